Context: an optimization exercise on an open-source flow, tuned for a short achievable clock period and few clock cycles. The choices shown serve that exercise and are no tape-out recipe.
Only simulation tests tie the RTL to the original design; equivalence was not proved.
Order is by start time. A run may have started before the one above it ended, and the first run may already hold edits.
The series may have gaps, and a smaller design here may also do less where the tests do not look.

`flow/design.v`:
```
module cpu(
    input  logic        clk, reset,
    output logic [31:0] pcF,
    input  logic [31:0] instrF,
    output logic        memwriteM,
    output logic [31:0] aluoutM, writedataM,
    input  logic [31:0] readdataM
);
    localparam int DSTEP = 8;             
    localparam int DCYC  = 32 / DSTEP;    
    logic rst_q;
    always_ff @(posedge clk or posedge reset) begin
        if (reset) rst_q <= 1'b1;
        else       rst_q <= 1'b0;
    end
    logic [7:0]   pc;                     
    assign pcF = {22'b0, pc, 2'b00};
    logic [7:0]   bt_tgt [0:255];
    logic [511:0] bt_ctr;
    logic [1:0]   ctr_f;
    logic [7:0]   pred_f;
    assign ctr_f  = bt_ctr[{pc, 1'b0} +: 2];
    assign pred_f = ctr_f[1] ? bt_tgt[pc] : pc + 8'd1;
    logic [31:0] ir;
    logic [7:0]  ir_pc, ir_pred;
    logic        ir_v;
    logic [31:0] h_i;
    logic [7:0]  h_pc, h_pred;
    logic        sel;
    logic [31:0] xi;
    logic [7:0]  xpc, xpred;
    logic        xv;
    assign xi    = sel ? h_i    : ir;
    assign xpc   = sel ? h_pc   : ir_pc;
    assign xpred = sel ? h_pred : ir_pred;
    assign xv    = sel | ir_v;
    logic [5:0] op, fn;
    logic [4:0] rs, rt, rd, dest;
    assign op = xi[31:26];
    assign fn = xi[5:0];
    assign rs = xi[25:21];
    assign rt = xi[20:16];
    assign rd = xi[15:11];
    logic is_r, is_addi, is_lw, is_sw, is_beq, is_j;
    logic f_sub, f_and, f_or, f_slt, f_mult, f_div, f_mflo, f_mfhi;
    assign is_r    = op == 6'h00;
    assign is_addi = op == 6'h08;
    assign is_lw   = op == 6'h23;
    assign is_sw   = op == 6'h2b;
    assign is_beq  = op == 6'h04;
    assign is_j    = op == 6'h02;
    assign f_sub   = fn == 6'h22;
    assign f_and   = fn == 6'h24;
    assign f_or    = fn == 6'h25;
    assign f_slt   = fn == 6'h2a;
    assign f_mult  = fn == 6'h18;
    assign f_div   = fn == 6'h1a;
    assign f_mflo  = fn == 6'h12;
    assign f_mfhi  = fn == 6'h10;
    logic uses_rs, uses_rt, regwrite, is_mdu;
    assign uses_rs  = is_r | is_addi | is_lw | is_sw | is_beq;
    assign uses_rt  = is_r | is_sw | is_beq;
    assign dest     = is_r ? rd : rt;
    assign regwrite = (is_r | is_addi | is_lw) & (dest != 5'd0);
    assign is_mdu   = is_r & (f_mult | f_div | f_mflo | f_mfhi);
    logic [31:0] rf [1:31];
    logic        m_rw, m_ld, w_rw, w_ld;
    logic [4:0]  m_dest, w_dest;
    logic [31:0] w_alu, w_rd, w_res;
    assign w_res = w_ld ? w_rd : w_alu;
    logic [31:0] A, B;
    always_comb begin
        if (rs == 5'd0)                 A = 32'd0;
        else if (m_rw && m_dest == rs)  A = aluoutM;
        else if (w_rw && w_dest == rs)  A = w_res;
        else                            A = rf[rs];
    end
    always_comb begin
        if (rt == 5'd0)                 B = 32'd0;
        else if (m_rw && m_dest == rt)  B = aluoutM;
        else if (w_rw && w_dest == rt)  B = w_res;
        else                            B = rf[rt];
    end
    logic [31:0] hi, lo;
    logic [63:0] prod;
    logic        busy, mul_p;
    logic stall;
    assign stall = xv & ((m_rw & m_ld & ((uses_rs & m_dest == rs) |
                                         (uses_rt & m_dest == rt))) |
                         (is_mdu & busy));
    logic go;
    assign go = xv & ~stall;
    logic [31:0] simm, res;
    assign simm = {{16{xi[15]}}, xi[15:0]};
    always_comb begin
        if (!is_r)       res = A + simm;
        else if (f_sub)  res = A - B;
        else if (f_and)  res = A & B;
        else if (f_or)   res = A | B;
        else if (f_slt)  res = {31'd0, (A[31] != B[31]) ? A[31] : (A < B)};
        else if (f_mflo) res = mul_p ? prod[31:0]  : lo;
        else if (f_mfhi) res = mul_p ? prod[63:32] : hi;
        else if (f_mult | f_div) res = 32'd0;
        else             res = A + B;
    end
    logic [7:0] seq, ttgt, actual;
    logic       taken, mispredict;
    assign seq    = xpc + 8'd1;
    assign ttgt   = is_j ? xi[7:0] : seq + xi[7:0];
    assign taken  = is_j | (is_beq & (A == B));
    assign actual = taken ? ttgt : seq;
    assign mispredict = go & (actual != xpred);
    always_ff @(posedge clk) begin
        if (rst_q) begin
            pc   <= 8'd0;
            ir_v <= 1'b0;
            sel  <= 1'b0;
        end else begin
            pc   <= mispredict ? actual : (stall ? pc : pred_f);
            ir_v <= ~mispredict;
            sel  <= stall;
        end
    end
    always_ff @(posedge clk) begin
        ir      <= instrF;
        ir_pc   <= pc;
        ir_pred <= pred_f;
        if (stall) begin
            h_i    <= xi;
            h_pc   <= xpc;
            h_pred <= xpred;
        end
    end
    logic bt_upd;
    logic [1:0] ctr_x, ctr_n;
    assign bt_upd = go & (is_beq | is_j);
    assign ctr_x  = bt_ctr[{xpc, 1'b0} +: 2];
    always_comb begin
        if (is_j)              ctr_n = 2'b11;
        else if (taken)        ctr_n = (ctr_x == 2'b11) ? 2'b11 : ctr_x + 2'b01;
        else                   ctr_n = (ctr_x == 2'b00) ? 2'b00 : ctr_x - 2'b01;
    end
    always_ff @(posedge clk) begin
        if (rst_q) bt_ctr <= '0;
        else if (bt_upd) bt_ctr[{xpc, 1'b0} +: 2] <= ctr_n;
    end
    always_ff @(posedge clk) begin
        if (bt_upd) bt_tgt[xpc] <= ttgt;
    end
    always_ff @(posedge clk or posedge reset) begin
        if (reset) memwriteM <= 1'b0;
        else       memwriteM <= go & is_sw & ~rst_q;
    end
    always_ff @(posedge clk) begin
        m_rw <= go & regwrite & ~rst_q;
        m_ld <= is_lw;
    end
    always_ff @(posedge clk) begin
        m_dest     <= dest;
        aluoutM    <= res;
        writedataM <= B;
    end
    always_ff @(posedge clk) begin
        w_rw <= m_rw & ~rst_q;
    end
    always_ff @(posedge clk) begin
        w_ld   <= m_ld;
        w_dest <= m_dest;
        w_alu  <= aluoutM;
        w_rd   <= readdataM;
        if (w_rw) rf[w_dest] <= w_res;
    end
    function automatic logic [63:0] dstep(input logic [63:0] rq, input logic [31:0] d,
                                          input logic [33:0] d3);
        logic [34:0] r4, s1, s2, s3;
        r4 = {1'b0, rq[63:30]};
        s1 = r4 - {3'b0, d};
        s2 = r4 - {2'b0, d, 1'b0};
        s3 = r4 - {1'b0, d3};
        if (!s3[34])      dstep = {s3[31:0], rq[29:0], 2'b11};
        else if (!s2[34]) dstep = {s2[31:0], rq[29:0], 2'b10};
        else if (!s1[34]) dstep = {s1[31:0], rq[29:0], 2'b01};
        else              dstep = {r4[31:0], rq[29:0], 2'b00};
    endfunction
    logic [31:0] ma, mb;
    logic [33:0] mb3;
    logic [3:0]  dcnt;
    assign busy = dcnt != 0;
    assign prod = {32'd0, ma} * {32'd0, mb};
    logic [63:0] dnext;
    always_comb begin
        dnext = {hi, lo};
        for (int k = 0; k < DSTEP / 2; k++) dnext = dstep(dnext, mb, mb3);
    end
    always_ff @(posedge clk) begin
        if (rst_q) begin
            mul_p <= 1'b0;
            dcnt  <= '0;
        end else begin
            mul_p <= go & is_r & f_mult;
            if (go & is_r & f_div) dcnt <= DCYC;
            else if (dcnt != 0)    dcnt <= dcnt - 1'b1;
        end
    end
    always_ff @(posedge clk) begin
        if (go & is_r & (f_mult | f_div)) begin
            ma  <= A;
            mb  <= B;
            mb3 <= {2'b0, B} + {1'b0, B, 1'b0};
        end
        if (go & is_r & f_div) begin
            hi <= 32'd0;
            lo <= A;
        end else if (mul_p) begin
            {hi, lo} <= prod;
        end else if (dcnt != 0) begin
            {hi, lo} <= dnext;
        end
    end
endmodule
```
`flow/run.sh`:
```
#!/bin/bash
# synth_recipe.tcl (not shown) runs the flow's synth.tcl, then flattens the netlist and writes it again
# the make line also repeats each setting of config.mk as NAME=value (left out here)
make -C /OpenROAD-flow-scripts/flow DESIGN_CONFIG=/design/flow/config.mk WORK_HOME=/design/flow/orfs CLKGATE_MAP_FILE= SYNTH_SCRIPT=/design/flow/synth_recipe.tcl finish
```
`flow/config.mk`:
```
export PLATFORM = sky130hd
export DESIGN_NAME = cpu
export DESIGN_NICKNAME = cpu
export VERILOG_FILES = /design/flow/design.v
export SDC_FILE = /design/flow/constraint.sdc
export NUM_CORES = 4
export LEC_CHECK = 0
export CAP_MARGIN = 20
export CORE_MARGIN = 2
export CORE_UTILIZATION = 40
export SLEW_MARGIN = 20
```
`flow/constraint.sdc`:
```
create_clock -name core_clock -period 150.0 [get_ports {clk}]
set_input_delay 30.0000 -clock core_clock [delete_from_list [all_inputs] [get_ports {clk}]]
set_output_delay 30.0000 -clock core_clock [all_outputs]
set_load 0.01 [all_outputs]
```
==> impl_metrics.ini, run 1 <==
[yosys]
synth-edff-count = 3217
seq_area_frac_synth_pct = 48.4
synthArstFlopShare_pct = 0.0503
synth-main-ff-cell = edfxtp_1
avgSynthCellArea_sq_um = 10.9
synth_cell_types = 93
synth_seq_cells = 3976
synth_warnings = 1
synth_area_sq_mm = 0.231
synthCells = 21288

[timing]
period_needed_ns = 32.46
rsz0062_at_grt = false
setup_violations = 0
slew_headroom_pct = 13.2
fin_ws_ns = 117.54
hold_violations = 0
drv_slew = 0
worst_pin_slew_ns = 1.29
fin_skew_ns = 0.125
fmax_ghz = 0.0308
fin_crit_sh_pct = 21.6
setup-tns-final_ns = 0

[floorplan]
die_w_um = 764
io_pins = 163
die_y_um = 764
rows = 279
start_util_pct = 40.1
die_area_sq_mm = 0.584
core_area_sq_mm = 0.576

[global_routing]
grtUsageMet2_pct = 40.4
grt_pass1_wl_um = 1160000
gr-max-usage-layer = met2
grt_max_degree = 213
grt_util_all_layers_pct = 26.7
use_met3_pct = 5.92
grt_pass1_vias = 166722
grt_use_met1_pct = 36.5
grt-ovfl-total = 0
antenna_found_initial = 76

[placed_design]
io_buffers = 138
dpl_worst_slack_ns = 118.56
gp_congestion = 0.974
hpwlAfterDp_um = 522000

[route]
postRouteWirelength_um = 800000
drt.antenna.violating_nets = 0
vias = 173708
via_per_inst = 5.99
drt_iter0_drc = 21676
wl_per_cell_um = 27.6
drc = 0
drtPass1Iterations = 9

[layout]
nNetsFinal = 22676
drive_gt1_share_pct = 9.68
syn_to_final_growth_pct = 10.5
num-fill-cells = 52849

[setup_path]
arrival_ns = 2.46
critical_path_required_ns = 120.00
crit_fanout = 31
worstPathCellList = clkdlybuf4s50_1
worstSetupStartpointType = flip-flop
critPathKind = reg -> out
cp_top_family = flip-flops
path_buf_inv = 1
slowest_stage = dfxtp_4
end_kind = output port
worst_path_largest_cell_delay_ns = 0.79

[cts]
clk_pin_slew_ns = 0.07
cts_setup_buffers = 0
clockRootBuffer = clkbuf_16
cts_resized = 0
cts_made_buffers = 419
clock_latency_ns = 1.06
cts_sinks = 3976
cts_hold_buf = 0
cts_tree = yes
cts-htree-levels = 5
cts.path.max_buffers = 4

[worst_hold_path]
hold_path.class = reg -> reg

[flow_run]
max_cap_viol_count = 0

[run_status]
status = finished clean
## cell usage in the layout (no fill, tap or decap), types with 65 or more instances in the layout
master / netlist / final
nor2b_1: 85 / 85
nand2b_1: 90 / 90
and2_1: 277 / 276
o211ai_1: 151 / 151
fa_1: 913 / 913
nor3_1: 496 / 491
xor2_1: 175 / 174
a21oi_1: 1094 / 1091
or3_1: 65 / 65
nand3_1: 1136 / 1129
a211oi_1: 115 / 114
inv_1: 1296 / 1287
ha_1: 825 / 825
mux4_2: 764 / 764
and3_1: 299 / 296
o21bai_1: 72 / 72
o21ai_0: 562 / 551
clkbuf_16: 0 / 430
clkinv_2: 0 / 73
nor2_1: 1165 / 1119
buf_4: 26 / 380
edfxtp_1: 3217 / 3217
clkbuf_1: 1165 / 89
mux2i_1: 153 / 133
a31oi_1: 167 / 166
a21o_1: 204 / 204
o21a_1: 84 / 84
clkdlybuf4s50_1: 0 / 138
dfxtp_1: 757 / 745
xnor2_1: 335 / 335
a311oi_1: 391 / 390
clkinv_1: 7 / 68
nand2_1: 4250 / 4243
## per-stage QoR
| step | area, sq um | utilization, % | hold slack, ns | cells |
|---|---|---|---|---|
| after floorplan | 231000 | - | 0.331 | 21312 |
| after global placement | 241000 | 41.8 | 0.338 | 28173 |
| after detailed placement | 241000 | 41.8 | 0.346 | 28175 |
| after CTS | 255000 | 44.3 | 0.366 | 28946 |
| after global routing | 255000 | 44.3 | 0.378 | 28954 |
| final | 255000 | 44.3 | 0.350 | 28979 |
## kinds of logic (layout without fill, tap and decap cells)
logic type	Yosys count	count (layout)	share of synthesized area, %
mux	970	970	8.37
buf+inv	2712	2622	4.45
other cells	1	55	0.00162
simple gates	8024	8024	15.0
fa+ha+maj	1738	1738	12.4
xor+xnor	510	510	1.93
compound gates	3357	3357	9.47
flops	3976	3976	48.4
## cell type report
cell class	instances	area (sq um)	area share [%]
Inverter	1307	4960	1.94
Clock buffer	549	11500	4.50
Antenna cell	30	75.1	0.0294
Sequential cell	3976	112000	43.8
Timing Repair Buffer	544	4760	1.86
Clock inverter	222	2620	1.03
Tap cell	7727	9670	3.79
Multi-Input combinational cell	14624	110000	43.1
## sequential cells by signal, summed over array words and instances (netlist names), 33 cells and up, named ones only
signal	flops
bt_ctr	512
bt_tgt	2048
mb3	33
rf	992
## metal layers
metal / vias to the layer above / wire, um
met2: 9479 / 351000
met3: 1888 / 85900
met5: - / 349
met1: 86974 / 318000
li1: 75311 / -
met4: 56 / 43800
## synth_stat cells (65+ instances only)
master | number | area share, %
xor2_1 | 175 | 0.66
o21ai_0 | 562 | 1.2
xnor2_1 | 335 | 1.3
inv_1 | 1296 | 2.1
buf_1 | 208 | 0.34
a311oi_1 | 391 | 1.5
a21oi_1 | 1094 | 2.4
mux4_2 | 764 | 7.4
a21o_1 | 204 | 0.66
o21a_1 | 84 | 0.27
nor2_1 | 1165 | 1.9
and2_1 | 277 | 0.75
nand2_1 | 4250 | 6.9
nor3_1 | 496 | 1.1
nor2b_1 | 85 | 0.23
o21bai_1 | 72 | 0.23
a31oi_1 | 167 | 0.45
nand2b_1 | 90 | 0.24
mux2i_1 | 153 | 0.66
dfxtp_1 | 757 | 6.6
fa_1 | 913 | 7.9
ha_1 | 825 | 4.5
or3_1 | 65 | 0.18
nand3_1 | 1136 | 2.5
clkbuf_1 | 1165 | 1.9
o211ai_1 | 151 | 0.49
edfxtp_1 | 3217 | 42
and3_1 | 299 | 0.81
a211oi_1 | 115 | 0.37
## worst paths after layout
| check | from | to | slack (ns) | cells past startpoint |
|---|---|---|---|---|
| hold / removal | m_ld$_DFF_P_ | w_ld$_DFF_P_ | 0.35 | 0 |
| min in group asynchronous | reset | memwriteM$_DFF_PP0_ | 29.21 | 2 |
| hold reg to reg | m_ld$_DFF_P_ | w_ld$_DFF_P_ | 0.35 | 0 |
| setup reg to reg | mb[1]$_DFFE_PP_ | hi[13]$_SDFFE_PP0P_ | 129.16 | 65 |
| max in group asynchronous | reset | rst_q$_DFF_PP1_ | 120.59 | 2 |
| setup / recovery | pc[1]$_SDFFE_PP0N_ | pcF[3] | 117.54 | 1 |
Testbench counts, summed over its fixed seeds: cycles 51,101.
Power of run 1 is left out: the tool's default activity adds up to more than one toggle a clock period on the data nets, which glitch-free logic cannot reach.
==> run 2, diff against run 1 <==
--- a/flow/design.v
+++ b/flow/design.v
@@ -13,14 +13,25 @@
         if (reset) rst_q <= 1'b1;
         else       rst_q <= 1'b0;
     end
-    logic [7:0]   pc;                     
-    assign pcF = {22'b0, pc, 2'b00};
-    logic [7:0]   bt_tgt [0:255];
-    logic [511:0] bt_ctr;
-    logic [1:0]   ctr_f;
-    logic [7:0]   pred_f;
-    assign ctr_f  = bt_ctr[{pc, 1'b0} +: 2];
-    assign pred_f = ctr_f[1] ? bt_tgt[pc] : pc + 8'd1;
+    logic [7:0]   pc, pc_o;
+    logic [7:0]   npc;
+    assign pcF = {22'b0, pc_o, 2'b00};
+    localparam int NB = 32;
+    logic [NB-1:0] b_v;
+    logic [7:0]    b_tag [0:NB-1];
+    logic [7:0]    b_tgt [0:NB-1];
+    logic [1:0]    b_ctr [0:NB-1];
+    logic [4:0]    b_ptr;
+    logic [NB-1:0] hf;
+    logic [7:0]    tgt_f, pred_f;
+    always_comb begin
+        tgt_f = 8'd0;
+        for (int i = 0; i < NB; i++) begin
+            hf[i] = b_v[i] & (b_tag[i] == pc) & b_ctr[i][1];
+            tgt_f = tgt_f | ({8{hf[i]}} & b_tgt[i]);
+        end
+    end
+    assign pred_f = (|hf) ? tgt_f : pc + 8'd1;
     logic [31:0] ir;
     logic [7:0]  ir_pc, ir_pred;
     logic        ir_v;
@@ -66,18 +77,18 @@
     logic [31:0] rf [1:31];
     logic        m_rw, m_ld, w_rw, w_ld;
     logic [4:0]  m_dest, w_dest;
-    logic [31:0] w_alu, w_rd, w_res;
+    logic [31:0] w_alu, w_rd, w_res, m_res;
     assign w_res = w_ld ? w_rd : w_alu;
     logic [31:0] A, B;
     always_comb begin
         if (rs == 5'd0)                 A = 32'd0;
-        else if (m_rw && m_dest == rs)  A = aluoutM;
+        else if (m_rw && m_dest == rs)  A = m_res;
         else if (w_rw && w_dest == rs)  A = w_res;
         else                            A = rf[rs];
     end
     always_comb begin
         if (rt == 5'd0)                 B = 32'd0;
-        else if (m_rw && m_dest == rt)  B = aluoutM;
+        else if (m_rw && m_dest == rt)  B = m_res;
         else if (w_rw && w_dest == rt)  B = w_res;
         else                            B = rf[rt];
     end
@@ -116,10 +127,16 @@
             ir_v <= 1'b0;
             sel  <= 1'b0;
         end else begin
-            pc   <= mispredict ? actual : (stall ? pc : pred_f);
+            pc   <= npc;
             ir_v <= ~mispredict;
             sel  <= stall;
         end
+    end
+    assign npc = mispredict ? actual : (stall ? pc : pred_f);
+    always_ff @(posedge clk or posedge reset) begin
+        if (reset)      pc_o <= 8'd0;
+        else if (rst_q) pc_o <= 8'd0;
+        else            pc_o <= npc;
     end
     always_ff @(posedge clk) begin
         ir      <= instrF;
@@ -132,20 +149,33 @@
         end
     end
     logic bt_upd;
-    logic [1:0] ctr_x, ctr_n;
+    logic [NB-1:0] hx;
+    always_comb
+        for (int i = 0; i < NB; i++) hx[i] = b_v[i] & (b_tag[i] == xpc);
     assign bt_upd = go & (is_beq | is_j);
-    assign ctr_x  = bt_ctr[{xpc, 1'b0} +: 2];
-    always_comb begin
-        if (is_j)              ctr_n = 2'b11;
-        else if (taken)        ctr_n = (ctr_x == 2'b11) ? 2'b11 : ctr_x + 2'b01;
-        else                   ctr_n = (ctr_x == 2'b00) ? 2'b00 : ctr_x - 2'b01;
-    end
-    always_ff @(posedge clk) begin
-        if (rst_q) bt_ctr <= '0;
-        else if (bt_upd) bt_ctr[{xpc, 1'b0} +: 2] <= ctr_n;
-    end
-    always_ff @(posedge clk) begin
-        if (bt_upd) bt_tgt[xpc] <= ttgt;
+    always_ff @(posedge clk) begin
+        if (rst_q) begin
+            b_v   <= '0;
+            b_ptr <= '0;
+        end else if (bt_upd) begin
+            if (|hx) begin
+                for (int i = 0; i < NB; i++) if (hx[i]) begin
+                    b_tgt[i] <= ttgt;
+                    if (is_j | taken) b_ctr[i] <= (b_ctr[i] == 2'b11) ? 2'b11 : b_ctr[i] + 2'b01;
+                    else              b_ctr[i] <= (b_ctr[i] == 2'b00) ? 2'b00 : b_ctr[i] - 2'b01;
+                end
+            end else if (taken) begin
+                b_v[b_ptr % NB]   <= 1'b1;
+                b_tag[b_ptr % NB] <= xpc;
+                b_tgt[b_ptr % NB] <= ttgt;
+                b_ctr[b_ptr % NB] <= is_j ? 2'b11 : 2'b10;
+                b_ptr <= (b_ptr + 5'd1) % NB;
+            end
+        end
+    end
+    always_ff @(posedge clk or posedge reset) begin
+        if (reset) aluoutM <= 32'd0;
+        else       aluoutM <= res;
     end
     always_ff @(posedge clk or posedge reset) begin
         if (reset) memwriteM <= 1'b0;
@@ -157,7 +187,7 @@
     end
     always_ff @(posedge clk) begin
         m_dest     <= dest;
-        aluoutM    <= res;
+        m_res      <= res;
         writedataM <= B;
     end
     always_ff @(posedge clk) begin
@@ -166,7 +196,7 @@
     always_ff @(posedge clk) begin
         w_ld   <= m_ld;
         w_dest <= m_dest;
-        w_alu  <= aluoutM;
+        w_alu  <= m_res;
         w_rd   <= readdataM;
         if (w_rw) rf[w_dest] <= w_res;
     end
==> impl_metrics.ini, run 2 <==
[timing]
fin_crit_sh_pct = 21.2
drv_slew = 0
setup_violations = 0
setup-tns-final_ns = 0
fin_ws_ns = 118.14
hold_violations = 0
fin_skew_ns = 0.144
fmax_ghz = 0.0314
rsz0062_at_grt = false
slew_headroom_pct = 7.92
period_needed_ns = 31.86
worst_pin_slew_ns = 1.35

[global_routing]
grt_util_all_layers_pct = 28.2
use_met3_pct = 4.91
grt-ovfl-total = 0
grt_pass1_vias = 124166
gr-max-usage-layer = met2
grt_pass1_wl_um = 826000
grtUsageMet2_pct = 44.1
grt_max_degree = 162
grt_use_met1_pct = 37.3
antenna_found_initial = 31

[cts]
cts-htree-levels = 4
cts_made_buffers = 232
clock_latency_ns = 1.02
clk_pin_slew_ns = 0.09
cts.path.max_buffers = 4
cts_tree = yes
cts_hold_buf = 0
cts_resized = 0
clockRootBuffer = clkbuf_16
cts_sinks = 2061
cts_setup_buffers = 0

[yosys]
avgSynthCellArea_sq_um = 9.42
synth_seq_cells = 2061
yosysTopAreaCell = edfxtp_1
seq_area_frac_synth_pct = 37.9
synthArstFlopShare_pct = 2.04
synth-edff-count = 1713
synth_top_area_share_pct = 33.2
synthCells = 16421
synth_cell_types = 97
netlist_top_cells_count = nand2_1 (3342), edfxtp_1 (1713), inv_1 (1342)
synth_area_sq_mm = 0.155
synth_warnings = 1
yosysMostFrequentCell = nand2_1
synth-main-ff-cell = edfxtp_1
synth.area.top_cells = edfxtp_1 (33%), fa_1 (12%), nand2_1 (8.1%), ha_1 (6.7%), xnor2_1 (4.2%)

[floorplan]
die_area_sq_mm = 0.392
die_w_um = 626
io_pins = 163
rows = 228
die_y_um = 626
core_area_sq_mm = 0.385
start_util_pct = 40.1

[setup_path]
r2r_start = mb[1]$_DFFE_PP_
cp-startpoint = writedataM[17]$_DFF_P_
worstPathCellList = clkdlybuf4s50_1
worstSetupStartpointType = flip-flop
cp_top_family = buffers and inverters
crit_fanout = 1
critPathKind = reg -> out
arrival_ns = 1.86
worst_path_largest_cell_delay_ns = 0.52
path_buf_inv = 1
rrSetupSlack_ns = 129.26
critical_path_required_ns = 120.00
slowest_stage = clkdlybuf4s50_1
end_kind = output port

[route]
postRouteWirelength_um = 569000
drc = 0
wl_per_cell_um = 26.3
drt_iter0_drc = 15280
drt.antenna.violating_nets = 0
vias = 128526
drtPass1Iterations = 6
via_per_inst = 5.95

[placed_design]
gp_congestion = 0.974
io_buffers = 138
hpwlAfterDp_um = 387000
dpl_worst_slack_ns = 118.63

[layout]
layout_commonest_cell = nand2_1
top_register = rf
syn_to_final_growth_pct = 9.98
drive_gt1_share_pct = 6.19
nNetsFinal = 18021
largest_reg_flops = 992
final_cell_mix = nand2_1 (3340), edfxtp_1 (1713), inv_1 (1336), fa_1 (913), a21oi_1 (848)
fin_util_pct = 44.2
num-fill-cells = 36582

[worst_hold_path]
hold_path.class = reg -> reg
hp-start = m_res[1]$_DFF_P_

[run_status]
status = finished clean

[flow_run]
max_cap_viol_count = 0
-- run 2: cell families after synthesis --
logic type,after synthesis,share of synthesized area (%)
simple gates,5981,17.1
compound gates,3078,13.3
buf+inv,2286,5.63
flops,2061,37.9
fa+ha+maj,1740,18.5
xor+xnor,1001,5.67
mux,273,1.87
other cells,1,0.00242
-- run 2: path summary, 6_finish.rpt --
check                      cells after the start               endpoint
max                                            1         writedataM[17]
min                                            0       w_alu[1]$_DFF_P_
max reg2reg                                   64    hi[16]$_SDFFE_PP0P_
min reg2reg                                    0       w_alu[1]$_DFF_P_
max in group asynchronous                      3  aluoutM[22]$_DFF_PP0_
min in group asynchronous                      3      pc_o[0]$_DFF_PP0_
-- run 2: per-layer routing --
metal	wire length [um]	up-vias
met5	77	-
met4	35900	12
met3	56500	1281
met2	252000	6862
met1	224000	63611
li1	-	56760
-- run 2: stage by stage --
stage	instance area [sq um]	instances	hold slack, ns
after floorplan	155000	16445	0.329
after global placement	162000	21157	0.337
after detailed placement	162000	21157	0.342
after CTS	170000	21587	0.315
after global routing	170000	21589	0.329
final	170000	21610	0.301
-- run 2: layout make-up --
type,instances,area [sq um],share of cell area (%)
Multi-Input combinational cell,12098,88300,51.9
Sequential cell,2061,58600,34.5
Clock buffer,325,6600,3.88
Tap cell,5175,6470,3.81
Inverter,1350,5100,3.00
Timing Repair Buffer,473,4010,2.36
Clock inverter,105,1030,0.607
Antenna cell,23,57.6,0.0338
Testbench counts for the RTL of run 2, summed over its fixed seeds: cycles 50,859.
Power of run 2 is left out for the same reason.
==> run 3, diff against run 2 <==
==> flow/flow/run.sh (new file) <==
#!/bin/bash
# Layout flow: the standard ORFS flow (standard.sh, unchanged synthesis)
# with two changes to how the layout is optimised:
#  - the port buffers are buf_4 cells instead of the default pick;
#  - the timing repair steps aim for SETUP_SLACK_MARGIN ns of setup slack, so
#    the resizer works on the I/O paths, which are met with a large slack at
#    the design's period and otherwise left unoptimised.
# The clock period, SDC and every other setting are the standard flow's.
set -uo pipefail
export BUFFER_PORTS_ARGS="-buffer_cell sky130_fd_sc_hd__buf_4"
export SETUP_SLACK_MARGIN=119.0
bash standard.sh > standard_flow.log 2>&1
status=$?
mkdir -p logs_orfs
cp -r orfs/logs/* logs_orfs/ 2>/dev/null || true
exit $status
==> flow/standard.sh (new file) <==
#!/bin/bash
# synth_recipe.tcl (not shown) runs the flow's synth.tcl, then flattens the netlist and writes it again
# the make line also repeats each setting of config.mk as NAME=value (left out here)
make -C /OpenROAD-flow-scripts/flow DESIGN_CONFIG=/design/flow/config.mk WORK_HOME=/design/flow/orfs CLKGATE_MAP_FILE= SYNTH_SCRIPT=/design/flow/synth_recipe.tcl "${@:-finish}"
removed: flow/run.sh
==> impl_metrics.ini, run 3 <==
[setup_path]
crit_fanout = 1
r2r-end = hi[16]$_SDFFE_PP0P_
worstPathCellList = buf_6
worstSetupStartpointType = flip-flop
r2r_start = mb[6]$_DFFE_PP_
rrSetupSlack_ns = 129.12
slowest_stage = dfrtp_1
cp_top_family = flip-flops
end_kind = output port
arrival_ns = 1.52
rr_worst_depth = 63
worst_path_largest_cell_delay_ns = 0.38
path_buf_inv = 1
critPathKind = reg -> out
critical_path_required_ns = 120.00

[global_routing]
grt-ovfl-total = 0
grt_max_degree = 133
grt_pass1_vias = 122999
grt_util_all_layers_pct = 28.2
antenna_found_initial = 31
grt_pass1_wl_um = 825000

[yosys]
synth.area.top_cells = edfxtp_1 (33%), fa_1 (12%), nand2_1 (8.1%), ha_1 (6.7%), xnor2_1 (4.2%)
synth_top_area_share_pct = 33.2
synth_warnings = 1
synth_seq_cells = 2061
synth_cell_types = 97
yosysMostFrequentCell = nand2_1
synthCells = 16421
yosysTopAreaCell = edfxtp_1
synth-edff-count = 1713
synthArstFlopShare_pct = 2.04
synth_area_sq_mm = 0.155
netlist_top_cells_count = nand2_1 (3342), edfxtp_1 (1713), inv_1 (1342)
avgSynthCellArea_sq_um = 9.42
seq_area_frac_synth_pct = 37.9
synth-main-ff-cell = edfxtp_1

[cts]
clk_pin_slew_ns = 0.06
cts_sinks = 2061
cts_setup_buffers = 0
cts.path.max_buffers = 4
clock_latency_ns = 1.03
cts-htree-levels = 4
cts_tree = yes
cts_made_buffers = 230
clockRootBuffer = clkbuf_16

[timing]
hold_violations = 0
period_needed_ns = 31.52
setup_violations = 0
fin_crit_sh_pct = 21.0
slew_headroom_pct = 19.7
rsz0062_at_grt = true
fmax_ghz = 0.0317
setup-tns-final_ns = 0
worst_pin_slew_ns = 1.20
drv_slew = 0
fin_skew_ns = 0.143

[route]
vias = 127987
drt.antenna.violating_nets = 0
wl_per_cell_um = 26.3
drc = 0
via_per_inst = 5.93
postRouteWirelength_um = 567000
drt_iter0_drc = 15248
drtPass1Iterations = 9

[placed_design]
io_buffers = 138
dp_cells = 21142
gp_congestion = 0.969
hpwlAfterDp_um = 385000

[layout]
fin_cells = 21586
layout_commonest_cell = nand2_1
top_register = rf
largest_reg_flops = 992
final_cell_mix = nand2_1 (3339), edfxtp_1 (1713), inv_1 (1336), fa_1 (913), a21oi_1 (848)
nNetsFinal = 18006
drive_gt1_share_pct = 7.17
syn_to_final_growth_pct = 9.89

[floorplan]
start_util_pct = 40.1
rows = 228
io_pins = 163
die_w_um = 626
core_area_sq_mm = 0.385
die_area_sq_mm = 0.392
die_y_um = 626

[worst_hold_path]
hold_path.class = reg -> reg
hold_end = w_alu[3]$_DFF_P_
min_path_cells = 0
hp-start = m_res[3]$_DFF_P_

[flow_run]
max_cap_viol_count = 0

[run_status]
status = finished clean
-- run 3: cell counts after synthesis --
Identical to the previous run, type by type.
-- run 3: how the worst max path moves through the flow --
stage	from	end	slack [ns]	depth (start not counted)
after floorplan	reset	aluoutM[0]$_DFF_PP0_	119.03	1
after global placement	reset	aluoutM[24]$_DFF_PP0_	118.98	3
after detailed placement	reset	aluoutM[24]$_DFF_PP0_	118.97	3
after CTS	aluoutM[14]$_DFF_PP0_	aluoutM[14]	118.44	1
after global routing	aluoutM[14]$_DFF_PP0_	aluoutM[14]	118.46	1
final	aluoutM[14]$_DFF_PP0_	aluoutM[14]	118.48	1
-- run 3: final cells by class --
class,instances,area (sq um)
inverter,1350,5100
tap,5175,6470
multi-input combinational,12098,88300
clock inverter,121,1130
clock buffer,309,6480
antenna,12,30.0
timing repair buffer,460,3870
fill,36933,215000
sequential,2061,58700
-- run 3: cells by family after synthesis --
| kind of cell | Yosys count | synth area share, % |
|---|---|---|
| and+or+nand+nor | 5981 | 17.1 |
| adders and majority gates | 1740 | 18.5 |
| buffers and inverters | 2286 | 5.63 |
| xor gates and xnor gates | 1001 | 5.67 |
| muxes | 273 | 1.87 |
| DFF | 2061 | 37.9 |
| AOI/OAI and AO/OA | 3078 | 13.3 |
| other | 1 | 0.00242 |
-- run 3: routing by layer --
metal / global-route usage, % / wire length, um
met2: 43.9 / 250000
met1: 37.7 / 225000
met3: 4.95 / 57900
met5: 0 / 101
met4: 14.7 / 34600
-- run 3: stage by stage --
| step | util, % | worst slack, ns | hold slack [ns] | cell area, sq um |
|---|---|---|---|---|
| after floorplan | - | 119.03 | 0.329 | 155000 |
| after global placement | 42.0 | 118.98 | 0.337 | 162000 |
| after detailed placement | 42.0 | 118.97 | 0.337 | 162000 |
| after CTS | 44.1 | 118.44 | 0.346 | 170000 |
| after global routing | 44.1 | 118.46 | 0.356 | 170000 |
| final | 44.1 | 118.48 | 0.338 | 170000 |
-- run 3: repair_timing --
item,CTS,global route
gates resized for setup,88,17
endpoints found under the hold margin,0,0
hold buffers,0,0
endpoints found under the setup margin,73,73
Power of run 3 is left out for the same reason.
==> run 4, diff against run 3 <==
--- a/flow/design.v
+++ b/flow/design.v
@@ -94,7 +94,8 @@
     end
     logic [31:0] hi, lo;
     logic [63:0] prod;
-    logic        busy, mul_p;
+    logic        busy, dlast, mul_p;
+    logic [63:0] dnext;
     logic stall;
     assign stall = xv & ((m_rw & m_ld & ((uses_rs & m_dest == rs) |
                                          (uses_rt & m_dest == rt))) |
@@ -109,8 +110,8 @@
         else if (f_and)  res = A & B;
         else if (f_or)   res = A | B;
         else if (f_slt)  res = {31'd0, (A[31] != B[31]) ? A[31] : (A < B)};
-        else if (f_mflo) res = mul_p ? prod[31:0]  : lo;
-        else if (f_mfhi) res = mul_p ? prod[63:32] : hi;
+        else if (f_mflo) res = mul_p ? prod[31:0]  : dlast ? dnext[31:0]  : lo;
+        else if (f_mfhi) res = mul_p ? prod[63:32] : dlast ? dnext[63:32] : hi;
         else if (f_mult | f_div) res = 32'd0;
         else             res = A + B;
     end
@@ -132,7 +133,10 @@
             sel  <= stall;
         end
     end
-    assign npc = mispredict ? actual : (stall ? pc : pred_f);
+    logic jF, take_jF;
+    assign jF      = instrF[31:26] == 6'h02;
+    assign take_jF = jF & ~mispredict & ~stall;
+    assign npc = take_jF ? instrF[7:0] : (mispredict ? actual : (stall ? pc : pred_f));
     always_ff @(posedge clk or posedge reset) begin
         if (reset)      pc_o <= 8'd0;
         else if (rst_q) pc_o <= 8'd0;
@@ -141,7 +145,7 @@
     always_ff @(posedge clk) begin
         ir      <= instrF;
         ir_pc   <= pc;
-        ir_pred <= pred_f;
+        ir_pred <= jF ? instrF[7:0] : pred_f;
         if (stall) begin
             h_i    <= xi;
             h_pc   <= xpc;
@@ -164,7 +168,7 @@
                     if (is_j | taken) b_ctr[i] <= (b_ctr[i] == 2'b11) ? 2'b11 : b_ctr[i] + 2'b01;
                     else              b_ctr[i] <= (b_ctr[i] == 2'b00) ? 2'b00 : b_ctr[i] - 2'b01;
                 end
-            end else if (taken) begin
+            end else if (taken & ~is_j) begin
                 b_v[b_ptr % NB]   <= 1'b1;
                 b_tag[b_ptr % NB] <= xpc;
                 b_tgt[b_ptr % NB] <= ttgt;
@@ -215,12 +219,25 @@
     logic [31:0] ma, mb;
     logic [33:0] mb3;
     logic [3:0]  dcnt;
-    assign busy = dcnt != 0;
+    assign busy  = dcnt[3:1] != 3'd0;
+    assign dlast = dcnt == 4'd1;
     assign prod = {32'd0, ma} * {32'd0, mb};
-    logic [63:0] dnext;
     always_comb begin
         dnext = {hi, lo};
         for (int k = 0; k < DSTEP / 2; k++) dnext = dstep(dnext, mb, mb3);
+    end
+    logic [5:0] dskip;
+    logic [3:0] dcyc0;
+    always_comb begin
+        if (B[31:24] != 8'd0 || A[31:8] < B[23:0]) begin
+            dskip = 6'd24; dcyc0 = 4'd1;
+        end else if (B[31:16] != 16'd0 || A[31:16] < B[15:0]) begin
+            dskip = 6'd16; dcyc0 = 4'd2;
+        end else if (B[31:8] != 24'd0 || A[31:24] < B[7:0]) begin
+            dskip = 6'd8;  dcyc0 = 4'd3;
+        end else begin
+            dskip = 6'd0;  dcyc0 = 4'd4;
+        end
     end
     always_ff @(posedge clk) begin
         if (rst_q) begin
@@ -228,7 +245,7 @@
             dcnt  <= '0;
         end else begin
             mul_p <= go & is_r & f_mult;
-            if (go & is_r & f_div) dcnt <= DCYC;
+            if (go & is_r & f_div) dcnt <= dcyc0;
             else if (dcnt != 0)    dcnt <= dcnt - 1'b1;
         end
     end
@@ -239,8 +256,7 @@
             mb3 <= {2'b0, B} + {1'b0, B, 1'b0};
         end
         if (go & is_r & f_div) begin
-            hi <= 32'd0;
-            lo <= A;
+            {hi, lo} <= {32'd0, A} << dskip;
         end else if (mul_p) begin
             {hi, lo} <= prod;
         end else if (dcnt != 0) begin
--- a/flow/config.mk
+++ b/flow/config.mk
@@ -7,5 +7,5 @@
 export LEC_CHECK = 0
 export CAP_MARGIN = 20
 export CORE_MARGIN = 2
-export CORE_UTILIZATION = 40
+export CORE_UTILIZATION = 65
 export SLEW_MARGIN = 20
==> impl_metrics.ini, run 4 <==
[timing]
period_needed_ns = 31.47
setup-tns-final_ns = 0
drv_slew = 0
setup_violations = 0
fmax_ghz = 0.0318
worst_pin_slew_ns = 1.41
fin_crit_sh_pct = 21.0
hold_violations = 0
rsz0062_at_grt = true
fin_skew_ns = 0.112
slew_headroom_pct = 5.82

[global_routing]
grt_pass1_vias = 130765
grt_pass1_wl_um = 859000
grt-ovfl-total = 0
antenna_found_initial = 40
grt_max_degree = 140
grt_util_all_layers_pct = 47.5

[cts]
cts_tree = yes
cts.path.max_buffers = 3
clock_latency_ns = 0.96
cts_made_buffers = 210
clockRootBuffer = clkbuf_16
cts_setup_buffers = 0
clk_pin_slew_ns = 0.07
cts_sinks = 2061
cts_hold_buf = 0
cts-htree-levels = 4

[yosys]
seq_area_frac_synth_pct = 37.4
avgSynthCellArea_sq_um = 9.35
synth_warnings = 1
synthCells = 16876
synth_area_sq_mm = 0.158
synthArstFlopShare_pct = 2.04
synth_seq_cells = 2061
yosysTopAreaCell = edfxtp_1
synth-edff-count = 1745
synth-main-ff-cell = edfxtp_1
synth_top_area_share_pct = 33.2
synth.area.top_cells = edfxtp_1 (33%), fa_1 (12%), nand2_1 (7.9%), ha_1 (7.0%), xnor2_1 (4.1%)
synth_cell_types = 117
yosysMostFrequentCell = nand2_1
netlist_top_cells_count = nand2_1 (3320), edfxtp_1 (1745), inv_1 (1357)

[worst_hold_path]
hold_path.class = reg -> reg
hp-start = m_res[27]$_DFF_P_

[run_status]
status = finished with violations
failed_checks = antenna violations

[route]
vias = 136964
wl_per_cell_um = 29.5
drtPass1Iterations = 9
postRouteWirelength_um = 594000
drc = 0
via_per_inst = 6.81
drt.antenna.violating_nets = 1
drt_iter0_drc = 21105

[layout]
layout_commonest_cell = nand2_1
nNetsFinal = 18561
largest_reg_flops = 992
multi_input_area_sq_mm = 0.0909
seq_area_sq_mm = 0.0590
drive_gt1_share_pct = 7.39
num-fill-cells = 18054
top_register = rf
syn_to_final_growth_pct = 8.28
final_cell_mix = nand2_1 (3318), edfxtp_1 (1745), inv_1 (1351), nand3_1 (954), fa_1 (913)

[floorplan]
die_y_um = 497
io_pins = 163
die_w_um = 497
rows = 180
start_util_pct = 65.5
die_area_sq_mm = 0.247
core_area_sq_mm = 0.241

[flow_run]
max_cap_viol_count = 0

[setup_path]
cp_top_family = flip-flops
worstSetupStartpointType = flip-flop
path_buf_inv = 1
critPathKind = reg -> out
crit_fanout = 1
worstPathCellList = buf_6
end_kind = output port
r2r_start = mb[2]$_DFFE_PP_
worst_path_largest_cell_delay_ns = 0.39
critical_path_required_ns = 120.00
arrival_ns = 1.47
cp-startpoint = pc_o[6]$_DFF_PP0_
slowest_stage = dfrtp_1

[placed_design]
io_buffers = 138
gp_congestion = 1.11
hpwlAfterDp_um = 401000
## run 4: changes by cell type after synthesis, sizes merged, moves of 62 or more
cell and delta:
nand4 +62, and3 -91, nor2 +103, o21ai +111, nand3 +219, a311oi -153, a21oi -129
## run 4: kinds of logic (layout without fill, tap and decap cells)
group	count (synthesis)	in the layout	share of synthesized area, %
multiplexers	247	247	1.66
flip-flops	2061	2061	37.4
XOR/XNOR	1013	1013	5.62
AO/OA/AOI/OAI	3132	3132	13.3
buffers and inverters	2312	2290	5.60
adder cells (fa/ha/maj)	1799	1799	18.6
AND/OR/NAND/NOR	6311	6311	17.8
other	1	65	0.00238
## run 4: path summary, 6_finish.rpt
kind	cells past startpoint	endpoint	slack, ns
hold / removal	0	w_alu[27]$_DFF_P_	0.33
max in group asynchronous	3	pc_o[2]$_DFF_PP0_	119.98
hold reg to reg	0	w_alu[27]$_DFF_P_	0.33
setup / recovery	1	pcF[8]	118.53
min in group asynchronous	2	aluoutM[31]$_DFF_PP0_	29.12
setup reg to reg	63	aluoutM[8]$_DFF_PP0_	127.42
## run 4: per-stage QoR
stage / setup WS, ns / instances / area (sq um) / util, % / hold slack, ns
final: 118.53 / 20103 / 171000 / 70.9 / 0.331
after global routing: 118.52 / 20079 / 171000 / 70.9 / 0.348
after CTS: 118.49 / 20062 / 171000 / 70.8 / 0.333
after detailed placement: 118.36 / 19669 / 163000 / 67.7 / 0.349
after global placement: 118.37 / 19668 / 163000 / 67.7 / 0.352
after floorplan: 118.70 / 16900 / 158000 / - / 0.329
## run 4: cell type report
type	instances	area share (%)
antenna	40	0.0586
clock buffer	292	3.52
clock inverter	101	0.780
inverter	1367	3.03
multi-input combinational	12527	53.2
sequential	2061	34.5
tap	3185	2.33
timing repair buffer	530	2.56
## run 4: timing repair
item,in CTS,in global routing
gates resized for setup,89,14
cloned,0,0
endpoints found under the setup margin,73,73
## run 4: routing by layer
metal / part of all wire (%) / global-route usage [%] / vias up
met5: 0.025 / 0.463 / -
met2: 42 / 70.1 / 10687
met4: 9.1 / 35.0 / 24
met3: 14 / 14.4 / 2626
li1: - / - / 58495
met1: 34 / 59.1 / 65132
Testbench counts for the RTL of run 4, summed over its fixed seeds: cycles 49,718.
Power of run 4 is left out for the same reason.
==> run 5, diff against run 4 <==
--- a/flow/design.v
+++ b/flow/design.v
@@ -77,18 +77,18 @@
     logic [31:0] rf [1:31];
     logic        m_rw, m_ld, w_rw, w_ld;
     logic [4:0]  m_dest, w_dest;
-    logic [31:0] w_alu, w_rd, w_res, m_res;
+    logic [31:0] w_alu, w_rd, w_res, m_res, m_fwd;
     assign w_res = w_ld ? w_rd : w_alu;
     logic [31:0] A, B;
     always_comb begin
         if (rs == 5'd0)                 A = 32'd0;
-        else if (m_rw && m_dest == rs)  A = m_res;
+        else if (m_rw && m_dest == rs)  A = m_fwd;
         else if (w_rw && w_dest == rs)  A = w_res;
         else                            A = rf[rs];
     end
     always_comb begin
         if (rt == 5'd0)                 B = 32'd0;
-        else if (m_rw && m_dest == rt)  B = m_res;
+        else if (m_rw && m_dest == rt)  B = m_fwd;
         else if (w_rw && w_dest == rt)  B = w_res;
         else                            B = rf[rt];
     end
@@ -96,10 +96,14 @@
     logic [63:0] prod;
     logic        busy, dlast, mul_p;
     logic [63:0] dnext;
+    logic dep_a, dep_b, alu_op, defer, sw_ld;
+    assign dep_a  = m_rw & m_ld & uses_rs & (m_dest == rs);
+    assign dep_b  = m_rw & m_ld & uses_rt & (m_dest == rt);
+    assign alu_op = is_addi | (is_r & ~is_mdu);
+    assign defer  = alu_op & (dep_a | dep_b);
+    assign sw_ld  = is_sw & dep_b & ~dep_a;
     logic stall;
-    assign stall = xv & ((m_rw & m_ld & ((uses_rs & m_dest == rs) |
-                                         (uses_rt & m_dest == rt))) |
-                         (is_mdu & busy));
+    assign stall = xv & (((dep_a | dep_b) & ~alu_op & ~sw_ld) | (is_mdu & busy));
     logic go;
     assign go = xv & ~stall;
     logic [31:0] simm, res;
@@ -192,15 +196,43 @@
     always_ff @(posedge clk) begin
         m_dest     <= dest;
         m_res      <= res;
-        writedataM <= B;
-    end
+        writedataM <= sw_ld ? readdataM : B;
+    end
+    logic        m_def, m_sela, m_selb;
+    logic [2:0]  m_ctl;
+    logic [31:0] m_opa, m_opb, la, lb, late;
+    always_ff @(posedge clk) begin
+        m_def  <= go & defer;
+        m_sela <= dep_a;
+        m_selb <= dep_b & is_r;
+        m_opa  <= A;
+        m_opb  <= is_r ? B : simm;
+        if (!is_r)      m_ctl <= 3'd0;
+        else if (f_sub) m_ctl <= 3'd1;
+        else if (f_and) m_ctl <= 3'd2;
+        else if (f_or)  m_ctl <= 3'd3;
+        else if (f_slt) m_ctl <= 3'd4;
+        else            m_ctl <= 3'd0;
+    end
+    assign la = m_sela ? w_rd : m_opa;
+    assign lb = m_selb ? w_rd : m_opb;
+    always_comb begin
+        case (m_ctl)
+            3'd1:    late = la - lb;
+            3'd2:    late = la & lb;
+            3'd3:    late = la | lb;
+            3'd4:    late = {31'd0, (la[31] != lb[31]) ? la[31] : (la < lb)};
+            default: late = la + lb;
+        endcase
+    end
+    assign m_fwd = m_def ? late : m_res;
     always_ff @(posedge clk) begin
         w_rw <= m_rw & ~rst_q;
     end
     always_ff @(posedge clk) begin
         w_ld   <= m_ld;
         w_dest <= m_dest;
-        w_alu  <= m_res;
+        w_alu  <= m_fwd;
         w_rd   <= readdataM;
         if (w_rw) rf[w_dest] <= w_res;
     end
--- a/flow/config.mk
+++ b/flow/config.mk
@@ -7,5 +7,5 @@
 export LEC_CHECK = 0
 export CAP_MARGIN = 20
 export CORE_MARGIN = 2
-export CORE_UTILIZATION = 65
+export CORE_UTILIZATION = 40
 export SLEW_MARGIN = 20
==> impl_metrics.ini, run 5 <==
[route]
wl_per_cell_um = 27.4
drtPass1Iterations = 7
postRouteWirelength_um = 642000
drc = 0
drt_iter0_drc = 17596
drt.antenna.violating_nets = 0
vias = 140738
via_per_inst = 6.00

[timing]
worst_pin_slew_ns = 1.37
setup_violations = 0
slew_headroom_pct = 7.52
hold_violations = 0
setup-tns-final_ns = 0
fmax_ghz = 0.0319
drv_slew = 0
period_needed_ns = 31.40
fin_crit_sh_pct = 20.9
rsz0062_at_grt = true
fin_skew_ns = 0.140

[yosys]
synth.area.top_cells = edfxtp_1 (32%), fa_1 (11%), nand2_1 (7.9%), ha_1 (7.4%), xnor2_1 (4.2%)
synth_xor_area_share_pct = 5.52
synth_mux_area_share_pct = 1.56
synth_area_sq_mm = 0.165
netlist_top_cells_count = nand2_1 (3480), edfxtp_1 (1745), inv_1 (1449)
yosysMostFrequentCell = nand2_1
seq_area_frac_synth_pct = 36.6
synth_warnings = 1
synthCells = 18010
synth_top_family_by_area = adder cells
synthSimpleGateAreaFrac_pct = 18.4
synthArstFlopShare_pct = 1.97
synth-compound-area-share_pct = 13.7
synthAdderAreaFrac_pct = 18.5
synth-main-ff-cell = edfxtp_1
synth_seq_cells = 2131
avgSynthCellArea_sq_um = 9.16
synth-edff-count = 1745
synth_cell_types = 114
yosysTopAreaCell = edfxtp_1
synth_top_area_share_pct = 31.7

[cts]
cts_hold_buf = 0
cts.path.max_buffers = 4
cts_sinks = 2131
clk_pin_slew_ns = 0.06
clock_latency_ns = 0.97
cts-htree-levels = 4
cts_tree = yes
clockRootBuffer = clkbuf_16
cts_made_buffers = 223

[placed_design]
hpwlAfterDp_um = 442000
gp_congestion = 1.03
io_buffers = 138

[setup_path]
path_buf_inv = 1
worstSetupStartpointType = flip-flop
worstPathCellList = buf_6
crit_fanout = 1
cp_top_family = flip-flops
critical_path_required_ns = 120.00
critPathKind = reg -> out
end_kind = output port
worst_path_largest_cell_delay_ns = 0.42
arrival_ns = 1.40
slowest_stage = dfrtp_1

[flow_run]
max_cap_viol_count = 0

[floorplan]
die_w_um = 646
rows = 235
die_area_sq_mm = 0.418
die_y_um = 646
io_pins = 163
start_util_pct = 40.2
core_area_sq_mm = 0.410

[layout]
final_cell_mix = nand2_1 (3478), edfxtp_1 (1745), inv_1 (1442), nand3_1 (1144), ha_1 (981)
top_register = rf
largest_reg_flops = 992
nNetsFinal = 19761
layout_commonest_cell = nand2_1
syn_to_final_growth_pct = 9.79
drive_gt1_share_pct = 7.23

[global_routing]
grt_pass1_wl_um = 926000
grt_max_degree = 161
antenna_found_initial = 23
grt_util_all_layers_pct = 29.9
grt_pass1_vias = 134226
grt-ovfl-total = 0

[worst_hold_path]
hold_path.class = reg -> reg

[run_status]
status = finished clean
[run 5: cell type report]
class                   instances  area (sq um)
diodes                         34          85.1
clock buffers                 290          6160
clock inverters               119          1390
fillers                     39508        229000
inverters                    1455          5510
multi-input cells           13420         96200
flip-flops and latches       2131         60400
well taps                    5451          6820
repair buffers                568          4640
[run 5: worst reg2reg max path: cells and delay by family (launching register included)]
family                     cells  cell delay, ns
adders and majority gates      4            1.60
DFF                            1            0.79
muxes                          1            0.53
and+or+nand+nor               12            2.29
AOI/OAI and AO/OA             41           14.56
buffers and inverters          9            2.73
[run 5: cells by family after synthesis]
group / after synthesis
AOI/OAI and AO/OA: 3373
xor gates and xnor gates: 1041
adders and majority gates: 1898
buffers and inverters: 2483
DFF: 2131
muxes: 243
other: 1
and+or+nand+nor: 6840
[run 5: per-layer routing]
metal,part of all wire [%],GRT usage (%)
met5,0.012,0
met4,7.0,18.1
met3,9.7,4.90
met2,44,46.4
met1,39,39.3
[run 5: worst paths after layout]
check,startpoint,slack (ns),to,cells past startpoint
setup / recovery,pc_o[4]$_DFF_PP0_,118.60,pcF[6],1
hold / removal,m_dest[0]$_DFF_P_,0.40,w_dest[0]$_DFF_P_,0
setup reg to reg,mb[14]$_DFFE_PP_,127.18,aluoutM[8]$_DFF_PP0_,67
hold reg to reg,m_dest[0]$_DFF_P_,0.40,w_dest[0]$_DFF_P_,0
max in group asynchronous,reset,120.04,aluoutM[2]$_DFF_PP0_,2
min in group asynchronous,reset,29.36,memwriteM$_DFF_PP0_,2
[run 5: metrics by stage]
stage	area, sq um	utilization (%)	hold WS [ns]	std cells	setup slack (ns)
detailed placement	173000	42.2	0.391	23019	118.11
CTS	181000	44.1	0.402	23428	118.56
floorplan	165000	-	0.329	18034	118.63
finish	181000	44.2	0.401	23468	118.60
global placement	173000	42.2	0.387	23019	118.12
global route	181000	44.2	0.415	23449	118.58
[run 5: repair_timing]
item	4_1_cts	5_1_grt
gates resized for setup	90	10
gates cloned	0	0
setup buffers	0	1
pin swaps	0	1
endpoints found under the setup margin	73	87
Testbench counts for the RTL of run 5, summed over its fixed seeds: cycles 49,398.
Power of run 5 is left out for the same reason.
==> run 6, diff against run 5 <==
==> flow/design.v (replaced) <==
module idec(
    input  logic [31:0] i,
    output logic [4:0]  rs, rt, dest,
    output logic        rw,              
    output logic        urs, urt,        
    output logic        lw, sw, mem, beq, j,
    output logic        mult, div, mflo, mfhi, mdu,
    output logic        imm,             
    output logic [2:0]  ctl              
);
    logic r, addi;
    logic [5:0] fn;
    assign fn   = i[5:0];
    assign r    = i[31:26] == 6'h00;
    assign addi = i[31:26] == 6'h08;
    assign lw   = i[31:26] == 6'h23;
    assign sw   = i[31:26] == 6'h2b;
    assign beq  = i[31:26] == 6'h04;
    assign j    = i[31:26] == 6'h02;
    assign mem  = lw | sw;
    assign mult = r & (fn == 6'h18);
    assign div  = r & (fn == 6'h1a);
    assign mflo = r & (fn == 6'h12);
    assign mfhi = r & (fn == 6'h10);
    assign mdu  = mult | div | mflo | mfhi;
    assign rs   = i[25:21];
    assign rt   = i[20:16];
    assign dest = r ? i[15:11] : i[20:16];
    assign rw   = (r | addi | lw) & (dest != 5'd0);
    assign urs  = r | addi | lw | sw | beq;
    assign urt  = r | sw | beq;
    assign imm  = ~r;
    always_comb begin
        if (!r)                ctl = 3'd0;
        else if (fn == 6'h22)  ctl = 3'd1;
        else if (fn == 6'h24)  ctl = 3'd2;
        else if (fn == 6'h25)  ctl = 3'd3;
        else if (fn == 6'h2a)  ctl = 3'd4;
        else if (mult | div)   ctl = 3'd5;
        else                   ctl = 3'd0;
    end
endmodule
module cpu(
    input  logic        clk, reset,
    output logic [31:0] pcF,
    input  logic [31:0] instrF,
    output logic        memwriteM,
    output logic [31:0] aluoutM, writedataM,
    input  logic [31:0] readdataM
);
    localparam int DSTEP = 8;             
    logic rst_q;
    always_ff @(posedge clk or posedge reset) begin
        if (reset) rst_q <= 1'b1;
        else       rst_q <= 1'b0;
    end
    logic [7:0]   pc_o;                   
    assign pcF = {22'b0, pc_o, 2'b00};
    logic [31:0]  fq;                     
    logic [7:0]   fq_pc;
    logic         fq_v;
    logic [31:0]  ice [0:127];            
    logic [31:0]  ico [0:127];            
    logic [255:0] icv;
    always_ff @(posedge clk) begin
        fq    <= instrF;
        fq_pc <= pc_o;
        if (fq_v) begin
            if (fq_pc[0]) ico[fq_pc[7:1]] <= fq;
            else          ice[fq_pc[7:1]] <= fq;
        end
    end
    always_ff @(posedge clk) begin
        if (rst_q) begin
            fq_v <= 1'b0;
            icv  <= '0;
        end else begin
            fq_v <= 1'b1;
            if (fq_v) icv[fq_pc] <= 1'b1;
        end
    end
    logic [7:0]  dpc, dpc1, dpc2;
    assign dpc1 = dpc + 8'd1;
    assign dpc2 = dpc + 8'd2;
    logic [6:0]  eidx, oidx;
    logic [31:0] ew, ow, i0, i1;
    logic        fe, fo, eav, oav, a0, a1;
    assign eidx = dpc[7:1] + {6'd0, dpc[0]};
    assign oidx = dpc[7:1];
    assign fe   = fq_v & ~fq_pc[0] & (fq_pc[7:1] == eidx);
    assign fo   = fq_v &  fq_pc[0] & (fq_pc[7:1] == oidx);
    assign ew   = fe ? fq : ice[eidx];
    assign ow   = fo ? fq : ico[oidx];
    assign eav  = fe | icv[{eidx, 1'b0}];
    assign oav  = fo | icv[{oidx, 1'b1}];
    assign i0   = dpc[0] ? ow : ew;
    assign i1   = dpc[0] ? ew : ow;
    assign a0   = dpc[0] ? oav : eav;
    assign a1   = dpc[0] ? eav : oav;
    logic [4:0] d0_rs, d0_rt, d0_dest, d1_rs, d1_rt, d1_dest;
    logic d0_rw, d0_urs, d0_urt, d0_lw, d0_sw, d0_mem, d0_beq, d0_j;
    logic d0_mult, d0_div, d0_mflo, d0_mfhi, d0_mdu, d0_imm;
    logic d1_rw, d1_urs, d1_urt, d1_lw, d1_sw, d1_mem, d1_beq, d1_j;
    logic d1_mult, d1_div, d1_mflo, d1_mfhi, d1_mdu, d1_imm;
    logic [2:0] d0_ctl, d1_ctl;
    idec dec_d0(.i(i0), .rs(d0_rs), .rt(d0_rt), .dest(d0_dest), .rw(d0_rw),
                .urs(d0_urs), .urt(d0_urt), .lw(d0_lw), .sw(d0_sw), .mem(d0_mem),
                .beq(d0_beq), .j(d0_j), .mult(d0_mult), .div(d0_div),
                .mflo(d0_mflo), .mfhi(d0_mfhi), .mdu(d0_mdu), .imm(d0_imm),
                .ctl(d0_ctl));
    idec dec_d1(.i(i1), .rs(d1_rs), .rt(d1_rt), .dest(d1_dest), .rw(d1_rw),
                .urs(d1_urs), .urt(d1_urt), .lw(d1_lw), .sw(d1_sw), .mem(d1_mem),
                .beq(d1_beq), .j(d1_j), .mult(d1_mult), .div(d1_div),
                .mflo(d1_mflo), .mfhi(d1_mfhi), .mdu(d1_mdu), .imm(d1_imm),
                .ctl(d1_ctl));
    logic [511:0] bctr;
    logic         p0, p1, tk0d, tk1d, pair;
    logic [7:0]   t0d, t1d, dnext;
    assign p0   = bctr[{dpc, 1'b1}];
    assign p1   = bctr[{dpc1, 1'b1}];
    assign t0d  = d0_j ? i0[7:0] : dpc1 + i0[7:0];
    assign t1d  = d1_j ? i1[7:0] : dpc2 + i1[7:0];
    assign tk0d = d0_j | (d0_beq & p0);
    assign tk1d = d1_j | (d1_beq & p1);
    assign pair = a1 & ~tk0d & ~(d0_mem & d1_mem) & ~(d0_mdu & d1_mdu) &
                  ~(d0_rw & ((d1_urs & d1_rs == d0_dest) |
                             (d1_urt & d1_rt == d0_dest) |
                             (d1_rw & d1_dest == d0_dest)));
    always_comb begin
        if (!a0)       dnext = dpc;
        else if (tk0d) dnext = t0d;
        else if (!pair) dnext = dpc1;
        else if (tk1d) dnext = t1d;
        else           dnext = dpc2;
    end
    logic [31:0] x0_i, x1_i;
    logic [7:0]  x0_pc, x_pred;
    logic        x0_v, x1_v;
    logic [7:0]  x1_pc;
    assign x1_pc = x0_pc + 8'd1;
    logic [4:0] e0_rs, e0_rt, e0_dest, e1_rs, e1_rt, e1_dest;
    logic e0_rw, e0_urs, e0_urt, e0_lw, e0_sw, e0_mem, e0_beq, e0_j;
    logic e0_mult, e0_div, e0_mflo, e0_mfhi, e0_mdu, e0_imm;
    logic e1_rw, e1_urs, e1_urt, e1_lw, e1_sw, e1_mem, e1_beq, e1_j;
    logic e1_mult, e1_div, e1_mflo, e1_mfhi, e1_mdu, e1_imm;
    logic [2:0] e0_ctl, e1_ctl;
    idec dec_x0(.i(x0_i), .rs(e0_rs), .rt(e0_rt), .dest(e0_dest), .rw(e0_rw),
                .urs(e0_urs), .urt(e0_urt), .lw(e0_lw), .sw(e0_sw), .mem(e0_mem),
                .beq(e0_beq), .j(e0_j), .mult(e0_mult), .div(e0_div),
                .mflo(e0_mflo), .mfhi(e0_mfhi), .mdu(e0_mdu), .imm(e0_imm),
                .ctl(e0_ctl));
    idec dec_x1(.i(x1_i), .rs(e1_rs), .rt(e1_rt), .dest(e1_dest), .rw(e1_rw),
                .urs(e1_urs), .urt(e1_urt), .lw(e1_lw), .sw(e1_sw), .mem(e1_mem),
                .beq(e1_beq), .j(e1_j), .mult(e1_mult), .div(e1_div),
                .mflo(e1_mflo), .mfhi(e1_mfhi), .mdu(e1_mdu), .imm(e1_imm),
                .ctl(e1_ctl));
    logic [31:0] rf [1:31];
    logic        m0_rw, m1_rw, m0_ld, m1_ld, w0_rw, w1_rw, w0_ld, w1_ld;
    logic [4:0]  m0_dest, m1_dest, w0_dest, w1_dest;
    logic [31:0] m0_res, m1_res, w0_alu, w1_alu, w_rd, w0_res, w1_res;
    assign w0_res = w0_ld ? w_rd : w0_alu;
    assign w1_res = w1_ld ? w_rd : w1_alu;
    function automatic logic [31:0] fwd(
        input logic [4:0] a,
        input logic m1rw, input logic [4:0] m1d, input logic [31:0] m1r,
        input logic m0rw, input logic [4:0] m0d, input logic [31:0] m0r,
        input logic w1rw, input logic [4:0] w1d, input logic [31:0] w1r,
        input logic w0rw, input logic [4:0] w0d, input logic [31:0] w0r,
        input logic [31:0] rfv);
        if (a == 5'd0)                fwd = 32'd0;
        else if (m1rw && m1d == a)    fwd = m1r;
        else if (m0rw && m0d == a)    fwd = m0r;
        else if (w1rw && w1d == a)    fwd = w1r;
        else if (w0rw && w0d == a)    fwd = w0r;
        else                          fwd = rfv;
    endfunction
    function automatic logic lwait(
        input logic u, input logic [4:0] a,
        input logic m1rw, input logic [4:0] m1d, input logic m1ld,
        input logic m0rw, input logic [4:0] m0d, input logic m0ld);
        if (!u || a == 5'd0)          lwait = 1'b0;
        else if (m1rw && m1d == a)    lwait = m1ld;
        else if (m0rw && m0d == a)    lwait = m0ld;
        else                          lwait = 1'b0;
    endfunction
    logic [31:0] A0, B0, A1, B1;
    always_comb begin
        A0 = fwd(e0_rs, m1_rw, m1_dest, m1_res, m0_rw, m0_dest, m0_res,
                 w1_rw, w1_dest, w1_res, w0_rw, w0_dest, w0_res, rf[e0_rs]);
        B0 = fwd(e0_rt, m1_rw, m1_dest, m1_res, m0_rw, m0_dest, m0_res,
                 w1_rw, w1_dest, w1_res, w0_rw, w0_dest, w0_res, rf[e0_rt]);
        A1 = fwd(e1_rs, m1_rw, m1_dest, m1_res, m0_rw, m0_dest, m0_res,
                 w1_rw, w1_dest, w1_res, w0_rw, w0_dest, w0_res, rf[e1_rs]);
        B1 = fwd(e1_rt, m1_rw, m1_dest, m1_res, m0_rw, m0_dest, m0_res,
                 w1_rw, w1_dest, w1_res, w0_rw, w0_dest, w0_res, rf[e1_rt]);
    end
    logic lu;
    always_comb begin
        lu = lwait(e0_urs, e0_rs, m1_rw, m1_dest, m1_ld, m0_rw, m0_dest, m0_ld) |
             lwait(e0_urt, e0_rt, m1_rw, m1_dest, m1_ld, m0_rw, m0_dest, m0_ld) |
             (x1_v & (lwait(e1_urs, e1_rs, m1_rw, m1_dest, m1_ld, m0_rw, m0_dest, m0_ld) |
                      lwait(e1_urt, e1_rt, m1_rw, m1_dest, m1_ld, m0_rw, m0_dest, m0_ld)));
    end
    logic [31:0] hi, lo;
    logic [63:0] prod, dnext_md;
    logic        busy, dlast, mul_p;
    logic xstall, go, go1;
    assign xstall = x0_v & (lu | (busy & (e0_mdu | (x1_v & e1_mdu))));
    assign go     = x0_v & ~xstall;
    function automatic logic [31:0] alu(
        input logic [31:0] a, input logic [31:0] b, input logic [2:0] c);
        case (c)
            3'd1:    alu = a - b;
            3'd2:    alu = a & b;
            3'd3:    alu = a | b;
            3'd4:    alu = {31'd0, (a[31] != b[31]) ? a[31] : (a < b)};
            3'd5:    alu = 32'd0;
            default: alu = a + b;
        endcase
    endfunction
    logic [31:0] lo_now, hi_now;          
    assign lo_now = mul_p ? prod[31:0]  : dlast ? dnext_md[31:0]  : lo;
    assign hi_now = mul_p ? prod[63:32] : dlast ? dnext_md[63:32] : hi;
    logic [31:0] s0, s1, res0, res1;
    assign s0 = {{16{x0_i[15]}}, x0_i[15:0]};
    assign s1 = {{16{x1_i[15]}}, x1_i[15:0]};
    always_comb begin
        if (e0_mflo)      res0 = lo_now;
        else if (e0_mfhi) res0 = hi_now;
        else              res0 = alu(A0, e0_imm ? s0 : B0, e0_ctl);
        if (e1_mflo)      res1 = lo_now;
        else if (e1_mfhi) res1 = hi_now;
        else              res1 = alu(A1, e1_imm ? s1 : B1, e1_ctl);
    end
    logic       tk0, tk1, mispredict;
    logic [7:0] t0, t1, actual;
    assign t0  = e0_j ? x0_i[7:0] : x1_pc + x0_i[7:0];
    assign t1  = e1_j ? x1_i[7:0] : x0_pc + 8'd2 + x1_i[7:0];
    assign tk0 = e0_j | (e0_beq & (A0 == B0));
    assign tk1 = e1_j | (e1_beq & (A1 == B1));
    always_comb begin
        if (tk0)        actual = t0;
        else if (!x1_v) actual = x1_pc;
        else if (tk1)   actual = t1;
        else            actual = x0_pc + 8'd2;
    end
    assign go1        = go & x1_v & ~tk0;
    assign mispredict = go & (actual != x_pred);
    logic [7:0] nd;
    assign nd = mispredict ? actual : (xstall ? dpc : dnext);
    always_ff @(posedge clk) begin
        if (rst_q) begin
            dpc  <= 8'd0;
            x0_v <= 1'b0;
            x1_v <= 1'b0;
        end else begin
            dpc <= nd;
            if (mispredict) begin
                x0_v <= 1'b0;
                x1_v <= 1'b0;
            end else if (!xstall) begin
                x0_v <= a0;
                x1_v <= a0 & ~tk0d & pair;
            end
        end
    end
    always_ff @(posedge clk) begin
        if (!xstall) begin
            x0_i   <= i0;
            x1_i   <= i1;
            x0_pc  <= dpc;
            x_pred <= dnext;
        end
    end
    function automatic logic have(input logic [7:0] a);
        have = icv[a] | (fq_v & fq_pc == a) | (pc_o == a);
    endfunction
    logic [7:0] pnext;
    always_comb begin
        if (!have(nd))                 pnext = nd;
        else if (!have(nd + 8'd1))     pnext = nd + 8'd1;
        else if (!have(nd + 8'd2))     pnext = nd + 8'd2;
        else                           pnext = nd + 8'd3;
    end
    always_ff @(posedge clk) begin
        if (rst_q) pc_o <= 8'd0;
        else       pc_o <= pnext;
    end
    always_ff @(posedge clk) begin
        if (rst_q) bctr <= {256{2'b01}};
        else begin
            if (go & e0_beq) begin
                if (tk0) bctr[{x0_pc, 1'b0} +: 2] <= (bctr[{x0_pc, 1'b0} +: 2] == 2'b11) ? 2'b11 : bctr[{x0_pc, 1'b0} +: 2] + 2'b01;
                else     bctr[{x0_pc, 1'b0} +: 2] <= (bctr[{x0_pc, 1'b0} +: 2] == 2'b00) ? 2'b00 : bctr[{x0_pc, 1'b0} +: 2] - 2'b01;
            end
            if (go1 & e1_beq) begin
                if (tk1) bctr[{x1_pc, 1'b0} +: 2] <= (bctr[{x1_pc, 1'b0} +: 2] == 2'b11) ? 2'b11 : bctr[{x1_pc, 1'b0} +: 2] + 2'b01;
                else     bctr[{x1_pc, 1'b0} +: 2] <= (bctr[{x1_pc, 1'b0} +: 2] == 2'b00) ? 2'b00 : bctr[{x1_pc, 1'b0} +: 2] - 2'b01;
            end
        end
    end
    logic msel;
    assign msel = ~e0_mem;
    always_ff @(posedge clk or posedge reset) begin
        if (reset) aluoutM <= 32'd0;
        else       aluoutM <= msel ? res1 : res0;
    end
    always_ff @(posedge clk or posedge reset) begin
        if (reset) memwriteM <= 1'b0;
        else       memwriteM <= ((go & e0_sw) | (go1 & e1_sw)) & ~rst_q;
    end
    always_ff @(posedge clk) begin
        writedataM <= msel ? B1 : B0;
        m0_rw   <= go & e0_rw & ~rst_q;
        m1_rw   <= go1 & e1_rw & ~rst_q;
        m0_ld   <= e0_lw;
        m1_ld   <= e1_lw;
        m0_dest <= e0_dest;
        m1_dest <= e1_dest;
        m0_res  <= res0;
        m1_res  <= res1;
    end
    always_ff @(posedge clk) begin
        w0_rw   <= m0_rw & ~rst_q;
        w1_rw   <= m1_rw & ~rst_q;
        w0_ld   <= m0_ld;
        w1_ld   <= m1_ld;
        w0_dest <= m0_dest;
        w1_dest <= m1_dest;
        w0_alu  <= m0_res;
        w1_alu  <= m1_res;
        w_rd    <= readdataM;
        if (w0_rw) rf[w0_dest] <= w0_res;
        if (w1_rw) rf[w1_dest] <= w1_res;
    end
    function automatic logic [63:0] dstep(input logic [63:0] rq, input logic [31:0] d,
                                          input logic [33:0] d3);
        logic [34:0] r4, q1, q2, q3;
        r4 = {1'b0, rq[63:30]};
        q1 = r4 - {3'b0, d};
        q2 = r4 - {2'b0, d, 1'b0};
        q3 = r4 - {1'b0, d3};
        if (!q3[34])      dstep = {q3[31:0], rq[29:0], 2'b11};
        else if (!q2[34]) dstep = {q2[31:0], rq[29:0], 2'b10};
        else if (!q1[34]) dstep = {q1[31:0], rq[29:0], 2'b01};
        else              dstep = {r4[31:0], rq[29:0], 2'b00};
    endfunction
    logic        mslot, mgo_mul, mgo_div;
    logic [31:0] MA, MB;
    assign mslot   = ~e0_mdu;
    assign MA      = mslot ? A1 : A0;
    assign MB      = mslot ? B1 : B0;
    assign mgo_mul = (go & e0_mult) | (go1 & e1_mult);
    assign mgo_div = (go & e0_div)  | (go1 & e1_div);
    logic [31:0] ma, mb;
    logic [33:0] mb3;
    logic [3:0]  dcnt;
    assign busy  = dcnt[3:1] != 3'd0;
    assign dlast = dcnt == 4'd1;
    assign prod  = {32'd0, ma} * {32'd0, mb};
    always_comb begin
        dnext_md = {hi, lo};
        for (int k = 0; k < DSTEP / 2; k++) dnext_md = dstep(dnext_md, mb, mb3);
    end
    logic [5:0] dskip;
    logic [3:0] dcyc0;
    always_comb begin
        if (MB[31:24] != 8'd0 || MA[31:8] < MB[23:0]) begin
            dskip = 6'd24; dcyc0 = 4'd1;
        end else if (MB[31:16] != 16'd0 || MA[31:16] < MB[15:0]) begin
            dskip = 6'd16; dcyc0 = 4'd2;
        end else if (MB[31:8] != 24'd0 || MA[31:24] < MB[7:0]) begin
            dskip = 6'd8;  dcyc0 = 4'd3;
        end else begin
            dskip = 6'd0;  dcyc0 = 4'd4;
        end
    end
    always_ff @(posedge clk) begin
        if (rst_q) begin
            mul_p <= 1'b0;
            dcnt  <= '0;
        end else begin
            mul_p <= mgo_mul;
            if (mgo_div)        dcnt <= dcyc0;
            else if (dcnt != 0) dcnt <= dcnt - 1'b1;
        end
    end
    always_ff @(posedge clk) begin
        if (mgo_mul | mgo_div) begin
            ma  <= MA;
            mb  <= MB;
            mb3 <= {2'b0, MB} + {1'b0, MB, 1'b0};
        end
        if (mgo_div) begin
            {hi, lo} <= {32'd0, MA} << dskip;
        end else if (mul_p) begin
            {hi, lo} <= prod;
        end else if (dcnt != 0) begin
            {hi, lo} <= dnext_md;
        end
    end
endmodule
==> flow/flow/run.sh (replaced) <==
#!/bin/bash
# Layout flow: the standard ORFS flow (standard.sh, unchanged synthesis)
# with these changes to how the layout is made:
#  - the port buffers are buf_4 cells instead of the default pick;
#  - the timing repair steps aim for SETUP_SLACK_MARGIN ns of setup slack, so
#    the resizer works on the I/O paths, which are met with a large slack at
#    the design's period and otherwise left unoptimised;
#  - the tools run on 8 threads (the design is large and routing is slow).
# The clock period, SDC and every other setting are the standard flow's.
set -uo pipefail
export BUFFER_PORTS_ARGS="-buffer_cell sky130_fd_sc_hd__buf_4"
export SETUP_SLACK_MARGIN=119.0
bash standard.sh NUM_CORES=8 finish > standard_flow.log 2>&1
status=$?
mkdir -p logs_orfs
cp -r orfs/logs/* logs_orfs/ 2>/dev/null || true
exit $status
--- a/flow/config.mk
+++ b/flow/config.mk
@@ -8,4 +8,6 @@
 export CAP_MARGIN = 20
 export CORE_MARGIN = 2
 export CORE_UTILIZATION = 40
+export PLACE_DENSITY = 0.5
 export SLEW_MARGIN = 20
+export SYNTH_MEMORY_MAX_BITS = 16384
==> impl_metrics.ini, run 6 <==
[cts]
cts.path.max_buffers = 6
cts_tree = yes
cts-htree-levels = 7
clk_pin_slew_ns = 0.06
clock_latency_ns = 1.36
clockRootBuffer = clkbuf_16
cts_made_buffers = 1266
cts_sinks = 10531

[layout]
final_cell_mix = edfxtp_1 (9425), mux4_2 (3679), nor2_1 (2961), nand2_1 (2868), a21oi_1 (2456)
drive_gt1_share_pct = 20.8
layout_commonest_cell = edfxtp_1
fin_util_pct = 45.1
nNetsFinal = 40434
syn_to_final_growth_pct = 12.6
fin_cells = 57554
num-fill-cells = 119529

[timing]
setup-tns-final_ns = 0
setup_violations = 0
rsz0062_at_grt = true
drv_slew = 0
period_needed_ns = 31.88
hold_violations = 0
slew_headroom_pct = 4.31
fmax_ghz = 0.0314
whs_ns = 0.388
worst_pin_slew_ns = 1.44
fin_crit_sh_pct = 21.3
fin_skew_ns = 0.147

[yosys]
yosysMostFrequentCell = edfxtp_1
yosysTopAreaCell = edfxtp_1
synthCells = 38123
netlist_top_cells_count = edfxtp_1 (9425), mux4_2 (3679), nor2_1 (3308)
synth_cell_types = 127
synth_top_area_share_pct = 52.3
synth_warnings = 2
avgSynthCellArea_sq_um = 14.2
synthArstFlopShare_pct = 0.323
seq_area_frac_synth_pct = 56.4
synth_seq_cells = 10531
synth_area_sq_mm = 0.541
synth-main-ff-cell = edfxtp_1
synth.area.top_cells = edfxtp_1 (52%), mux4_2 (15%), dfxtp_1 (4.0%), fa_1 (3.4%), mux2i_1 (2.8%)
synth-edff-count = 9425

[run_status]
status = finished clean

[floorplan]
rows = 427
die_area_sq_mm = 1.36
start_util_pct = 40.1
die_y_um = 1170
core_area_sq_mm = 1.35
io_pins = 163
die_w_um = 1170

[global_routing]
grt_util_all_layers_pct = 33.1
grt-ovfl-total = 0
antenna_found_initial = 211
grt_pass1_wl_um = 3120000
grt_pass1_vias = 359331
grt_max_degree = 170

[route]
vias = 374493
drt_iter0_drc = 56437
via_per_inst = 6.51
wl_per_cell_um = 40.3
drtPass1Iterations = 8
drc = 0
postRouteWirelength_um = 2320000
drt.antenna.violating_nets = 0

[setup_path]
path_buf_inv = 1
end_kind = output port
worst_path_largest_cell_delay_ns = 0.36
cp_top_family = flip-flops
worstSetupStartpointType = flip-flop
crit_fanout = 2
critical_path_required_ns = 120.00
arrival_ns = 1.88
critPathKind = reg -> out
worstPathCellList = buf_12
slowest_stage = dfxtp_4

[placed_design]
gp_congestion = 1.00
io_buffers = 138
hpwlAfterDp_um = 1500000
dp_cells = 55185

[worst_hold_path]
hold_path.class = reg -> reg

[flow_run]
max_cap_viol_count = 0
-- run 6: cell types whose count changed after synthesis, sizes merged, moves of 874 or more --
cell / before / now
mux2i: 157 / 1513
buf: 199 / 1073
a21oi: 870 / 2477
edfxtp: 1745 / 9425
mux4: 2 / 3679
nor2: 876 / 3311
-- run 6: kinds of logic (layout without fill, tap and decap cells) --
| group | after synthesis | after routing | synth area share [%] |
|---|---|---|---|
| DFF | 10531 | 10531 | 56.4 |
| AOI/OAI and AO/OA | 6964 | 6964 | 8.22 |
| and+or+nand+nor | 8382 | 8382 | 6.70 |
| muxes | 5371 | 5371 | 18.5 |
| other | 1 | 183 | 0.000693 |
| adders and majority gates | 1900 | 1900 | 5.66 |
| xor gates and xnor gates | 636 | 636 | 1.03 |
| buffers and inverters | 4338 | 5569 | 3.48 |
-- run 6: stage by stage --
step           setup WS [ns]  area [sq um]
4_1_cts               118.05        608000
3_3_place_gp          119.20        569000
3_5_place_dp          119.17        570000
2_1_floorplan         119.25        541000
5_1_grt               118.10        609000
6_report              118.12        609000
-- run 6: layout make-up --
cell class                      count  area [sq um]  area share [%]
Timing Repair Buffer             1733         14400            2.36
Sequential cell                 10531        306000            50.1
Tap cell                        18018         22500            3.70
Antenna cell                      158           395          0.0649
Clock buffer                     1599         33900            5.56
Clock inverter                    575          4580           0.751
Inverter                         1662          6290            1.03
Multi-Input combinational cell  23278        222000            36.4
-- run 6: repair_timing --
| item | 4_1_cts | 5_1_grt |
|---|---|---|
| cloned | 0 | 0 |
| pin swaps | 0 | 0 |
| hold buffers | 0 | 0 |
| setup buffers | 8 | 0 |
| gates resized for setup | 116 | 3 |
| endpoints found under the setup margin | 73 | 73 |
-- run 6: final timing paths --
path                                     from                     to  slack (ns)  depth (start not counted)
setup / recovery           pc_o[7]$_SDFF_PP0_                 pcF[9]      118.12                          1
hold / removal                  m1_ld$_DFF_P_          w1_ld$_DFF_P_        0.39                          0
setup reg to reg              mb[2]$_DFFE_PP_  aluoutM[15]$_DFF_PP0_      123.24                         92
hold reg to reg                 m1_ld$_DFF_P_          w1_ld$_DFF_P_        0.39                          0
max in group asynchronous               reset   aluoutM[0]$_DFF_PP0_      120.69                          2
min in group asynchronous               reset  aluoutM[12]$_DFF_PP0_       28.88                          2
-- run 6: metal layers --
layer | up-vias | share of wire [%] | global-route usage [%]
li1 | 148496 | - | -
met3 | 5276 | 9.9 | 7.42
met1 | 196846 | 38 | 43.5
met4 | 62 | 7.2 | 19.4
met2 | 23813 | 45 | 50.7
met5 | - | 0.018 | 0
Testbench counts for the RTL of run 6, summed over its fixed seeds: cycles 33,971.
Power of run 6 is not shown: the default activity estimate is doubtful for this run.

[re-timing with driven ports]
The flow's constraints put no driver on any port. The routed layouts listed below were extracted and timed again, unchanged, in two steps.
Step 1 sets driving cells, clkbuf_16 on the clock port and buf_2 on the other inputs (assumed; they add their load-dependent delay and slew).
Step 2 also shifts input and output timing later by t, the mid clock arrival at the registers, as if the neighbouring blocks saw the same clock.
Three values: ideal, step 1, step 2; two values: the first two.
| run | shift t [ns] | setup slack, ns | worst setup path after step 2 |
|---|---|---|---|
| run 1 | 1.135 | 117.536 / 117.399 / 118.534 | register to output |
| run 2 | 1.050 | 118.140 / 118.026 / 118.711 | input, reset recovery |
| run 3 | 1.079 | 118.483 / 118.364 / 118.909 | input, reset recovery |
| run 4 | 1.008 | 118.534 / 118.427 / 118.306 | input to register |
| run 5 | 0.996 | 118.604 / 118.507 / 118.331 | input to register |
| run 6 | 1.467 | 118.123 / 117.940 / 119.369 | input, reset recovery |
The setup slack of run 5, which loses most, moves by -0.097 ns with the drivers and by -0.273 ns with both steps. The worst setup slack also covers recovery checks on asynchronous resets.
